From an optimization exercise on the open Yosys and OpenROAD flow, aimed at small area; shortcuts taken in it are not production practice.
Function was checked by simulation only, so behaviour that the tests miss may differ from the original.
Order is by start time. A run may have started before the one above it ended, and the first run may already hold edits.
Some runs may be left out. An edit can pass the tests and still lose a function that they never use.
Power is estimated from default activity; no workload was simulated. No driver is modelled on the clock port, so clocking that relies on it looks cheaper here than on a real chip.

File: design/flow/design.v
module bufferDepth1 #(
    parameter WIDTH = 64
) (
    input clk, reset,
    input wrEnable, rdEnable,
    input [WIDTH-1:0] dataIn,
    output [WIDTH-1:0] dataOut,
    output full, empty
);
    reg [WIDTH-1:0] memory;                      
    reg fullFlag;                                
    assign full = fullFlag;
    assign empty = ~fullFlag;
    assign dataOut = memory;                     
    always @(posedge clk) begin
        if (reset) begin
            memory <= 0;
            fullFlag <= 0;
        end
        else begin
            if (wrEnable & (!fullFlag)) begin
                memory <= dataIn;
                fullFlag <= 1;
            end
            if (rdEnable & fullFlag) begin
                fullFlag <= 0;
            end
        end
    end
endmodule
module rotating_prioritizer (
    input clk, reset,
    input polarity,
    input req0, req1,
    output grant0, grant1
);
    reg grantReg0, grantReg1;
    assign grant0 = grantReg0;
    assign grant1 = grantReg1;
    reg lastGrant0, lastGrant1;
    reg reqF0, reqF1;
    reg grantF0, grantF1;
    always @(*) begin
        if (reqF0) begin
            grantF0 = 1;
            grantF1 = 0;
        end
        else begin
            grantF0 = 0;
            grantF1 = reqF1;
        end
    end
    always @(*) begin
        if (polarity) begin
            if (lastGrant1) begin
                {reqF0, reqF1} = {req0, req1};
                {grantReg0, grantReg1} = {grantF0, grantF1};              
            end
            else begin
                {reqF0, reqF1} = {req1, req0};
                {grantReg0, grantReg1} = {grantF1, grantF0};
            end
        end
        else begin  
            if (lastGrant0) begin
                {reqF0, reqF1} = {req0, req1};
                {grantReg0, grantReg1} = {grantF0, grantF1};              
            end
            else begin
                {reqF0, reqF1} = {req1, req0};
                {grantReg0, grantReg1} = {grantF1, grantF0};
            end
        end
    end
    always @(posedge clk) begin
        if (reset) begin
            lastGrant0 <= 1;  
            lastGrant1 <= 1;
        end
        else begin
            if (polarity) begin
                if (~req0 || ~req1) begin  
                    lastGrant1 <= 1;
                end
                else begin
                    if (grantReg0) begin
                        lastGrant1 <= 0;
                    end
                    if (grantReg1) begin
                        lastGrant1 <= 1;
                    end
                end
            end
            else begin  
                if (~req0 || ~req1) begin  
                    lastGrant0 <= 1;
                end
                else begin
                    if (grantReg0) begin
                        lastGrant0 <= 0;
                    end
                    if (grantReg1) begin
                        lastGrant0 <= 1;
                    end
                end
            end
        end
    end
endmodule
module cardinal_router 
#(
    parameter PACKET_SIZE = 64
)
(
    input clk, reset,                     
    output polarity,
    input cwsi,                          
    output cwri,                         
    input [PACKET_SIZE - 1:0] cwdi,      
    input ccwsi,                         
    output ccwri,                        
    input [PACKET_SIZE - 1:0] ccwdi,     
    input pesi,                          
    output peri,                         
    input [PACKET_SIZE - 1:0] pedi,      
    output cwso,                         
    input cwro,                          
    output [PACKET_SIZE - 1:0] cwdo,     
    output ccwso,                        
    input ccwro,                         
    output [PACKET_SIZE - 1:0] ccwdo,    
    output peso,                         
    input pero,                          
    output [PACKET_SIZE - 1:0] pedo      
);
    wire fullCwi0, fullCwi1, fullCcwi0, fullCcwi1, fullPei0, fullPei1;
    wire emptyCwi0, emptyCwi1, emptyCcwi0, emptyCcwi1, emptyPei0, emptyPei1;
    reg rdEnableCwi0, rdEnableCwi1, rdEnableCcwi0, rdEnableCcwi1, rdEnablePei0, rdEnablePei1;
    reg wrEnableCwi0, wrEnableCwi1, wrEnableCcwi0, wrEnableCcwi1, wrEnablePei0, wrEnablePei1;
    wire [PACKET_SIZE - 1:0] dataCwi0, dataCwi1, dataCcwi0, dataCcwi1, dataPei0, dataPei1;
    bufferDepth1 bufCwi0
    (
        .clk(clk),
        .reset(reset),
        .full(fullCwi0),
        .empty(emptyCwi0),
        .rdEnable(rdEnableCwi0),
        .wrEnable(wrEnableCwi0),
        .dataIn(cwdi),
        .dataOut(dataCwi0)
    );
    bufferDepth1 bufCwi1
    (
        .clk(clk),
        .reset(reset),
        .full(fullCwi1),
        .empty(emptyCwi1),
        .rdEnable(rdEnableCwi1),
        .wrEnable(wrEnableCwi1),
        .dataIn(cwdi),
        .dataOut(dataCwi1)
    );
    bufferDepth1 bufCcwi0
    (
        .clk(clk),
        .reset(reset),
        .full(fullCcwi0),
        .empty(emptyCcwi0),
        .rdEnable(rdEnableCcwi0),
        .wrEnable(wrEnableCcwi0),
        .dataIn(ccwdi),
        .dataOut(dataCcwi0)
    );
    bufferDepth1 bufCcwi1
    (
        .clk(clk),
        .reset(reset),
        .full(fullCcwi1),
        .empty(emptyCcwi1),
        .rdEnable(rdEnableCcwi1),
        .wrEnable(wrEnableCcwi1),
        .dataIn(ccwdi),
        .dataOut(dataCcwi1)
    );
    bufferDepth1 bufPei0
    (
        .clk(clk),
        .reset(reset),
        .full(fullPei0),
        .empty(emptyPei0),
        .rdEnable(rdEnablePei0),
        .wrEnable(wrEnablePei0),
        .dataIn(pedi),
        .dataOut(dataPei0)
    );   
    bufferDepth1 bufPei1
    (
        .clk(clk),
        .reset(reset),
        .full(fullPei1),
        .empty(emptyPei1),
        .rdEnable(rdEnablePei1),
        .wrEnable(wrEnablePei1),
        .dataIn(pedi),
        .dataOut(dataPei1)
    ); 
    wire fullCwo0, fullCwo1, fullCcwo0, fullCcwo1, fullPeo0, fullPeo1;
    wire emptyCwo0, emptyCwo1, emptyCcwo0, emptyCcwo1, emptyPeo0, emptyPeo1;
    wire rdEnableCwo0, rdEnableCwo1, rdEnableCcwo0, rdEnableCcwo1, rdEnablePeo0, rdEnablePeo1;
    reg wrEnableCwo0, wrEnableCwo1, wrEnableCcwo0, wrEnableCcwo1, wrEnablePeo0, wrEnablePeo1;
    reg [PACKET_SIZE - 1:0] dataInCwo0, dataInCwo1, dataInCcwo0, dataInCcwo1, dataInPeo0, dataInPeo1;
    wire [PACKET_SIZE - 1:0] dataOutCwo0, dataOutCwo1, dataOutCcwo0, dataOutCcwo1, dataOutPeo0, dataOutPeo1;
    bufferDepth1 bufCwo0
    (
        .clk(clk),
        .reset(reset),
        .full(fullCwo0),
        .empty(emptyCwo0),
        .rdEnable(rdEnableCwo0),
        .wrEnable(wrEnableCwo0),
        .dataIn(dataInCwo0),
        .dataOut(dataOutCwo0)
    );
    bufferDepth1 bufCwo1
    (
        .clk(clk),
        .reset(reset),
        .full(fullCwo1),
        .empty(emptyCwo1),
        .rdEnable(rdEnableCwo1),
        .wrEnable(wrEnableCwo1),
        .dataIn(dataInCwo1),
        .dataOut(dataOutCwo1)
    );
    bufferDepth1 bufCcwo0
    (
        .clk(clk),
        .reset(reset),
        .full(fullCcwo0),
        .empty(emptyCcwo0),
        .rdEnable(rdEnableCcwo0),
        .wrEnable(wrEnableCcwo0),
        .dataIn(dataInCcwo0),
        .dataOut(dataOutCcwo0)
    );
    bufferDepth1 bufCcwo1
    (
        .clk(clk),
        .reset(reset),
        .full(fullCcwo1),
        .empty(emptyCcwo1),
        .rdEnable(rdEnableCcwo1),
        .wrEnable(wrEnableCcwo1),
        .dataIn(dataInCcwo1),
        .dataOut(dataOutCcwo1)
    );
    bufferDepth1 bufPeo0
    (
        .clk(clk),
        .reset(reset),
        .full(fullPeo0),
        .empty(emptyPeo0),
        .rdEnable(rdEnablePeo0),
        .wrEnable(wrEnablePeo0),
        .dataIn(dataInPeo0),
        .dataOut(dataOutPeo0)
    );   
    bufferDepth1 bufPeo1
    (
        .clk(clk),
        .reset(reset),
        .full(fullPeo1),
        .empty(emptyPeo1),
        .rdEnable(rdEnablePeo1),
        .wrEnable(wrEnablePeo1),
        .dataIn(dataInPeo1),
        .dataOut(dataOutPeo1)
    );  
    reg reqCwiCwo, reqCwiPeo;
    reg reqCcwiCcwo, reqCcwiPeo;
    reg reqPeiCwo, reqPeiCcwo;
    wire grantCwiCwo, grantCwiPeo; 
    wire grantCcwiCcwo, grantCcwiPeo;
    wire grantPeiCwo, grantPeiCcwo;
    rotating_prioritizer arbiterCwo
    (
        .clk(clk),
        .reset(reset),
        .polarity(polarity),
        .req0(reqCwiCwo),
        .req1(reqPeiCwo),
        .grant0(grantCwiCwo),
        .grant1(grantPeiCwo)
    );
    rotating_prioritizer arbiterCcwo
    (
        .clk(clk),
        .reset(reset),
        .polarity(polarity),
        .req0(reqCcwiCcwo),
        .req1(reqPeiCcwo),
        .grant0(grantCcwiCcwo),
        .grant1(grantPeiCcwo)
    );
    rotating_prioritizer arbiterPeo
    (
        .clk(clk),
        .reset(reset),
        .polarity(polarity),
        .req0(reqCwiPeo),
        .req1(reqCcwiPeo),
        .grant0(grantCwiPeo),
        .grant1(grantCcwiPeo)
    );
    reg cwriReg, ccwriReg, periReg;
    reg cwsoReg, ccwsoReg, pesoReg;
    reg polarityReg;
    assign cwri     = cwriReg;
    assign ccwri    = ccwriReg;
    assign peri     = periReg;
    assign cwso     = cwsoReg;
    assign ccwso    = ccwsoReg;
    assign peso     = pesoReg;
    assign cwdo = (polarityReg == 0)   ? dataOutCwo1   : dataOutCwo0;
    assign ccwdo = (polarityReg == 0)  ? dataOutCcwo1  : dataOutCcwo0;  
    assign pedo = (polarityReg == 0)   ? dataOutPeo1   : dataOutPeo0; 
    assign rdEnableCwo0     = (polarityReg == 1)   ? (cwsoReg & cwro)      : 0;
    assign rdEnableCwo1     = (polarityReg == 0)   ? (cwsoReg & cwro)      : 0;
    assign rdEnableCcwo0    = (polarityReg == 1)   ? (ccwsoReg & ccwro)    : 0;  
    assign rdEnableCcwo1    = (polarityReg == 0)   ? (ccwsoReg & ccwro)    : 0;  
    assign rdEnablePeo0     = (polarityReg == 1)   ? (pesoReg & pero)      : 0;
    assign rdEnablePeo1     = (polarityReg == 0)   ? (pesoReg & pero)      : 0;  
    assign polarity = polarityReg;
    always @(posedge clk) begin
        if (reset) begin
            polarityReg <= 0;
        end
        else begin
            polarityReg <= ~polarityReg;
        end
    end
    always @(*) begin
        if(polarityReg == 0) begin
            if(emptyCwi1) begin 
                cwriReg = 1;
            end
            else begin 
                cwriReg = 0;
            end
            if(emptyCcwi1) begin 
                ccwriReg = 1;
            end
            else begin 
                ccwriReg = 0;
            end
            if(emptyPei1) begin 
                periReg = 1; 
            end
            else begin 
                periReg = 0;
            end
        end
        else begin  
            if(emptyCwi0) begin 
                cwriReg = 1;
            end
            else begin 
                cwriReg = 0;
            end
            if(emptyCcwi0) begin 
                ccwriReg = 1;
            end
            else begin 
                ccwriReg = 0;
            end
            if(emptyPei0) begin 
                periReg = 1;
            end
            else begin 
                periReg = 0;
            end
        end
    end
    always @(*) begin
        if(polarityReg == 0) begin
            wrEnableCwi0 = 0;
            wrEnableCcwi0 = 0;
            wrEnablePei0 = 0;
            if(cwsi && cwriReg) begin 
                wrEnableCwi1 = 1;
            end
            else begin 
                wrEnableCwi1 = 0;
            end
            if(ccwsi && ccwriReg) begin
                wrEnableCcwi1 = 1;
            end
            else begin 
                wrEnableCcwi1 = 0; 
            end
            if(pesi && periReg) begin 
                wrEnablePei1 = 1;
            end
            else begin 
                wrEnablePei1 = 0;   
            end
        end
        else begin
            wrEnableCwi1 = 0;
            wrEnableCcwi1 = 0;
            wrEnablePei1 = 0;
            if(cwsi && cwriReg) begin 
                wrEnableCwi0 = 1;
            end
            else begin 
                wrEnableCwi0 = 0;
            end
            if(ccwsi && ccwriReg) begin 
                wrEnableCcwi0 = 1;
            end
            else begin 
                wrEnableCcwi0 = 0; 
            end
            if(pesi && periReg) begin 
                wrEnablePei0 = 1;
            end
            else begin 
                wrEnablePei0 = 0; 
            end
        end 
    end
    always @(*) begin
        reqCwiCwo = 0;
        reqCwiPeo = 0;
        reqCcwiCcwo = 0;
        reqCcwiPeo = 0;
        reqPeiCwo = 0;
        reqPeiCcwo = 0;
        if(polarityReg == 0) begin  
            if(fullCwi0 && (dataCwi0[48] == 1) && emptyCwo0) begin 
                reqCwiCwo = 1;
            end
            if(fullCwi0 && (dataCwi0[48] == 0) && emptyPeo0) begin 
                reqCwiPeo = 1;
            end
            if(fullCcwi0 && (dataCcwi0[48] == 1) && emptyCcwo0) begin 
                reqCcwiCcwo = 1;
            end
            if(fullCcwi0 && (dataCcwi0[48] == 0) && emptyPeo0) begin 
                reqCcwiPeo = 1;
            end
            if(fullPei0 && (dataPei0[62] == 0) && emptyCwo0) begin 
                reqPeiCwo = 1;
            end
            if(fullPei0 && (dataPei0[62] == 1) && emptyCcwo0) begin 
                reqPeiCcwo = 1;
            end
        end
        else begin  
            if(fullCwi1 && (dataCwi1[48] == 1) && emptyCwo1) begin 
                reqCwiCwo = 1;
            end
            if(fullCwi1 && (dataCwi1[48] == 0) && emptyPeo1) begin 
                reqCwiPeo = 1;
            end
            if(fullCcwi1 && (dataCcwi1[48] == 1) && emptyCcwo1) begin 
                reqCcwiCcwo = 1;
            end
            if(fullCcwi1 && (dataCcwi1[48] == 0) && emptyPeo1) begin 
                reqCcwiPeo = 1;
            end
            if(fullPei1 && (dataPei1[62] == 0) && emptyCwo1) begin 
                reqPeiCwo = 1;
            end
            if(fullPei1 && (dataPei1[62] == 1) && emptyCcwo1) begin 
                reqPeiCcwo = 1;
            end
        end
    end
    always @(*) begin
        rdEnableCwi0 = 0;
        rdEnableCwi1 = 0;
        rdEnableCcwi0 = 0;
        rdEnableCcwi1 = 0;
        rdEnablePei0 = 0;
        rdEnablePei1 = 0;
        wrEnableCwo0 = 0;
        wrEnableCwo1 = 0;
        wrEnableCcwo0 = 0;
        wrEnableCcwo1 = 0;
        wrEnablePeo0 = 0;
        wrEnablePeo1 = 0;
        dataInCwo0 = 64'bx;
        dataInCwo1 = 64'bx;
        dataInCcwo0 = 64'bx;
        dataInCcwo1 = 64'bx;
        dataInPeo0 = 64'bx;
        dataInPeo1 = 64'bx;
        if(polarityReg == 0)  
        begin
            if(grantCwiCwo) begin                            
                rdEnableCwi0 = 1;
                wrEnableCwo0 = 1;
                dataInCwo0 = dataCwi0;                       
                dataInCwo0[55-:8] = dataCwi0[55-:8] >> 1;    
            end
            if(grantCwiPeo) begin
                rdEnableCwi0 = 1;
                wrEnablePeo0 = 1;
                dataInPeo0 = dataCwi0;
                dataInPeo0[55-:8] = dataCwi0[55-:8] >> 1;
            end
            if(grantCcwiCcwo) begin
                rdEnableCcwi0 = 1;
                wrEnableCcwo0 = 1;
                dataInCcwo0 = dataCcwi0;
                dataInCcwo0[55-:8] = dataCcwi0[55-:8] >> 1;
            end
            if(grantCcwiPeo) begin
                rdEnableCcwi0 = 1;
                wrEnablePeo0 = 1;
                dataInPeo0 = dataCcwi0;
                dataInPeo0[55-:8] = dataCcwi0[55-:8] >> 1;
            end
            if(grantPeiCwo) begin
                rdEnablePei0 = 1;
                wrEnableCwo0 = 1;
                dataInCwo0 = dataPei0;
                dataInCwo0[55-:8] = dataPei0[55-:8] >> 1;
            end
            if(grantPeiCcwo) begin
                rdEnablePei0 = 1;
                wrEnableCcwo0 = 1;
                dataInCcwo0 = dataPei0;
                dataInCcwo0[55-:8] = dataPei0[55-:8] >> 1;
            end
        end
        else  
        begin
            if(grantCwiCwo) begin
                rdEnableCwi1 = 1;
                wrEnableCwo1 = 1;
                dataInCwo1 = dataCwi1;
                dataInCwo1[55-:8] = dataCwi1[55-:8] >> 1;
            end
            if(grantCwiPeo) begin
                rdEnableCwi1 = 1;
                wrEnablePeo1 = 1;
                dataInPeo1 = dataCwi1;
                dataInPeo1[55-:8] = dataCwi1[55-:8] >> 1;
            end
            if(grantCcwiCcwo) begin
                rdEnableCcwi1 = 1;
                wrEnableCcwo1 = 1;
                dataInCcwo1 = dataCcwi1;
                dataInCcwo1[55-:8] = dataCcwi1[55-:8] >> 1;
            end
            if(grantCcwiPeo) begin
                rdEnableCcwi1 = 1;
                wrEnablePeo1 = 1;
                dataInPeo1 = dataCcwi1;
                dataInPeo1[55-:8] = dataCcwi1[55-:8] >> 1;
            end
            if(grantPeiCwo) begin
                rdEnablePei1 = 1;
                wrEnableCwo1 = 1;
                dataInCwo1 = dataPei1;
                dataInCwo1[55-:8] = dataPei1[55-:8] >> 1;
            end
            if(grantPeiCcwo) begin
                rdEnablePei1 = 1;
                wrEnableCcwo1 = 1;
                dataInCcwo1 = dataPei1;
                dataInCcwo1[55-:8] = dataPei1[55-:8] >> 1;
            end
        end
    end
    always @(*) begin
        cwsoReg     = (polarityReg == 0) ? (fullCwo1 & cwro)   : (fullCwo0 & cwro);
        ccwsoReg    = (polarityReg == 0) ? (fullCcwo1 & ccwro) : (fullCcwo0 & ccwro);  
        pesoReg     = (polarityReg == 0) ? (fullPeo1 & pero)   : (fullPeo0 & pero);    
    end 
endmodule 
File: design/flow/run.sh
#!/bin/bash
# synth_recipe.tcl (not shown) runs the flow's synth.tcl, then flattens the netlist and writes it again
# the make line also repeats each setting of config.mk as NAME=value (left out here)
make -C /OpenROAD-flow-scripts/flow DESIGN_CONFIG=/design/flow/config.mk WORK_HOME=/design/flow/orfs CLKGATE_MAP_FILE= SYNTH_SCRIPT=/design/flow/synth_recipe.tcl finish
File: design/flow/config.mk
export PLATFORM = sky130hd
export DESIGN_NAME = cardinal_router
export DESIGN_NICKNAME = cardinal_router
export VERILOG_FILES = /design/flow/design.v
export SDC_FILE = /design/flow/constraint.sdc
export NUM_CORES = 4
export LEC_CHECK = 0
export CAP_MARGIN = 20
export CORE_MARGIN = 2
export CORE_UTILIZATION = 40
export SLEW_MARGIN = 20
File: design/flow/constraint.sdc
create_clock -name core_clock -period 4.0 [get_ports {clk}]
set_input_delay 0.8000 -clock core_clock [delete_from_list [all_inputs] [get_ports {clk}]]
set_output_delay 0.8000 -clock core_clock [all_outputs]
set_load 0.01 [all_outputs]
==> results of run 1 <==
[layout by cell type, fill, tap and decap left out, types with 3 or more instances in the layout]
master / count
a211oi_1: 316
a21o_1: 3
a21oi_1: 392
a221o_1: 32
a221o_2: 31
a32oi_1: 4
and2_1: 63
buf_12: 23
buf_4: 36
bufinv_16: 3
clkbuf_1: 20
clkbuf_16: 87
clkbuf_8: 24
clkdlybuf4s50_1: 393
clkinv_2: 9
clkinv_4: 3
conb_1: 3
dfxtp_1: 778
diode_2: 4
inv_1: 8
mux2_2: 192
mux2i_1: 321
nand2_1: 786
nand2b_1: 4
nand3b_1: 3
nor2_1: 336
nor2_4: 6
nor2b_1: 3
o21ai_0: 12
or2_4: 4
[report_power, final]
part           internal (mW)  switching [mW]
Combinational          0.961            1.41
Clock                   4.66            3.30
Sequential              8.16           0.254
Total                   13.8            4.96
[how the worst max path moves through the flow]
stage,from,end,slack [ns],cells past startpoint
global route,polarityReg$_SDFF_PP0_,ccwdo[13],0.35,3
floorplan,polarityReg$_SDFF_PP0_,ccwdo[10],1.03,6
finish,polarityReg$_SDFF_PP0_,ccwdo[13],0.42,3
detailed placement,polarityReg$_SDFF_PP0_,bufCcwo0.memory[44]$_SDFFE_PP0P_,0.90,8
global placement,polarityReg$_SDFF_PP0_,bufCcwo0.memory[63]$_SDFFE_PP0P_,1.00,8
CTS,polarityReg$_SDFF_PP0_,ccwdo[13],0.39,3
[Yosys cell counts, drive strengths merged (2+ instances only)]
cell type and number:
nor3b 3, or2 7, nor4b 3, a21o 3, inv 8, nor3 3
buf 89, a31o 2, nor2 342, a221o 63, mux2i 321, o211ai 2
o31a 2, mux2 192, nand3 2, a21oi 395, and2 64, o32ai 2
a32oi 4, nand2b 4, nor2b 3, clkbuf 224, nand3b 3, a31oi 2
o31ai 2, dfxtp 779, o21ai 13, nand2 786, a211oi 317
[state kept, by name, indices dropped and copies added (netlist names), 64 cells and up]
register / cells
bufCwi1.memory: 64
bufCcwi0.memory: 64
bufCwi0.memory: 64
bufCcwi1.memory: 64
[routing by layer]
metal  share of wire [%]  global-route usage [%]  up-vias
met4                 3.5                    10.1        6
li1                    -                       -    13160
met5               0.036                       0        -
met2                  47                    42.6      805
met3                 5.6                    3.68      211
met1                  44                    34.5    12805
[cells by family after synthesis]
group,after synthesis
flops,779
compound gates,815
mux,513
other cells,1
simple gates,1226
buf+inv,321
[worst max-delay path, stage by stage (launching register included)]
cell	delay [ns]
dfxtp_4	0.51
buf_4	0.59
mux2_2	0.46
clkdlybuf4s50_1	0.52
[layout make-up]
type / instances / area, um^2
inverters: 8 / 30.0
multi-input cells: 2557 / 15800
fillers: 7801 / 40400
clock buffers: 131 / 2580
repair buffers: 453 / 4680
flip-flops and latches: 779 / 15600
well taps: 1060 / 1330
diodes: 4 / 10.0
clock inverters: 21 / 264
[through the flow]
step / utilization (%) / std cells / total power, mW / area, um^2
6_report: 49.9 / 5013 / 18.7 / 40200
5_1_grt: 49.9 / 5013 / 19.4 / 40200
4_1_cts: 49.9 / 5009 / 18.9 / 40200
3_5_place_dp: 46.3 / 4857 / 10.9 / 37400
3_3_place_gp: 46.3 / 4857 / 10.9 / 37400
2_1_floorplan: - / 3657 / 9.85 / 32600
==> flow_metrics.tcl, run 1 <==
set metrics [dict create \
    finalCritPeriodShare_pct 89.5 \
    skew_ns 0.0242 \
    grt_antenna_before_repair 7 \
    die_w_um 290 \
    drv_slew 0 \
    startpoint_type "register" \
    dp_hpwl_mm 65.2 \
    grt_max_degree 212 \
    tightest_slew_ns 1.12 \
    holdBufCountCts 0 \
    clock_path_buffers 3 \
    status "timing/DRC/antenna clean" \
    syn-cell-area_um2 32600 \
    hold_ws_ns 0.463 \
    powerDensity_nw_per_um2 466 \
    layout-drive-gt1-share_pct 11.3 \
    synth_compound_area_share_pct 16.5 \
    grt_pass1_vias 26162 \
    synth_top_family_by_area "multiplexers" \
    path_class "register to primary output" \
    reg2reg_to "bufCwo0.memory[23]$_SDFFE_PP0P_" \
    num_vias 26987 \
    hold_viol 0 \
    yosysSeqAreaShare_pct 47.8 \
    cts-buffers-inserted 85 \
    setup_slack_ns 0.419 \
    wl_per_cell_um 22.3 \
    min_from "bufCcwi1.memory[63]$_SDFFE_PP0P_" \
    yosysTopAreaCell "dfxtp_1" \
    grt_pass1_wl_mm 164 \
    num_io_pins 399 \
    core-area_um2 80700 \
    route.detailed.drc 0 \
    pre_cts_slack_ns 0.905 \
    start_util_pct 40.4 \
    track_usage_pct 25.9 \
    fin_crit_ns 3.58 \
    yosysWarnings 3 \
    vias_per_cell 5.38 \
    ir_drop_mv 0.326 \
    max_freq_mhz 279 \
    hold_path_end "bufCcwi1.memory[63]$_SDFFE_PP0P_" \
    grt_remaining_overflow 0 \
    postSynthAreaPerCell_um2 8.93 \
    synthSimpleGateAreaFrac_pct 15.0 \
    ctsResizeCount 0 \
    gp_congestion 0.767 \
    first_pass_iters 5 \
    clk_pin_slew_worst_paths_ns 0.06 \
    cts_htree_levels 3 \
    cts-root-buf "clkbuf_16" \
    synthAdderAreaFrac_pct 0 \
    cts_tree "built" \
    hold_class "register to register" \
    fin_setup_tns_ns 0 \
    hold_depth 2 \
    clk-insertion-delay-late_ns 0.64 \
    max_slew_margin_pct 25.5 \
    yosys.area.top_type_share_pct 47.8 \
    rr_worst_depth 8 \
    synthDistinctLibCells 55 \
    drv_cap 0 \
    p_leak_nw 13.9 \
    finalSetupViolCount 0 \
    portBuffers 394 \
    ys_top_cells_by_area "dfxtp_1 (48%), mux2i_1 (9.8%), nand2_1 (9.0%), a211oi_1 (7.3%), mux2_2 (6.6%)" \
    ys.flop_type "dfxtp_1" \
    r2r-start "polarityReg$_SDFF_PP0_" \
    clkSinkCount 779 \
    die_y_um 290 \
    async_reset_ff_share_pct 0 \
    drt_iter0_drc 1961 \
    rsz0062_at_grt "false" \
    ys_ff_latch 779 \
    synthMuxAreaShare_pct 16.5 \
    cts_setup_buffers 0 \
    required_ns 3.20 \
    worst_ep_arrival_time_ns 2.78 \
    synth_edf_count 0 \
    critPathCaptureType "primary output" \
    rows 104 \
    dieArea_um2 83900 \
    finalWirelength_mm 112 \
    nets 4084 \
    ant_nets 0 \
    syn2layout_area_growth_pct 23.4 \
    r2r_slack_ns 0.96 \
    cp_max_fo 43 \
    syn_inst 3655 \
    yosys.area_share.xor_xnor_pct 0 \
]
==> run 2, diff against run 1 <==
==> design/flow/design.v (replaced) <==
module in_pair #(
    parameter WIDTH = 64
) (
    input clk, reset,
    input send,                  
    input rd,                    
    input [WIDTH-1:0] dataIn,
    output ready,                
    output intFull,              
    output [WIDTH-1:0] intData   
);
    reg extFull, intFullR;
    reg [WIDTH-1:0] extMem, intMem;
    assign ready   = ~extFull;
    assign intFull = intFullR;
    assign intData = intMem;
    always @(posedge clk) begin
        if (reset) begin
            extFull  <= 1'b0;
            intFullR <= 1'b0;
        end else begin
            intFullR <= extFull | send;
            extFull  <= intFullR & ~rd;
        end
    end
    always @(posedge clk) begin
        intMem <= extFull ? extMem : dataIn;
        extMem <= intMem;
    end
endmodule
module out_pair #(
    parameter WIDTH = 64
) (
    input clk, reset,
    input ready,                 
    input wr,                    
    input [WIDTH-1:0] dataIn,
    output send,                 
    output intEmpty,             
    output [WIDTH-1:0] extData   
);
    reg extFull, intFullR;
    reg [WIDTH-1:0] extMem, intMem;
    assign send     = extFull & ready;
    assign intEmpty = ~intFullR;
    assign extData  = extMem;
    always @(posedge clk) begin
        if (reset) begin
            extFull  <= 1'b0;
            intFullR <= 1'b0;
        end else begin
            extFull  <= intFullR | wr;
            intFullR <= extFull & ~ready;
        end
    end
    always @(posedge clk) begin
        extMem <= intFullR ? intMem : dataIn;
        intMem <= extMem;
    end
endmodule
module rotating_prioritizer (
    input clk, reset,
    input req0, req1,
    output grant0, grant1
);
    reg priInt, priExt;
    assign grant0 = req0 & (~req1 | priInt);
    assign grant1 = req1 & (~req0 | ~priInt);
    always @(posedge clk) begin
        if (reset) begin
            priInt <= 1'b1;
            priExt <= 1'b1;
        end else begin
            priInt <= priExt;
            priExt <= ~(req0 & req1 & priInt);
        end
    end
endmodule
module cardinal_router
#(
    parameter PACKET_SIZE = 64
)
(
    input clk, reset,                     
    output polarity,
    input cwsi,                          
    output cwri,                         
    input [PACKET_SIZE - 1:0] cwdi,      
    input ccwsi,                         
    output ccwri,                        
    input [PACKET_SIZE - 1:0] ccwdi,     
    input pesi,                          
    output peri,                         
    input [PACKET_SIZE - 1:0] pedi,      
    output cwso,                         
    input cwro,                          
    output [PACKET_SIZE - 1:0] cwdo,     
    output ccwso,                        
    input ccwro,                         
    output [PACKET_SIZE - 1:0] ccwdo,    
    output peso,                         
    input pero,                          
    output [PACKET_SIZE - 1:0] pedo      
);
    reg polarityReg;
    assign polarity = polarityReg;
    always @(posedge clk) begin
        if (reset) polarityReg <= 1'b0;
        else       polarityReg <= ~polarityReg;
    end
    wire fullCwi, fullCcwi, fullPei;
    wire rdCwi, rdCcwi, rdPei;
    wire [PACKET_SIZE - 1:0] dataCwi, dataCcwi, dataPei;
    in_pair #(PACKET_SIZE) bufCwi  (.clk(clk), .reset(reset), .send(cwsi),  .rd(rdCwi),  .dataIn(cwdi),
                                    .ready(cwri),  .intFull(fullCwi),  .intData(dataCwi));
    in_pair #(PACKET_SIZE) bufCcwi (.clk(clk), .reset(reset), .send(ccwsi), .rd(rdCcwi), .dataIn(ccwdi),
                                    .ready(ccwri), .intFull(fullCcwi), .intData(dataCcwi));
    in_pair #(PACKET_SIZE) bufPei  (.clk(clk), .reset(reset), .send(pesi),  .rd(rdPei),  .dataIn(pedi),
                                    .ready(peri),  .intFull(fullPei),  .intData(dataPei));
    wire emptyCwo, emptyCcwo, emptyPeo;
    wire wrCwo, wrCcwo, wrPeo;
    wire [PACKET_SIZE - 2:0] dataInCwo, dataInCcwo, dataInPeo;
    wire [PACKET_SIZE - 2:0] dataOutCwo, dataOutCcwo, dataOutPeo;
    assign cwdo  = {dataOutCwo[62:55],  1'b0, dataOutCwo[54:0]};
    assign ccwdo = {dataOutCcwo[62:55], 1'b0, dataOutCcwo[54:0]};
    assign pedo  = {dataOutPeo[62:55],  1'b0, dataOutPeo[54:0]};
    out_pair #(PACKET_SIZE - 1) bufCwo  (.clk(clk), .reset(reset), .ready(cwro),  .wr(wrCwo),  .dataIn(dataInCwo),
                                     .send(cwso),  .intEmpty(emptyCwo),  .extData(dataOutCwo));
    out_pair #(PACKET_SIZE - 1) bufCcwo (.clk(clk), .reset(reset), .ready(ccwro), .wr(wrCcwo), .dataIn(dataInCcwo),
                                     .send(ccwso), .intEmpty(emptyCcwo), .extData(dataOutCcwo));
    out_pair #(PACKET_SIZE - 1) bufPeo  (.clk(clk), .reset(reset), .ready(pero),  .wr(wrPeo),  .dataIn(dataInPeo),
                                     .send(peso),  .intEmpty(emptyPeo),  .extData(dataOutPeo));
    wire reqCwiCwo   = fullCwi  &  dataCwi[48]  & emptyCwo;
    wire reqCwiPeo   = fullCwi  & ~dataCwi[48]  & emptyPeo;
    wire reqCcwiCcwo = fullCcwi &  dataCcwi[48] & emptyCcwo;
    wire reqCcwiPeo  = fullCcwi & ~dataCcwi[48] & emptyPeo;
    wire reqPeiCwo   = fullPei  & ~dataPei[62]  & emptyCwo;
    wire reqPeiCcwo  = fullPei  &  dataPei[62]  & emptyCcwo;
    wire grantCwiCwo, grantPeiCwo, grantCcwiCcwo, grantPeiCcwo, grantCwiPeo, grantCcwiPeo;
    rotating_prioritizer arbiterCwo  (.clk(clk), .reset(reset), .req0(reqCwiCwo),   .req1(reqPeiCwo),
                                      .grant0(grantCwiCwo),   .grant1(grantPeiCwo));
    rotating_prioritizer arbiterCcwo (.clk(clk), .reset(reset), .req0(reqCcwiCcwo), .req1(reqPeiCcwo),
                                      .grant0(grantCcwiCcwo), .grant1(grantPeiCcwo));
    rotating_prioritizer arbiterPeo  (.clk(clk), .reset(reset), .req0(reqCwiPeo),   .req1(reqCcwiPeo),
                                      .grant0(grantCwiPeo),   .grant1(grantCcwiPeo));
    assign rdCwi  = grantCwiCwo | grantCwiPeo;
    assign rdCcwi = grantCcwiCcwo | grantCcwiPeo;
    assign rdPei  = grantPeiCwo | grantPeiCcwo;
    assign wrCwo  = grantCwiCwo | grantPeiCwo;
    assign wrCcwo = grantCcwiCcwo | grantPeiCcwo;
    assign wrPeo  = grantCwiPeo | grantCcwiPeo;
    function [PACKET_SIZE - 2:0] hop;
        input [PACKET_SIZE - 1:0] p;
        begin
            hop = {p[63:56], p[55:49], p[47:0]};
        end
    endfunction
    assign dataInCwo  = grantPeiCwo  ? hop(dataPei)  : hop(dataCwi);
    assign dataInCcwo = grantPeiCcwo ? hop(dataPei)  : hop(dataCcwi);
    assign dataInPeo  = grantCcwiPeo ? hop(dataCcwi) : hop(dataCwi);
endmodule
==> run 2 against run 1 <==
Effect of this change: still clean; synthesized cell count fell by 51%; power fell by 5.2%; register-to-register slack improved by 0.86 ns; first-iteration DRC count fell by 55%; worst setup slack improved by 0.77 ns; via count fell by 45%; clock power fell by 5.0%; sequential power rose by 4.8%; critical path type unchanged; critical endpoint is now cwri; largest cell class is now sequential cells; largest power group unchanged.
==> flow_metrics.tcl, run 2 <==
set metrics [dict create \
    status "timing/DRC/antenna clean" \
    grt_max_degree 81 \
    ys_ff_latch 779 \
    grt_pass1_wl_mm 97.4 \
    synth_common_cells "dfxtp_1 (779), mux2_2 (191), a21oi_1 (129), nor2b_1 (129), a31oi_1 (124)" \
    hold_class "register to register" \
    clk-insertion-delay-late_ns 0.62 \
    first_pass_iters 5 \
    ir_drop_mv 0.338 \
    grt_pass1_vias 15575 \
    rsz0062_at_grt "false" \
    r2r-start "bufCwi.intMem[48]$_DFF_P_" \
    rr_worst_depth 4 \
    tightest_slew_ns 1.11 \
    final_cell_mix "dfxtp_1 (773), clkdlybuf4s50_1 (394), mux2_2 (191)" \
    gp_congestion 0.771 \
    critPathCaptureType "primary output" \
    hold_depth 0 \
    max_stage_delay_ns 0.80 \
    finalCritPeriodShare_pct 70.3 \
    holdBufCountCts 0 \
    start_util_pct 40.7 \
    core-area_um2 55300 \
    yosysSeqAreaShare_pct 69.4 \
    design_area_um2 29800 \
    yosysWarnings 4 \
    ys.flop_type "dfxtp_1" \
    syn-cell-area_um2 22500 \
    grt_remaining_overflow 0 \
    die_y_um 241 \
    yosys.area.top_type_share_pct 69.4 \
    wl_per_cell_um 22.2 \
    cts_setup_buffers 0 \
    num_vias 14887 \
    max_freq_mhz 356 \
    worst_ep_arrival_time_ns 2.01 \
    layout-drive-gt1-share_pct 16.3 \
    drv_cap 0 \
    cts-root-buf "clkbuf_16" \
    dp_hpwl_mm 39.0 \
    synth_edf_count 0 \
    syn_inst 1780 \
    worstSetupStartpoint "bufCwi.extFull$_SDFF_PP0_" \
    postSynthAreaPerCell_um2 12.6 \
    finalWirelength_mm 65.7 \
    nets 2347 \
    route.detailed.drc 0 \
    grt_antenna_before_repair 17 \
    min_from "bufCcwo.extMem[24]$_DFF_P_" \
    clock_path_buffers 3 \
    portBuffers 394 \
    die_w_um 241 \
    required_ns 3.20 \
    drv_slew 0 \
    p_leak_nw 11.5 \
    ys_top_cells_by_area "dfxtp_1 (69%), mux2_2 (9.6%), nor2b_1 (3.6%), a31oi_1 (3.5%), a21oi_1 (2.9%)" \
    hold_viol 0 \
    rows 86 \
    ctsResizeCount 0 \
    track_usage_pct 22.4 \
    max_slew_margin_pct 26.1 \
    startpoint_type "register" \
    yosysTopAreaCell "dfxtp_1" \
    path_class "register to primary output" \
    async_reset_ff_share_pct 0 \
    synthMostInstantiatedCell "dfxtp_1" \
    synthDistinctLibCells 32 \
    drt_iter0_drc 877 \
    num_io_pins 399 \
    crit_slowest_cell "dfxtp_4" \
    powerDensity_nw_per_um2 597 \
    clkSinkCount 779 \
    cp_max_fo 34 \
    fin_crit_ns 2.81 \
    cp_cell_sequence "inv_1, clkdlybuf4s50_1" \
    cts_htree_levels 3 \
    clk_pin_slew_worst_paths_ns 0.06 \
    fin_setup_tns_ns 0 \
    final_common_cell "dfxtp_1" \
    dieArea_um2 58100 \
    syn2layout_area_growth_pct 32.4 \
    skew_ns 0.0190 \
    vias_per_cell 5.02 \
    cts_tree "built" \
    ant_nets 0 \
    dpl-instance-area_um2 27100 \
    finalSetupViolCount 0 \
    cts-buffers-inserted 78 \
    hold_ws_ns 0.345 \
]
run 2: cell count changes after synthesis, sizes merged, moves of 5 or more:
cell / before / now
nand2: 786 / 3
nor2: 342 / 9
mux2i: 321 / 0
a211oi: 317 / 0
a21oi: 395 / 130
clkbuf: 224 / 84
nor2b: 3 / 129
a31oi: 2 / 124
o21ai: 13 / 130
buf: 89 / 44
inv: 8 / 3
run 2: critical path, delay by kind of cell, from the launching register on:
| family | cells | cell delay (ns) |
|---|---|---|
| buffers and inverters | 2 | 0.60 |
| flip-flops | 1 | 0.80 |
run 2: area by class of cell:
cell class / instances / area, um^2
inverter: 3 / 11.3
sequential: 779 / 15600
tap: 748 / 936
fill: 4753 / 25500
multi-input combinational: 872 / 6370
clock buffer: 100 / 2160
antenna: 7 / 17.5
timing repair buffer: 413 / 4140
clock inverter: 44 / 524
run 2: final timing paths:
check | end | slack, ns
worst max-delay path | cwri | 1.19
worst min-delay path | bufCcwo.intMem[24]$_DFF_P_ | 0.34
worst max register to register | bufPei.extFull$_SDFF_PP0_ | 1.82
worst min register to register | bufCcwo.intMem[24]$_DFF_P_ | 0.34
run 2: report_power, final:
group          internal, mW  total [mW]  switching [mW]
clock network          4.49        7.56            3.06
registers              8.46        8.81           0.343
logic                 0.804        1.40           0.592
total                  13.8        17.8            4.00
run 2: stage by stage:
stage / std cells / total power [mW] / setup slack (ns) / utilization (%)
floorplan: 1782 / 9.42 / 2.25 / -
global placement: 2815 / 10.3 / 1.27 / 48.9
detailed placement: 2815 / 10.4 / 1.28 / 48.9
CTS: 2959 / 17.9 / 1.13 / 53.8
global route: 2965 / 18.4 / 1.08 / 53.8
finish: 2966 / 17.8 / 1.19 / 53.8
run 2: per-layer routing:
metal	GRT usage (%)	part of all wire [%]
met4	7.74	2.6
met1	28.3	43
met5	0	0.21
met2	36.7	47
met3	6.43	6.5
run 2: cells by family (layout without fill, tap and decap cells):
logic type / after synthesis / count (layout) / share of synthesized area, %
mux: 191 / 191 / 9.57
simple gates: 231 / 231 / 6.39
flops: 779 / 779 / 69.4
other cells: 1 / 10 / 0.0167
buf+inv: 131 / 560 / 2.62
compound gates: 447 / 447 / 12.1
==> run 3, diff against run 2 <==
--- a/design/flow/design.v
+++ b/design/flow/design.v
@@ -33,8 +33,8 @@
 ) (
     input clk, reset,
     input ready,                 
-    input wr,                    
-    input [WIDTH-1:0] dataIn,
+    input wr0, wr1,              
+    input [WIDTH-1:0] dataIn0, dataIn1,
     output send,                 
     output intEmpty,             
     output [WIDTH-1:0] extData   
@@ -49,12 +49,12 @@
             extFull  <= 1'b0;
             intFullR <= 1'b0;
         end else begin
-            extFull  <= intFullR | wr;
+            extFull  <= intFullR | wr0 | wr1;
             intFullR <= extFull & ~ready;
         end
     end
     always @(posedge clk) begin
-        extMem <= intFullR ? intMem : dataIn;
+        extMem <= ({WIDTH{intFullR}} & intMem) | ({WIDTH{wr0}} & dataIn0) | ({WIDTH{wr1}} & dataIn1);
         intMem <= extMem;
     end
 endmodule
@@ -118,18 +118,6 @@
     in_pair #(PACKET_SIZE) bufPei  (.clk(clk), .reset(reset), .send(pesi),  .rd(rdPei),  .dataIn(pedi),
                                     .ready(peri),  .intFull(fullPei),  .intData(dataPei));
     wire emptyCwo, emptyCcwo, emptyPeo;
-    wire wrCwo, wrCcwo, wrPeo;
-    wire [PACKET_SIZE - 2:0] dataInCwo, dataInCcwo, dataInPeo;
-    wire [PACKET_SIZE - 2:0] dataOutCwo, dataOutCcwo, dataOutPeo;
-    assign cwdo  = {dataOutCwo[62:55],  1'b0, dataOutCwo[54:0]};
-    assign ccwdo = {dataOutCcwo[62:55], 1'b0, dataOutCcwo[54:0]};
-    assign pedo  = {dataOutPeo[62:55],  1'b0, dataOutPeo[54:0]};
-    out_pair #(PACKET_SIZE - 1) bufCwo  (.clk(clk), .reset(reset), .ready(cwro),  .wr(wrCwo),  .dataIn(dataInCwo),
-                                     .send(cwso),  .intEmpty(emptyCwo),  .extData(dataOutCwo));
-    out_pair #(PACKET_SIZE - 1) bufCcwo (.clk(clk), .reset(reset), .ready(ccwro), .wr(wrCcwo), .dataIn(dataInCcwo),
-                                     .send(ccwso), .intEmpty(emptyCcwo), .extData(dataOutCcwo));
-    out_pair #(PACKET_SIZE - 1) bufPeo  (.clk(clk), .reset(reset), .ready(pero),  .wr(wrPeo),  .dataIn(dataInPeo),
-                                     .send(peso),  .intEmpty(emptyPeo),  .extData(dataOutPeo));
     wire reqCwiCwo   = fullCwi  &  dataCwi[48]  & emptyCwo;
     wire reqCwiPeo   = fullCwi  & ~dataCwi[48]  & emptyPeo;
     wire reqCcwiCcwo = fullCcwi &  dataCcwi[48] & emptyCcwo;
@@ -143,19 +131,23 @@
                                       .grant0(grantCcwiCcwo), .grant1(grantPeiCcwo));
     rotating_prioritizer arbiterPeo  (.clk(clk), .reset(reset), .req0(reqCwiPeo),   .req1(reqCcwiPeo),
                                       .grant0(grantCwiPeo),   .grant1(grantCcwiPeo));
-    assign rdCwi  = grantCwiCwo | grantCwiPeo;
-    assign rdCcwi = grantCcwiCcwo | grantCcwiPeo;
-    assign rdPei  = grantPeiCwo | grantPeiCcwo;
-    assign wrCwo  = grantCwiCwo | grantPeiCwo;
-    assign wrCcwo = grantCcwiCcwo | grantPeiCcwo;
-    assign wrPeo  = grantCwiPeo | grantCcwiPeo;
     function [PACKET_SIZE - 2:0] hop;
         input [PACKET_SIZE - 1:0] p;
         begin
             hop = {p[63:56], p[55:49], p[47:0]};
         end
     endfunction
-    assign dataInCwo  = grantPeiCwo  ? hop(dataPei)  : hop(dataCwi);
-    assign dataInCcwo = grantPeiCcwo ? hop(dataPei)  : hop(dataCcwi);
-    assign dataInPeo  = grantCcwiPeo ? hop(dataCcwi) : hop(dataCwi);
+    wire [PACKET_SIZE - 2:0] dataOutCwo, dataOutCcwo, dataOutPeo;
+    assign cwdo  = {dataOutCwo[62:55],  1'b0, dataOutCwo[54:0]};
+    assign ccwdo = {dataOutCcwo[62:55], 1'b0, dataOutCcwo[54:0]};
+    assign pedo  = {dataOutPeo[62:55],  1'b0, dataOutPeo[54:0]};
+    out_pair #(PACKET_SIZE - 1) bufCwo  (.clk(clk), .reset(reset), .ready(cwro),  .wr0(grantCwiCwo),   .wr1(grantPeiCwo),  .dataIn0(hop(dataCwi)),  .dataIn1(hop(dataPei)),
+                                     .send(cwso),  .intEmpty(emptyCwo),  .extData(dataOutCwo));
+    out_pair #(PACKET_SIZE - 1) bufCcwo (.clk(clk), .reset(reset), .ready(ccwro), .wr0(grantCcwiCcwo), .wr1(grantPeiCcwo), .dataIn0(hop(dataCcwi)), .dataIn1(hop(dataPei)),
+                                     .send(ccwso), .intEmpty(emptyCcwo), .extData(dataOutCcwo));
+    out_pair #(PACKET_SIZE - 1) bufPeo  (.clk(clk), .reset(reset), .ready(pero),  .wr0(grantCwiPeo),   .wr1(grantCcwiPeo), .dataIn0(hop(dataCwi)),  .dataIn1(hop(dataCcwi)),
+                                     .send(peso),  .intEmpty(emptyPeo),  .extData(dataOutPeo));
+    assign rdCwi  = grantCwiCwo | grantCwiPeo;
+    assign rdCcwi = grantCcwiCcwo | grantCcwiPeo;
+    assign rdPei  = grantPeiCwo | grantPeiCcwo;
 endmodule
==> design/flow/flow/run.sh (new file) <==
#!/bin/bash
# Standard layout, with the port buffers made of the smallest buffer cell
# and custom clock tree synthesis arguments.
set -e
export BUFFER_PORTS_ARGS="-buffer_cell sky130_fd_sc_hd__buf_1"
export CTS_ARGS="-sink_clustering_enable -repair_clock_nets -dont_use_dummy_load -sink_clustering_size 30 -sink_clustering_max_diameter 100"
bash standard.sh > standard.log 2>&1
==> design/flow/standard.sh (new file) <==
#!/bin/bash
# synth_recipe.tcl (not shown) runs the flow's synth.tcl, then flattens the netlist and writes it again
# the make line also repeats each setting of config.mk as NAME=value (left out here)
make -C /OpenROAD-flow-scripts/flow DESIGN_CONFIG=/design/flow/config.mk WORK_HOME=/design/flow/orfs CLKGATE_MAP_FILE= SYNTH_SCRIPT=/design/flow/synth_recipe.tcl "${@:-finish}"
removed: design/flow/run.sh
==> run 3 against run 2 <==
Effect of this change: combinational power down 43%; wire length is 17% lower; fmax rose by 12%; critical path depth did not move; non-clock buffer count is 2 lower; area after synthesis down 3.8%; power fell by 27%; via count shrank 16%; largest power group unchanged; final cell count decreased by 15%; critical endpoint is now peri; first-iteration DRC count decreased by 25%; die area fell by 3.7%; clock power shrank 53%.
==> flow_metrics.tcl, run 3 <==
set metrics [dict create \
    nets 2039 \
    required_ns 3.20 \
    syn2layout_area_growth_pct 12.7 \
    synth_common_cells "dfxtp_1 (779), mux2_2 (191), and2_1 (190)" \
    drv_slew 0 \
    hold_ws_ns 0.353 \
    status "timing/DRC/antenna clean" \
    max_freq_mhz 400 \
    die_w_um 237 \
    cts_htree_levels 1 \
    synth_compound_area_share_pct 9.11 \
    async_reset_ff_share_pct 0 \
    fin_crit_ns 2.50 \
    num_vias 12567 \
    clock_path_buffers 3 \
    critPathCaptureType "primary output" \
    synthAdderAreaFrac_pct 0 \
    final_cell_mix "dfxtp_1 (773), buf_1 (394), mux2_2 (191)" \
    postSynthAreaPerCell_um2 14.6 \
    ys_ff_latch 779 \
    max_slew_margin_pct 23.5 \
    cp_max_fo 35 \
    portBuffers 394 \
    powerDensity_nw_per_um2 532 \
    hold_depth 2 \
    track_usage_pct 19.0 \
    first_pass_iters 4 \
    route.detailed.drc 0 \
    p_leak_nw 9.41 \
    skew_ns 0.0280 \
    ant_nets 0 \
    holdBufCountCts 0 \
    grt_remaining_overflow 0 \
    grt_antenna_before_repair 11 \
    clk-insertion-delay-late_ns 0.62 \
    ctsResizeCount 0 \
    synthDistinctLibCells 30 \
    fillerInstances 4932 \
    gp_congestion 0.760 \
    grt_max_degree 67 \
    hold_viol 0 \
    syn-cell-area_um2 21600 \
    cts_tree "built" \
    drt_iter0_drc 661 \
    yosysWarnings 4 \
    yosys.area.top_type_share_pct 72.1 \
    ys_top_cells_by_area "dfxtp_1 (72%), mux2_2 (9.9%), a221o_1 (8.5%), and2_1 (5.5%), buf_2 (0.81%)" \
    dp_hpwl_mm 32.8 \
    clk_pin_slew_worst_paths_ns 0.11 \
    synthMostInstantiatedCell "dfxtp_1" \
    cts-root-buf "clkbuf_16" \
    vias_per_cell 4.96 \
    rsz0062_at_grt "false" \
    finalCritPeriodShare_pct 62.6 \
    hold_class "input pin to register" \
    fin_setup_tns_ns 0 \
    num_io_pins 399 \
    synthMuxAreaShare_pct 9.94 \
    dieArea_um2 56000 \
    cts_setup_buffers 0 \
    final_common_cell "dfxtp_1" \
    syn_inst 1482 \
    layout-drive-gt1-share_pct 14.1 \
    clkSinkCount 779 \
    rows 85 \
    worst_ep_arrival_time_ns 1.70 \
    start_util_pct 40.3 \
    core-area_um2 53700 \
    finalSetupViolCount 0 \
    path_class "register to primary output" \
    rr_worst_depth 4 \
    tightest_slew_ns 1.15 \
    yosysTopAreaCell "dfxtp_1" \
    grt_pass1_vias 12909 \
    synth_edf_count 0 \
    cts-buffers-inserted 29 \
    wl_per_cell_um 21.6 \
    ir_drop_mv 0.374 \
    finalWirelength_mm 54.8 \
    yosys.area_share.xor_xnor_pct 0 \
    yosysSeqAreaShare_pct 72.1 \
    die_y_um 237 \
    grt_pass1_wl_mm 81.2 \
    startpoint_type "register" \
    drv_cap 0 \
    synthSimpleGateAreaFrac_pct 6.37 \
    synth_top_family_by_area "multiplexers" \
    ys.flop_type "dfxtp_1" \
]
==> run 3: critical path, cell delays in order (launching register included) <==
cell	delay, ns
dfxtp_4	0.81
inv_1	0.10
buf_1	0.15
==> run 3: cell type report <==
cell class	count	area (um^2)	share of cell area, %
clock buffer	29	726	2.98
multi-input combinational	611	5550	22.7
antenna	1	2.50	0.0103
inverter	7	26.3	0.108
tap	696	871	3.57
sequential	779	15600	64.0
timing repair buffer	411	1610	6.59
==> run 3: final timing paths <==
path                              from                          to  slack, ns
min                               pero  bufPeo.intFullR$_SDFF_PP0_       0.35
max          bufPei.extFull$_SDFF_PP0_                        peri       1.50
min reg2reg  bufCwo.extMem[29]$_DFF_P_   bufCwo.intMem[29]$_DFF_P_       0.36
max reg2reg  bufPei.intMem[62]$_DFF_P_   bufCwo.extMem[32]$_DFF_P_       1.76
==> run 3: stage by stage <==
stage | setup WS (ns) | cell area (um^2) | power, mW | utilization, % | cells
global placement | 1.80 | 23700 | 9.61 | 44.1 | 2504
floorplan | 2.24 | 21600 | 9.21 | - | 1484
finish | 1.50 | 24400 | 13.0 | 45.4 | 2534
detailed placement | 1.75 | 23700 | 9.63 | 44.1 | 2504
global route | 1.42 | 24400 | 13.5 | 45.4 | 2534
CTS | 1.46 | 24400 | 13.1 | 45.4 | 2533
==> run 3: power breakdown <==
| group | internal, mW | switching, mW |
|---|---|---|
| Clock | 1.31 | 2.21 |
| Combinational | 0.373 | 0.423 |
| Sequential | 8.36 | 0.295 |
| Total | 10.0 | 2.93 |
==> run 3: logic make-up after synthesis <==
logic type             after synthesis
DFF                                779
and+or+nand+nor                    220
AOI/OAI and AO/OA                  197
muxes                              191
buffers and inverters               94
other                                1
==> run 3: metal layers <==
metal / share of wire [%] / track usage [%] / vias to the layer above
met5: 0.22 / 0 / -
met4: 2.1 / 4.14 / 18
met3: 5.7 / 4.64 / 82
met2: 47 / 31.5 / 295
met1: 45 / 25.1 / 6263
li1: - / - / 5909
==> run 4, diff against run 3 <==
--- a/design/flow/config.mk
+++ b/design/flow/config.mk
@@ -7,5 +7,6 @@
 export LEC_CHECK = 0
 export CAP_MARGIN = 20
 export CORE_MARGIN = 2
-export CORE_UTILIZATION = 40
+export CORE_UTILIZATION = 65
+export PLACE_DENSITY = 0.75
 export SLEW_MARGIN = 20
==> run 4 against run 3 <==
Effect of this change: worst setup slack worse by 0.040 ns; combinational power shrank 2.9%; non-clock buffer count unchanged; clock skew fell by 0.0082 ns; synthesized cell count unchanged; count of clock-buffer cells in the layout unchanged; final area fell by 1.3%; power shrank 0.62%; register-to-register slack worse by 0.05 ns; fmax down 1.6%; global-route usage grew 9.5 points; area after synthesis stayed put; critical endpoint is now cwri.
==> flow_metrics.tcl, run 4 <==
set metrics [dict create \
    holdBufCountCts 0 \
    p_leak_nw 9.40 \
    syn2layout_area_growth_pct 11.3 \
    cts_setup_buffers 0 \
    max_freq_mhz 393 \
    pwr-share-comb_pct 6.0 \
    cts-buffers-inserted 29 \
    gp_congestion 0.828 \
    cts_htree_levels 1 \
    final_common_cell "dfxtp_1" \
    tightest_slew_ns 1.03 \
    finalSetupViolCount 0 \
    p_int_mw 10.0 \
    powerDensity_nw_per_um2 535 \
    yosysTopAreaCell "dfxtp_1" \
    rsz0062_at_grt "false" \
    yosys.area.top_type_share_pct 72.1 \
    finalWirelength_mm 50.8 \
    synthDistinctLibCells 30 \
    startpoint_type "register" \
    cts_tree "built" \
    drv_slew 0 \
    fin_cells 2287 \
    async_reset_ff_share_pct 0 \
    placed_cells 2250 \
    hold_ws_ns 0.353 \
    nets 2039 \
    clockPowerShare_pct 26.7 \
    yosysWarnings 4 \
    syn_inst 1482 \
    num_io_pins 399 \
    p_sw_mw 2.85 \
    ir_drop_mv 0.417 \
    rows 66 \
    route.detailed.drc 0 \
    ys.flop_type "dfxtp_1" \
    wl_per_cell_um 22.2 \
    yosysSeqAreaShare_pct 72.1 \
    drv_cap 0 \
    grt_pass1_vias 13120 \
    clock_path_buffers 3 \
    dp_hpwl_mm 31.4 \
    start_util_pct 66.2 \
    syn-cell-area_um2 21600 \
    cts-root-buf "clkbuf_16" \
    grt_antenna_before_repair 11 \
    postSynthAreaPerCell_um2 14.6 \
    fin_setup_tns_ns 0 \
    clk_pin_slew_worst_paths_ns 0.11 \
    finalCritPeriodShare_pct 63.6 \
    worst_ep_arrival_time_ns 1.74 \
    critPathCaptureType "primary output" \
    ys_top_cells_by_area "dfxtp_1 (72%), mux2_2 (9.9%), a221o_1 (8.5%), and2_1 (5.5%), buf_2 (0.81%)" \
    synth_common_cells "dfxtp_1 (779), mux2_2 (191), and2_1 (190)" \
    final_cell_mix "dfxtp_1 (773), buf_1 (394), mux2_2 (191)" \
    vias_per_cell 5.58 \
    synth_edf_count 0 \
    swShare_pct 22.1 \
    status "timing/DRC/antenna clean" \
    grt_max_degree 66 \
    grt_remaining_overflow 0 \
    cp_max_fo 43 \
    required_ns 3.20 \
    die_w_um 186 \
    die_y_um 186 \
    seq_power_share_pct 67.3 \
    core-area_um2 32700 \
    drt_iter0_drc 784 \
    grt_pass1_wl_mm 76.8 \
    clk-insertion-delay-late_ns 0.59 \
    hold_viol 0 \
    dieArea_um2 34800 \
    track_usage_pct 28.5 \
    ys_ff_latch 779 \
    clkSinkCount 779 \
    num_vias 12754 \
    max_slew_margin_pct 31.6 \
    fin_crit_ns 2.54 \
    skew_ns 0.0198 \
    fillerInstances 2326 \
    path_class "register to primary output" \
    first_pass_iters 5 \
    portBuffers 394 \
    hold_class "register to register" \
    layout-drive-gt1-share_pct 14.1 \
    ctsResizeCount 0 \
    synthMostInstantiatedCell "dfxtp_1" \
    ant_nets 0 \
]
run 4: critical path, cell delays in order (launching register included):
cell,delay [ns]
dfxtp_4,0.87
inv_1,0.12
buf_1,0.16
run 4: kinds of logic (layout without fill, tap and decap cells):
kind of cell,Yosys count,count (layout),synth area share (%)
muxes,191,191,9.94
AOI/OAI and AO/OA,197,197,9.11
DFF,779,779,72.1
and+or+nand+nor,220,220,6.37
buffers and inverters,94,447,2.51
other,1,11,0.0173
run 4: path summary, 6_finish.rpt:
kind	cells past startpoint	to	slack (ns)	start
max	2	cwri	1.46	bufCwi.extFull$_SDFF_PP0_
min	0	bufPeo.intMem[6]$_DFF_P_	0.35	bufPeo.extMem[6]$_DFF_P_
max reg2reg	4	bufCwo.extMem[2]$_DFF_P_	1.71	bufCwo.intFullR$_SDFF_PP0_
min reg2reg	0	bufPeo.intMem[6]$_DFF_P_	0.35	bufPeo.extMem[6]$_DFF_P_
run 4: per-stage QoR:
step | power [mW] | setup slack [ns] | utilization (%) | area, um^2
after floorplan | 9.21 | 2.24 | - | 21600
after global placement | 9.57 | 1.75 | 71.4 | 23300
after detailed placement | 9.61 | 1.69 | 71.4 | 23300
after CTS | 12.9 | 1.41 | 73.6 | 24100
after global routing | 13.3 | 1.39 | 73.6 | 24100
final | 12.9 | 1.46 | 73.6 | 24100
run 4: power groups by stage:
stage               registers [mW]  clock network (mW)  logic, mW
finish                        8.67                3.45      0.773
global route                  8.74                3.77      0.825
CTS                           8.67                3.49      0.777
detailed placement            8.84                   0      0.770
global placement              8.82                   0      0.747
floorplan                     8.79                   0      0.425
run 4: cell type report:
cell class / count / area [um^2] / share of cell area (%)
antenna: 8 / 20.0 / 0.0831
timing repair buffer: 411 / 1610 / 6.67
tap: 442 / 553 / 2.30
clock buffer: 29 / 726 / 3.01
sequential: 779 / 15600 / 64.8
multi-input combinational: 611 / 5540 / 23.0
inverter: 7 / 26.3 / 0.109
run 4: routing by layer:
metal	GRT usage (%)	part of all wire (%)
met1	38.2	43
met2	46.5	46
met3	6.15	7.6
met4	9.31	3.2
met5	0	0.087
==> run 5, diff against run 4 <==
==> design/flow/flow/run.sh (replaced) <==
#!/bin/bash
# The standard layout (standard.sh) with three changes:
#  - synthesis maps the logic with ABC's area mapper (flow/abc_map.script);
#    everything else in synth_recipe.tcl is kept as it is,
#  - the port buffers are the smallest buffer cell,
#  - clock tree synthesis clusters up to 30 sinks per leaf buffer and adds no
#    dummy loads.
set -euo pipefail
W=$PWD
{ head -n 1 synth_recipe.tcl; echo "source $W/flow/abc_override.tcl"; tail -n +2 synth_recipe.tcl; } > synth_area.tcl
sed "s#SYNTH_SCRIPT=[^ ]*synth_recipe.tcl#SYNTH_SCRIPT=$W/synth_area.tcl#" standard.sh > standard_area.sh
grep -q "SYNTH_SCRIPT=$W/synth_area.tcl" standard_area.sh
export FLOW_ABC_SCRIPT=$W/flow/abc_map.script
export BUFFER_PORTS_ARGS="-buffer_cell sky130_fd_sc_hd__buf_1"
export CTS_ARGS="-sink_clustering_enable -repair_clock_nets -dont_use_dummy_load -sink_clustering_size 30 -sink_clustering_max_diameter 100"
bash standard_area.sh > standard.log 2>&1
==> design/flow/flow/abc_map.script (new file) <==
strash
dch
amap
topo
dnsize -c
==> design/flow/flow/abc_override.tcl (new file) <==
# Technology mapping with ABC's area mapper (amap) in place of the speed script.
# Only the combinational mapping changes: the registers are mapped before ABC
# runs, so they keep the standard synthesis's names and cells.
proc abc {args} {
  set i [lsearch -exact $args -script]
  if { $i >= 0 } { lset args [expr { $i + 1 }] $::env(FLOW_ABC_SCRIPT) }
  yosys abc {*}$args
}
--- a/design/flow/config.mk
+++ b/design/flow/config.mk
@@ -7,6 +7,5 @@
 export LEC_CHECK = 0
 export CAP_MARGIN = 20
 export CORE_MARGIN = 2
-export CORE_UTILIZATION = 65
-export PLACE_DENSITY = 0.75
+export CORE_UTILIZATION = 40
 export SLEW_MARGIN = 20
==> run 5 against run 4 <==
Effect of this change: fmax fell by 23%; global-route usage shrank 6.6 points; sequential share of layout area up 1.6 points; first-iteration DRC count grew 80%; wire length is 17% higher; largest power group unchanged.
==> flow_metrics.tcl, run 5 <==
set metrics [dict create \
    nets 2050 \
    grt_max_degree 65 \
    synthMostInstantiatedCell "dfxtp_1" \
    fin_cells 2522 \
    holdBufCountCts 0 \
    worst_ep_arrival_time_ns 2.49 \
    drv_cap 0 \
    fin_setup_tns_ns 0 \
    final_cell_mix "dfxtp_1 (773), buf_1 (394), clkinv_1 (193)" \
    grt_pass1_vias 13518 \
    ant_nets 0 \
    track_usage_pct 21.9 \
    route.detailed.drc 0 \
    cp_max_fo 31 \
    placed_cells 2490 \
    p_leak_nw 9.31 \
    required_ns 3.20 \
    startpoint_type "register" \
    cts-root-buf "clkbuf_16" \
    postSynthAreaPerCell_um2 14.3 \
    yosys.area.top_type_share_pct 77.4 \
    ir_drop_mv 0.452 \
    synthDistinctLibCells 18 \
    rows 82 \
    min_from "bufPeo.extMem[3]$_DFF_P_" \
    ys.flop_type "dfxtp_1" \
    drv_slew 0 \
    crit_slowest_cell "clkinv_2" \
    pre_cts_slack_ns 1.34 \
    worstSetupStartpoint "bufCcwi.extFull$_SDFF_PP0_" \
    total_power_mw 13.3 \
    die_y_um 228 \
    max_freq_mhz 304 \
    tightest_slew_ns 0.878 \
    rsz0062_at_grt "false" \
    cts_htree_levels 1 \
    start_util_pct 40.3 \
    clkSinkCount 779 \
    syn-cell-area_um2 20100 \
    critPathCaptureType "primary output" \
    setup_slack_ns 0.706 \
    fin_crit_ns 3.29 \
    yosysTopAreaCell "dfxtp_1" \
    clk-insertion-delay-late_ns 0.62 \
    skew_ns 0.0686 \
    finalCritPeriodShare_pct 82.4 \
    grt_antenna_before_repair 5 \
    final_common_cell "dfxtp_1" \
    grt_pass1_wl_mm 86.8 \
    post-route-util_pct 47.0 \
    num_io_pins 399 \
    cts_setup_buffers 0 \
    wl_per_cell_um 23.5 \
    cp_cell_sequence "clkinv_2, buf_1" \
    powerDensity_nw_per_um2 566 \
    cts-buffers-inserted 30 \
    finalSetupViolCount 0 \
    max_slew_margin_pct 41.5 \
    ctsResizeCount 0 \
    synth_edf_count 0 \
    portBuffers 394 \
    ys_ff_latch 779 \
    hold_ws_ns 0.345 \
    finalWirelength_mm 59.4 \
    first_pass_iters 7 \
    fillerInstances 4612 \
    max_stage_delay_ns 0.78 \
    core-area_um2 50000 \
    yosysWarnings 4 \
    synth_common_cells "dfxtp_1 (779), clkinv_1 (196), a22o_1 (192)" \
    status "timing/DRC/antenna clean" \
    cts_tree "built" \
    hold_viol 0 \
    vias_per_cell 5.34 \
    yosysSeqAreaShare_pct 77.4 \
    dp_hpwl_mm 34.8 \
    ys_top_cells_by_area "dfxtp_1 (77%), a222oi_1 (9.3%), a22o_1 (8.3%), clkinv_1 (3.7%), nor2_1 (0.26%)" \
    clk_pin_slew_worst_paths_ns 0.11 \
    grt_remaining_overflow 0 \
    clock_path_buffers 3 \
    dpl-instance-area_um2 22700 \
    gp_congestion 0.802 \
    path_class "register to primary output" \
    die_w_um 228 \
    r2r-start "bufCcwi.extFull$_SDFF_PP0_" \
    drt_iter0_drc 1412 \
    r2r_slack_ns 1.39 \
    design_area_um2 23500 \
    dieArea_um2 52200 \
    syn2layout_area_growth_pct 16.6 \
    hold_class "register to register" \
    layout-drive-gt1-share_pct 3.52 \
    num_vias 13470 \
    async_reset_ff_share_pct 0 \
    syn_inst 1405 \
]
## run 5: changes by cell type after synthesis, moves of 183 or more
cell and change:
clkinv_1 +196, a22o_1 +191, mux2_2 -191, and2_1 -190, a222oi_1 +187, a221o_1 -183
## run 5: kinds of logic after synthesis
group,synth area share (%)
simple gates,0.987
other cells,0.0186
compound gates,17.8
buf+inv,3.76
flops,77.4
## run 5: path summary, 6_finish.rpt
| check | endpoint | cells past startpoint |
|---|---|---|
| max | ccwri | 2 |
| min | bufPeo.intMem[3]$_DFF_P_ | 0 |
| max reg2reg | bufCcwi.intMem[24]$_DFF_P_ | 3 |
| min reg2reg | bufPeo.intMem[3]$_DFF_P_ | 0 |
## run 5: per-layer routing
metal | track usage (%) | part of all wire (%) | up-vias
met5 | 0 | 0.074 | -
met4 | 6.25 | 2.6 | 6
met3 | 4.98 | 8.8 | 86
met2 | 36.4 | 47 | 538
met1 | 28.6 | 42 | 6738
li1 | - | - | 6102
## run 5: power by group
group	internal, mW	switching (mW)
clock network	1.35	2.22
logic	0.379	0.579
registers	8.44	0.354
total	10.2	3.15
## run 5: worst max-delay path, delay by kind of cell (launching register included)
| kind | cells | cell delay (ns) |
|---|---|---|
| buf+inv | 2 | 1.10 |
| flops | 1 | 0.75 |
## run 5: area by class of cell
class	instances	area [um^2]	area share, %
well taps	672	841	3.58
repair buffers	414	1690	7.20
diodes	2	5.00	0.0213
flip-flops and latches	779	15600	66.4
clock buffers	30	751	3.19
multi-input cells	429	3860	16.4
inverters	196	739	3.15
==> run 6, diff against run 5 <==
--- a/design/flow/flow/run.sh
+++ b/design/flow/flow/run.sh
@@ -12,5 +12,5 @@
 grep -q "SYNTH_SCRIPT=$W/synth_area.tcl" standard_area.sh
 export FLOW_ABC_SCRIPT=$W/flow/abc_map.script
 export BUFFER_PORTS_ARGS="-buffer_cell sky130_fd_sc_hd__buf_1"
-export CTS_ARGS="-sink_clustering_enable -repair_clock_nets -dont_use_dummy_load -sink_clustering_size 30 -sink_clustering_max_diameter 100"
+export CTS_ARGS="-sink_clustering_enable -repair_clock_nets -dont_use_dummy_load -sink_clustering_size 35 -sink_clustering_max_diameter 120"
 bash standard_area.sh > standard.log 2>&1
==> run 6 against run 5 <==
Effect of this change: still clean; final area decreased by 0.43%; via count about the same; die area unchanged; power decreased by 1.6%; fmax increased by 0.46%; area after synthesis unchanged; core utilization decreased by 0.20 points; first-iteration DRC count decreased by 4.0%; sequential power about the same; final cell count decreased by 0.16%; combinational power about the same; synthesized cell count unchanged; critical path type unchanged; largest power group unchanged.
==> flow_metrics.tcl, run 6 <==
set metrics [dict create \
    final_cell_mix "dfxtp_1 (773), buf_1 (394), clkinv_1 (193)" \
    clk-insertion-delay-late_ns 0.61 \
    finalCritPeriodShare_pct 82.0 \
    ys_top_cells_by_area "dfxtp_1 (77%), a222oi_1 (9.3%), a22o_1 (8.3%), clkinv_1 (3.7%), nor2_1 (0.26%)" \
    grt_max_degree 65 \
    worst_ep_arrival_time_ns 2.48 \
    hold_depth 0 \
    seq_power_share_pct 67.1 \
    rsz0062_at_grt "false" \
    clk_pin_slew_worst_paths_ns 0.12 \
    core-area_um2 50000 \
    fin_crit_ns 3.28 \
    wl_per_cell_um 23.5 \
    cp_max_fo 31 \
    multi_input_area_um2 3860 \
    num_vias 13462 \
    max_stage_delay_ns 0.79 \
    p_sw_mw 3.10 \
    synthAdderAreaFrac_pct 0 \
    synth_common_cells "dfxtp_1 (779), clkinv_1 (196), a22o_1 (192)" \
    die_w_um 228 \
    drv_slew 0 \
    hold_viol 0 \
    holdBufCountCts 0 \
    fillerInstances 4627 \
    crit_slowest_cell "clkinv_2" \
    critPathCaptureType "primary output" \
    rr_worst_depth 3 \
    skew_ns 0.0603 \
    yosysTopAreaCell "dfxtp_1" \
    dpl-instance-area_um2 22700 \
    clockPowerShare_pct 25.5 \
    pre_cts_slack_ns 1.34 \
    p_leak_nw 9.26 \
    start_util_pct 40.3 \
    final_common_cell "dfxtp_1" \
    cts_htree_levels 1 \
    finalSetupViolCount 0 \
    portBuffers 394 \
    async_reset_ff_share_pct 0 \
    cts-root-buf "clkbuf_16" \
    grt_antenna_before_repair 5 \
    ant_nets 0 \
    fin_setup_tns_ns 0 \
    route.detailed.drc 0 \
    swShare_pct 23.7 \
    pwr-share-comb_pct 7.3 \
    required_ns 3.20 \
    syn2layout_area_growth_pct 16.1 \
    clock_path_buffers 3 \
    dieArea_um2 52200 \
    synth_edf_count 0 \
    grt_pass1_vias 13495 \
    cp_cell_sequence "clkinv_2, buf_1" \
    max_freq_mhz 305 \
    yosys.area_share.xor_xnor_pct 0 \
    dp_hpwl_mm 34.8 \
    drv_cap 0 \
    ff_latch_area_um2 15600 \
    die_y_um 228 \
    yosys.area.top_type_share_pct 77.4 \
    cts_setup_buffers 0 \
    synth_top_family_by_area "compound AO/OA/AOI/OAI gates" \
    layout-drive-gt1-share_pct 3.31 \
    postSynthAreaPerCell_um2 14.3 \
    powerDensity_nw_per_um2 560 \
    yosysSeqAreaShare_pct 77.4 \
    synthMostInstantiatedCell "dfxtp_1" \
    synthDistinctLibCells 18 \
    ir_drop_mv 0.311 \
    p_int_mw 10.0 \
    synthSimpleGateAreaFrac_pct 0.987 \
    grt_pass1_wl_mm 86.7 \
    synth_compound_area_share_pct 17.8 \
    path_class "register to primary output" \
    hold_class "register to register" \
    nets 2046 \
    r2r_slack_ns 1.41 \
    vias_per_cell 5.35 \
    design_area_um2 23400 \
    startpoint_type "register" \
    cts-buffers-inserted 26 \
    tightest_slew_ns 0.871 \
    syn-cell-area_um2 20100 \
    clkSinkCount 779 \
    ys_ff_latch 779 \
    first_pass_iters 9 \
    gp_congestion 0.802 \
    track_usage_pct 21.8 \
    syn_inst 1405 \
    max_slew_margin_pct 41.9 \
    synthMuxAreaShare_pct 0 \
    hold_ws_ns 0.351 \
    setup_slack_ns 0.721 \
    finalWirelength_mm 59.2 \
    grt_remaining_overflow 0 \
    drt_iter0_drc 1355 \
    num_io_pins 399 \
    ctsResizeCount 0 \
    ys.flop_type "dfxtp_1" \
    cts_tree "built" \
    yosysWarnings 4 \
    status "timing/DRC/antenna clean" \
    rows 82 \
]
run 6: changes by cell type in the layout (fill, tap and decap cells not counted), sizes merged:
cell,delta
clkbuf,-4
run 6: power by group through the flow:
stage	combinational, mW	clock [mW]	sequential, mW
finish	0.958	3.35	8.80
global route	1.04	3.68	8.87
CTS	0.967	3.43	8.80
detailed placement	0.960	0	8.96
global placement	0.948	0	8.94
floorplan	0.419	0	8.94
run 6: cell type report:
cell class	count	share of cell area (%)
clock buffers	26	2.78
repair buffers	414	7.23
diodes	2	0.0214
well taps	672	3.59
multi-input cells	429	16.5
flip-flops and latches	779	66.7
inverters	196	3.16
run 6: kinds of logic (layout without fill, tap and decap cells):
kind of cell           count (synthesis)  count (layout)
AOI/OAI and AO/OA                    385             385
and+or+nand+nor                       41              41
other                                  1               5
DFF                                  779             779
buffers and inverters                199             636
run 6: worst max-delay path: cells and delay by family (launching register included):
kind | cells | cell delay, ns
buf+inv | 2 | 1.11
flops | 1 | 0.77
run 6: path summary, 6_finish.rpt:
path	from	endpoint
setup reg to reg	bufCcwi.extFull$_SDFF_PP0_	bufCcwi.intMem[62]$_DFF_P_
hold reg to reg	bufCcwo.extMem[41]$_DFF_P_	bufCcwo.intMem[41]$_DFF_P_
hold / removal	bufCcwo.extMem[41]$_DFF_P_	bufCcwo.intMem[41]$_DFF_P_
setup / recovery	bufCcwi.extFull$_SDFF_PP0_	ccwri
run 6: routing by layer:
layer / track usage, % / vias up / wire length (um)
met1: 28.5 / 6733 / 24800
met3: 4.70 / 87 / 4850
met2: 36.7 / 547 / 27900
met4: 5.76 / 6 / 1540
li1: - / 6089 / -
met5: 0 / - / 44
run 6: metrics by stage:
step / cells / power [mW] / util [%]
after floorplan: 1407 / 9.36 / -
after global placement: 2490 / 9.89 / 45.5
after detailed placement: 2490 / 9.92 / 45.5
after CTS: 2516 / 13.2 / 46.8
after global routing: 2517 / 13.6 / 46.8
final: 2518 / 13.1 / 46.8
==> run 7, diff against run 6 <==
--- a/design/flow/flow/run.sh
+++ b/design/flow/flow/run.sh
@@ -12,5 +12,5 @@
 grep -q "SYNTH_SCRIPT=$W/synth_area.tcl" standard_area.sh
 export FLOW_ABC_SCRIPT=$W/flow/abc_map.script
 export BUFFER_PORTS_ARGS="-buffer_cell sky130_fd_sc_hd__buf_1"
-export CTS_ARGS="-sink_clustering_enable -repair_clock_nets -dont_use_dummy_load -sink_clustering_size 35 -sink_clustering_max_diameter 120"
+export CTS_ARGS="-sink_clustering_enable -repair_clock_nets -dont_use_dummy_load -sink_clustering_size 30 -sink_clustering_max_diameter 100 -buf_list \"sky130_fd_sc_hd__clkbuf_8 sky130_fd_sc_hd__clkbuf_16\""
 bash standard_area.sh > standard.log 2>&1
==> run 7 against run 6 <==
Effect of this change: still clean on timing, DRC and antenna; flip-flop and latch count stayed put; critical path depth stayed put; final cell count is 0.16% higher; critical path type unchanged; largest cell class unchanged.
==> flow_metrics.tcl, run 7 <==
set metrics [dict create \
    status "timing/DRC/antenna clean" \
    ir_drop_mv 0.452 \
    powerDensity_nw_per_um2 566 \
    finalCritPeriodShare_pct 82.4 \
    synth_edf_count 0 \
    synthMuxAreaShare_pct 0 \
    fin_crit_ns 3.29 \
    cp_max_fo 31 \
    synthDistinctLibCells 18 \
    placed_cells 2490 \
    clock_path_buffers 3 \
    tightest_slew_ns 0.878 \
    track_usage_pct 21.9 \
    required_ns 3.20 \
    worst_ep_arrival_time_ns 2.49 \
    max_freq_mhz 304 \
    skew_ns 0.0686 \
    ys_top_cells_by_area "dfxtp_1 (77%), a222oi_1 (9.3%), a22o_1 (8.3%), clkinv_1 (3.7%), nor2_1 (0.26%)" \
    clk_pin_slew_worst_paths_ns 0.11 \
    synth_common_cells "dfxtp_1 (779), clkinv_1 (196), a22o_1 (192)" \
    synth_compound_area_share_pct 17.8 \
    rows 82 \
    vias_per_cell 5.34 \
    num_io_pins 399 \
    synth_top_family_by_area "compound AO/OA/AOI/OAI gates" \
    drv_cap 0 \
    cts_setup_buffers 0 \
    final_cell_mix "dfxtp_1 (773), buf_1 (394), clkinv_1 (193)" \
    clk-insertion-delay-late_ns 0.62 \
    grt_remaining_overflow 0 \
    cp_cell_sequence "clkinv_2, buf_1" \
    first_pass_iters 7 \
    route.detailed.drc 0 \
    cts-buffers-inserted 30 \
    grt_pass1_vias 13518 \
    startpoint_type "register" \
    yosys.area.top_type_share_pct 77.4 \
    grt_antenna_before_repair 5 \
    synthMostInstantiatedCell "dfxtp_1" \
    hold_class "register to register" \
    synthAdderAreaFrac_pct 0 \
    yosysTopAreaCell "dfxtp_1" \
    num_vias 13470 \
    finalWirelength_mm 59.4 \
    syn_inst 1405 \
    syn2layout_area_growth_pct 16.6 \
    cts-root-buf "clkbuf_16" \
    die_y_um 228 \
    start_util_pct 40.3 \
    die_w_um 228 \
    yosys.area_share.xor_xnor_pct 0 \
    gp_congestion 0.802 \
    dieArea_um2 52200 \
    final_common_cell "dfxtp_1" \
    ys_ff_latch 779 \
    dp_hpwl_mm 34.8 \
    ys.flop_type "dfxtp_1" \
    max_stage_delay_ns 0.78 \
    fin_setup_tns_ns 0 \
    crit_slowest_cell "clkinv_2" \
    max_slew_margin_pct 41.5 \
    wl_per_cell_um 23.5 \
    postSynthAreaPerCell_um2 14.3 \
    cts_htree_levels 1 \
    path_class "register to primary output" \
    portBuffers 394 \
    drt_iter0_drc 1412 \
    finalSetupViolCount 0 \
    cts_tree "built" \
    async_reset_ff_share_pct 0 \
    grt_pass1_wl_mm 86.8 \
    cp.buffers_inverters 2 \
    critPathCaptureType "primary output" \
    yosysWarnings 4 \
    holdBufCountCts 0 \
    ctsResizeCount 0 \
    ant_nets 0 \
    synthSimpleGateAreaFrac_pct 0.987 \
    syn-cell-area_um2 20100 \
    rsz0062_at_grt "false" \
    core-area_um2 50000 \
    fin_cells 2522 \
    p_leak_nw 9.31 \
    nets 2050 \
    layout-drive-gt1-share_pct 3.52 \
    drv_slew 0 \
    clkSinkCount 779 \
    hold_viol 0 \
    critical-path-top-delay-family "buffers and inverters" \
    yosysSeqAreaShare_pct 77.4 \
    grt_max_degree 65 \
]
==> run 7: cell count changes in the layout (fill, tap and decap cells not counted), sizes merged <==
cell	delta
clkbuf	+4
==> run 7: worst reg2reg max path: cells and delay by family, from the launching register on <==
kind            cells  cell delay (ns)
compound gates      1             0.28
buf+inv             2             1.47
flops               1             0.75
==> run 7: layout make-up <==
type	count	area, um^2
clock buffers	30	751
multi-input cells	429	3860
fillers	4612	26500
diodes	2	5.00
well taps	672	841
flip-flops and latches	779	15600
repair buffers	414	1690
inverters	196	739
==> run 7: stage by stage <==
stage | power (mW) | hold slack (ns) | setup slack, ns | cell area, um^2 | util (%)
after floorplan | 9.36 | 0.345 | 0.421 | 20200 | -
after global placement | 9.89 | 0.335 | 1.32 | 22700 | 45.5
after detailed placement | 9.92 | 0.333 | 1.34 | 22700 | 45.5
after CTS | 13.4 | 0.332 | 0.640 | 23500 | 47.0
after global routing | 13.8 | 0.345 | 0.610 | 23500 | 47.0
final | 13.3 | 0.345 | 0.706 | 23500 | 47.0
==> run 7: kinds of logic after synthesis <==
group,count (synthesis)
AO/OA/AOI/OAI,385
buffers and inverters,199
flip-flops,779
other,1
AND/OR/NAND/NOR,41
==> run 7: metal layers <==
| metal | global-route usage (%) | vias up | wire length [um] |
|---|---|---|---|
| met2 | 36.4 | 538 | 27800 |
| li1 | - | 6102 | - |
| met1 | 28.6 | 6738 | 24800 |
| met3 | 4.98 | 86 | 5220 |
| met5 | 0 | - | 44 |
| met4 | 6.25 | 6 | 1550 |
==> run 7: worst paths after layout <==
check	start	endpoint	slack [ns]	cells past startpoint
worst min-delay path	bufPeo.extMem[3]$_DFF_P_	bufPeo.intMem[3]$_DFF_P_	0.34	0
worst min register to register	bufPeo.extMem[3]$_DFF_P_	bufPeo.intMem[3]$_DFF_P_	0.34	0
worst max register to register	bufCcwi.extFull$_SDFF_PP0_	bufCcwi.intMem[24]$_DFF_P_	1.39	3
worst max-delay path	bufCcwi.extFull$_SDFF_PP0_	ccwri	0.71	2
==> run 7: where the power goes <==
group,total [mW],switching (mW),internal [mW]
clock,3.56,2.22,1.35
combinational,0.958,0.579,0.379
sequential,8.79,0.354,8.44
total,13.3,3.15,10.2
==> run 8, diff against run 7 <==
--- a/design/flow/flow/run.sh
+++ b/design/flow/flow/run.sh
@@ -12,5 +12,5 @@
 grep -q "SYNTH_SCRIPT=$W/synth_area.tcl" standard_area.sh
 export FLOW_ABC_SCRIPT=$W/flow/abc_map.script
 export BUFFER_PORTS_ARGS="-buffer_cell sky130_fd_sc_hd__buf_1"
-export CTS_ARGS="-sink_clustering_enable -repair_clock_nets -dont_use_dummy_load -sink_clustering_size 30 -sink_clustering_max_diameter 100 -buf_list \"sky130_fd_sc_hd__clkbuf_8 sky130_fd_sc_hd__clkbuf_16\""
+export CTS_ARGS="-sink_clustering_enable -repair_clock_nets -dont_use_dummy_load -sink_clustering_size 20 -sink_clustering_max_diameter 60 -sink_clustering_buffer sky130_fd_sc_hd__clkbuf_8"
 bash standard_area.sh > standard.log 2>&1
==> run 8 against run 7 <==
Effect of this change: critical path depth did not move; die area did not move; synthesized cell count did not move; wire length rose by 0.72%; via count rose by 0.56%; final cell count rose by 0.79%; fmax rose by 0.80%; count of clock-buffer cells in the layout rose by 19; area after synthesis did not move; hold slack got worse by 0.027 ns; sequential share of layout area barely moved.
==> flow_metrics.tcl, run 8 <==
set metrics [dict create \
    cts-root-buf "clkbuf_16" \
    ys.flop_type "dfxtp_1" \
    hold_path_end "bufPeo.intMem[32]$_DFF_P_" \
    core-area_um2 50000 \
    num_io_pins 399 \
    max_freq_mhz 306 \
    startpoint_type "register" \
    drt_iter0_drc 1365 \
    swShare_pct 24.2 \
    grt_pass1_wl_mm 87.4 \
    ctsResizeCount 0 \
    fin_crit_ns 3.27 \
    r2r-start "bufCcwi.extFull$_SDFF_PP0_" \
    max_stage_delay_ns 0.79 \
    hold_ws_ns 0.318 \
    hold_class "register to register" \
    rr_worst_depth 3 \
    dp_hpwl_mm 34.8 \
    rows 82 \
    ys_ff_latch 779 \
    p_leak_nw 9.32 \
    cts-buffers-inserted 49 \
    grt_antenna_before_repair 5 \
    status "timing/DRC/antenna clean" \
    reg2reg_to "bufCcwi.intMem[21]$_DFF_P_" \
    p_int_mw 10.0 \
    route.detailed.drc 0 \
    skew_ns 0.0672 \
    nets 2069 \
    syn_inst 1405 \
    portBuffers 394 \
    required_ns 3.20 \
    drv_slew 0 \
    syn-cell-area_um2 20100 \
    cts_setup_buffers 0 \
    synthDistinctLibCells 18 \
    cp_cell_sequence "clkinv_2, buf_1" \
    placed_cells 2490 \
    async_reset_ff_share_pct 0 \
    min_from "bufPeo.extMem[32]$_DFF_P_" \
    r2r_slack_ns 1.30 \
    start_util_pct 40.3 \
    num_vias 13545 \
    p_sw_mw 3.20 \
    hold_depth 0 \
    clkSinkCount 779 \
    clk_pin_slew_worst_paths_ns 0.11 \
    grt_max_degree 65 \
    path_class "register to primary output" \
    final_cell_mix "dfxtp_1 (773), buf_1 (394), clkinv_1 (193)" \
    grt_pass1_vias 13672 \
    cp_max_fo 31 \
    clk-insertion-delay-late_ns 0.58 \
    layout-drive-gt1-share_pct 4.50 \
    clock_path_buffers 3 \
    total_power_mw 13.2 \
    rsz0062_at_grt "false" \
    powerDensity_nw_per_um2 564 \
    finalSetupViolCount 0 \
    dieArea_um2 52200 \
    track_usage_pct 22.2 \
    seq_power_share_pct 66.4 \
    worst_ep_arrival_time_ns 2.47 \
    synthMostInstantiatedCell "dfxtp_1" \
    cts_tree "built" \
    final_common_cell "dfxtp_1" \
    yosys.area.top_type_share_pct 77.4 \
    ant_nets 0 \
    first_pass_iters 6 \
    postSynthAreaPerCell_um2 14.3 \
    wl_per_cell_um 23.5 \
    ir_drop_mv 0.325 \
    ys_top_cells_by_area "dfxtp_1 (77%), a222oi_1 (9.3%), a22o_1 (8.3%), clkinv_1 (3.7%), nor2_1 (0.26%)" \
    tightest_slew_ns 0.879 \
    finalWirelength_mm 59.8 \
    die_w_um 228 \
    grt_remaining_overflow 0 \
    clockPowerShare_pct 26.4 \
    critPathCaptureType "primary output" \
    crit_slowest_cell "clkinv_2" \
    yosysWarnings 4 \
    synth_common_cells "dfxtp_1 (779), clkinv_1 (196), a22o_1 (192)" \
    fin_cells 2542 \
    yosysSeqAreaShare_pct 77.4 \
    finalCritPeriodShare_pct 81.7 \
    post-route-util_pct 47.0 \
    max_slew_margin_pct 41.4 \
    holdBufCountCts 0 \
    synth_edf_count 0 \
    drv_cap 0 \
    gp_congestion 0.802 \
    cts_htree_levels 2 \
    pwr-share-comb_pct 7.3 \
    vias_per_cell 5.33 \
    hold_viol 0 \
    fin_setup_tns_ns 0 \
    die_y_um 228 \
    syn2layout_area_growth_pct 16.6 \
    yosysTopAreaCell "dfxtp_1" \
]
[run 8: worst max path at each step]
stage / slack [ns] / cells past startpoint / from / end
floorplan: 0.42 / 1 / bufCcwi.extFull$_SDFF_PP0_ / ccwri
global placement: 1.32 / 2 / bufCcwi.extFull$_SDFF_PP0_ / ccwri
detailed placement: 1.34 / 2 / bufCcwi.extFull$_SDFF_PP0_ / ccwri
CTS: 0.69 / 2 / bufCcwi.extFull$_SDFF_PP0_ / ccwri
global route: 0.65 / 2 / bufCcwi.extFull$_SDFF_PP0_ / ccwri
finish: 0.73 / 2 / bufCcwi.extFull$_SDFF_PP0_ / ccwri
[run 8: power groups by stage]
stage | Sequential [mW] | Combinational (mW) | Clock, mW
global route | 8.87 | 1.04 | 3.87
CTS | 8.79 | 0.967 | 3.59
global placement | 8.94 | 0.948 | 0
detailed placement | 8.96 | 0.960 | 0
floorplan | 8.94 | 0.419 | 0
finish | 8.79 | 0.961 | 3.49
[run 8: cells by family (layout without fill, tap and decap cells)]
logic type / count (synthesis) / after routing / synth area share, %
and+or+nand+nor: 41 / 41 / 0.987
other: 1 / 6 / 0.0186
AOI/OAI and AO/OA: 385 / 385 / 17.8
DFF: 779 / 779 / 77.4
buffers and inverters: 199 / 659 / 3.76
[run 8: layer usage]
| layer | share of wire (%) | routed length, um | track usage, % | up-vias |
|---|---|---|---|---|
| li1 | - | - | - | 6132 |
| met1 | 42 | 24900 | 28.6 | 6727 |
| met2 | 47 | 27900 | 36.4 | 572 |
| met3 | 8.9 | 5350 | 5.48 | 110 |
| met4 | 2.8 | 1650 | 7.68 | 4 |
| met5 | 0.045 | 27 | 0 | - |
[run 8: cell type report]
cell class / instances / area [um^2]
clock buffer: 49 / 731
antenna: 3 / 7.51
fill: 4646 / 26500
sequential: 779 / 15600
timing repair buffer: 414 / 1690
tap: 672 / 841
inverter: 196 / 739
multi-input combinational: 429 / 3860
[run 8: stage by stage]
step	setup WS, ns	cell area, um^2
2_1_floorplan	0.421	20200
3_3_place_gp	1.32	22700
3_5_place_dp	1.34	22700
4_1_cts	0.691	23500
5_1_grt	0.653	23500
6_report	0.732	23500
[run 8: critical path, delay by kind of cell (launching register included)]
kind,cells,cell delay [ns]
buffers and inverters,2,1.11
flip-flops,1,0.76
==> run 9, diff against run 8 <==
==> design/flow/run.sh (new file) <==
#!/bin/bash
# synth_recipe.tcl (not shown) runs the flow's synth.tcl, then flattens the netlist and writes it again
# the make line also repeats each setting of config.mk as NAME=value (left out here)
make -C /OpenROAD-flow-scripts/flow DESIGN_CONFIG=/design/flow/config.mk WORK_HOME=/design/flow/orfs CLKGATE_MAP_FILE= SYNTH_SCRIPT=/design/flow/synth_recipe.tcl finish
--- a/design/flow/config.mk
+++ b/design/flow/config.mk
@@ -8,4 +8,6 @@
 export CAP_MARGIN = 20
 export CORE_MARGIN = 2
 export CORE_UTILIZATION = 40
+export CTS_CLUSTER_DIAMETER = 100
+export CTS_CLUSTER_SIZE = 30
 export SLEW_MARGIN = 20
removed: design/flow/flow/run.sh
removed: design/flow/flow/abc_map.script
removed: design/flow/flow/abc_override.tcl
removed: design/flow/standard.sh
==> run 9 against run 8 <==
Effect of this change: non-clock buffer count decreased by 3; first-iteration DRC count decreased by 52%; combinational power increased by 14%; clock power increased by 5%; wire length decreased by 5.7%; die area increased by 7.3%; sequential share of layout area decreased by 8.6 points; clock skew decreased by 0.036 ns; largest power group unchanged; highest routed layer unchanged.
==> flow_metrics.tcl, run 9 <==
set metrics [dict create \
    hold_class "register to register" \
    route.detailed.drc 0 \
    max_slew_margin_pct 33.2 \
    ys_ff_latch 779 \
    yosysWarnings 4 \
    synth_edf_count 0 \
    synthMuxAreaShare_pct 9.94 \
    nets 2040 \
    cts-root-buf "clkbuf_16" \
    crit_slowest_cell "dfxtp_4" \
    dieArea_um2 56000 \
    rows 85 \
    drv_cap 0 \
    fin_setup_tns_ns 0 \
    synthSimpleGateAreaFrac_pct 6.37 \
    track_usage_pct 19.6 \
    grt_max_degree 67 \
    clock_path_buffers 3 \
    dp_hpwl_mm 33.8 \
    ctsResizeCount 0 \
    final_cell_mix "dfxtp_1 (773), clkdlybuf4s50_1 (394), mux2_2 (191)" \
    max_freq_mhz 351 \
    m1WireLength_mm 26.3 \
    yosysSeqAreaShare_pct 72.1 \
    clk_pin_slew_worst_paths_ns 0.11 \
    finalCritPeriodShare_pct 71.2 \
    max_stage_delay_ns 0.81 \
    syn2layout_area_growth_pct 24.5 \
    synthDistinctLibCells 30 \
    clk-insertion-delay-late_ns 0.62 \
    first_pass_iters 4 \
    portBuffers 394 \
    layout-drive-gt1-share_pct 14.3 \
    cts_tree "built" \
    hold_viol 0 \
    start_util_pct 40.3 \
    route.met2.wl_mm 26.1 \
    ys.flop_type "dfxtp_1" \
    yosysTopAreaCell "dfxtp_1" \
    syn_inst 1482 \
    vias_per_cell 5.00 \
    synth_common_cells "dfxtp_1 (779), mux2_2 (191), and2_1 (190)" \
    tightest_slew_ns 1.00 \
    yosys.area_share.xor_xnor_pct 0 \
    path_class "register to primary output" \
    p_leak_nw 10.4 \
    clkSinkCount 779 \
    synthMostInstantiatedCell "dfxtp_1" \
    cts-buffers-inserted 30 \
    synth_top_family_by_area "multiplexers" \
    final_common_cell "dfxtp_1" \
    required_ns 3.20 \
    async_reset_ff_share_pct 0 \
    core-area_um2 53700 \
    fin_crit_ns 2.85 \
    die_w_um 237 \
    grt_pass1_vias 13129 \
    cp.buffers_inverters 2 \
    cts_htree_levels 1 \
    die_y_um 237 \
    finalWirelength_mm 56.4 \
    skew_ns 0.0315 \
    critPathCaptureType "primary output" \
    status "timing/DRC/antenna clean" \
    drv_slew 0 \
    wl_per_cell_um 22.2 \
    powerDensity_nw_per_um2 499 \
    grt_antenna_before_repair 8 \
    finalSetupViolCount 0 \
    grt_remaining_overflow 0 \
    ant_nets 0 \
    grt_pass1_wl_mm 83.8 \
    startpoint_type "register" \
    drt_iter0_drc 657 \
    cp_max_fo 35 \
    num_vias 12706 \
    worst_ep_arrival_time_ns 2.05 \
    rsz0062_at_grt "false" \
    hold_ws_ns 0.342 \
    yosys.area.top_type_share_pct 72.1 \
    wl_met3_mm 3.12 \
    syn-cell-area_um2 21600 \
    synth_compound_area_share_pct 9.11 \
    postSynthAreaPerCell_um2 14.6 \
    num_io_pins 399 \
    critical-path-top-delay-family "flip-flops" \
    cts_setup_buffers 0 \
    holdBufCountCts 0 \
    gp_congestion 0.744 \
    ir_drop_mv 0.421 \
    highest_layer "met5" \
    synthAdderAreaFrac_pct 0 \
    cp_cell_sequence "inv_1, clkdlybuf4s50_1" \
    ys_top_cells_by_area "dfxtp_1 (72%), mux2_2 (9.9%), a221o_1 (8.5%), and2_1 (5.5%), buf_2 (0.81%)" \
]
run 9: cell count changes in the layout (fill, tap and decap cells not counted), moves of 5 or more:
cell and delta:
and2_1 +190, clkinv_1 -193, clkbuf_16 +26, inv_1 +7
buf_1 -394, clkdlybuf4s50_1 +394, a221o_1 +183, nor3_1 -7
mux2_2 +191, nor2_1 -7, buf_12 -5, clkbuf_8 -44
a22o_1 -191, a222oi_1 -187
run 9: final timing paths:
kind	start	endpoint	slack [ns]	cells past startpoint
worst max-delay path	bufCwi.extFull$_SDFF_PP0_	cwri	1.15	2
worst min-delay path	bufPei.intMem[56]$_DFF_P_	bufPei.extMem[56]$_DFF_P_	0.34	0
worst max register to register	bufCcwi.intMem[48]$_DFF_P_	bufPeo.extMem[13]$_DFF_P_	1.79	4
worst min register to register	bufPei.intMem[56]$_DFF_P_	bufPei.extMem[56]$_DFF_P_	0.34	0
run 9: metal layers:
| layer | vias up | global-route usage [%] |
|---|---|---|
| met4 | 12 | 3.30 |
| met5 | - | 0 |
| met2 | 299 | 31.9 |
| li1 | 5913 | - |
| met3 | 63 | 4.12 |
| met1 | 6419 | 27.4 |
run 9: cells by family after synthesis:
family	Yosys count
buffers and inverters	94
AO/OA/AOI/OAI	197
multiplexers	191
flip-flops	779
AND/OR/NAND/NOR	220
other	1
run 9: cell type report:
cell class,count,area (um^2)
Fill cell,4672,26800
Sequential cell,779,15600
Multi-Input combinational cell,611,5550
Timing Repair Buffer,411,4070
Tap cell,696,871
Clock buffer,32,779
Clock inverter,2,37.5
Inverter,7,26.3
Antenna cell,2,5.00
run 9: worst reg2reg max path, delay by kind of cell (launching register included):
| family | cells | cell delay [ns] |
|---|---|---|
| buffers and inverters | 1 | 0.63 |
| flip-flops | 1 | 0.37 |
| AND/OR/NAND/NOR | 1 | 0.25 |
| AO/OA/AOI/OAI | 2 | 0.90 |
run 9: report_power, final:
group          total [mW]  internal (mW)  switching, mW
Clock                3.68           1.41           2.27
Combinational        1.10          0.675          0.428
Sequential           8.66           8.36          0.301
Total                13.4           10.4           3.00
run 9: per-stage QoR:
step	setup WS, ns	instances	power [mW]	instance area (um^2)	util [%]
after global placement	1.16	2504	9.92	26100	48.6
after global routing	1.06	2539	14.0	26900	50.2
after detailed placement	1.17	2504	9.94	26100	48.6
after CTS	1.09	2538	13.6	26900	50.2
after floorplan	2.24	1484	9.21	21600	-
final	1.15	2540	13.4	26900	50.2

==> afterwards: timing with drivers on the ports <==
The results above use ideal ports. As a check the final layouts listed here were re-extracted and re-timed, cells and wires unchanged. Step 1: set_driving_cell puts a clkbuf_16 on clk and a buf_2 on each other input, an assumption about the parent block. Step 2 times the ports against the registers' clock, not the clock port: input delays grow and output delays shrink by t, the midpoint of the rising clock arrivals with the driver on. Slacks: no drivers / after step 1 / after step 2; pairs: no drivers / after step 1.
| run | t (ns) | setup WS [ns] | hold slack, ns |
|---|---|---|---|
| run 1 | 0.700 | 0.419 / 0.347 / 0.958 | 0.463 / 0.463 / 0.463 |
| run 2 | 0.667 | 1.190 / 1.130 / 1.244 | 0.345 / 0.345 / 0.345 |
| run 3 | 0.666 | 1.498 / 1.439 / 1.758 | 0.353 / 0.355 / 0.355 |
| run 4 | 0.634 | 1.458 / 1.404 / 1.708 | 0.353 / 0.339 / 0.353 |
| run 5 | 0.647 | 0.706 / 0.650 / 1.296 | 0.345 / 0.333 / 0.345 |
| run 6 | 0.637 | 0.721 / 0.666 / 1.304 | 0.351 / 0.350 / 0.351 |
| run 7 | 0.647 | 0.706 / 0.650 / 1.296 | 0.345 / 0.333 / 0.345 |
| run 8 | 0.604 | 0.732 / 0.675 / 1.279 | 0.318 / 0.318 / 0.318 |
| run 9 | 0.659 | 1.151 / 1.093 / 1.160 | 0.342 / 0.342 / 0.342 |
After both steps setup and hold are still met in every run listed.
